Background: an optimization exercise with open tools, aiming at small area and a short achievable clock period. Do not read the settings as production practice.
The RTL was checked by simulation tests, not by an equivalence proof against the original design.
Order is by start time. A run may have started before the one above it ended, and the first run may already hold edits.
Some runs may be left out. An edit can pass the tests and still lose a function that they never use.

**design/flow/config.mk**
```make
export PLATFORM = sky130hd
export DESIGN_NAME = top_module
export DESIGN_NICKNAME = top_module
export VERILOG_FILES = /design/flow/design.v
export SDC_FILE = /design/flow/constraint.sdc
export NUM_CORES = 4
export LEC_CHECK = 0
export CAP_MARGIN = 20
export CORE_MARGIN = 2
export CORE_UTILIZATION = 40
export PLACE_DENSITY = 0.6
export SLEW_MARGIN = 20
```
**design/flow/constraint.sdc**
```tcl
create_clock -name core_clock -period 45.0 [get_ports {clk}]
set_input_delay 9.0000 -clock core_clock [delete_from_list [all_inputs] [get_ports {clk}]]
set_output_delay 9.0000 -clock core_clock [all_outputs]
set_load 0.01 [all_outputs]
```
**design/flow/design.v**
```verilog
module address_incrementer(
  input clk,
  input reset,
  input [31:0] address,
  input [31:0] increment,
  output reg [31:0] next_address
);
  always @(posedge clk or negedge reset) begin
    if (!reset) begin
      next_address <= 32'b0;
    end else begin
      next_address <= address + increment;
    end
  end
endmodule
module address_register(
  input clk,
  input reset,
  input [31:0] input_address,
  output reg [31:0] output_address
);
  always @(posedge clk or negedge reset) begin
    if (!reset) begin
      output_address <= 32'b0;
    end else begin
      output_address <= input_address;
    end
  end
endmodule
module barrel_shifter(
  input [31:0] data_in,
  input [4:0] shift_amount,
  input [1:0] shift_type,
  output [31:0] data_out
);
  wire [31:0] shifted_data;
  wire [63:0] rotated = {data_in, data_in} >> shift_amount;
  assign shifted_data = (shift_type == 2'b00) ? data_in >> shift_amount :
                        (shift_type == 2'b01) ? data_in << shift_amount :
                        (shift_type == 2'b10) ? $unsigned($signed(data_in) >>> shift_amount) :
                                                rotated[31:0];
  assign data_out = shifted_data;
endmodule
module booth_multiplier(
  input clk,
  input reset,
  input signed [31:0] multiplicand,
  input signed [31:0] multiplier,
  output reg signed [63:0] product
);
  reg signed [32:0] A;
  reg [31:0] S;
  reg s_1;
  reg [32:0] M;
  reg [32:0] addend;
  reg cin;
  integer i;
  always @* begin
    M = {multiplicand[31], multiplicand};
    A = 33'b0;
    S = multiplier;
    s_1 = 1'b0;
    for (i = 0; i < 32; i = i + 1) begin
      if (S[0] && !s_1) begin
        addend = ~M;
        cin = 1'b1;
      end else if (!S[0] && s_1) begin
        addend = M;
        cin = 1'b0;
      end else begin
        addend = 33'b0;
        cin = 1'b0;
      end
      A = A + addend + {32'b0, cin};
      {A, S, s_1} = {A[32], A, S};
    end
  end
  always @(posedge clk or negedge reset) begin
    if (!reset) begin
      product <= 64'b0;
    end else begin
      product <= {A[31:0], S};
    end
  end
endmodule
module register_bank(
  input clk,
  input reset,
  input [4:0] reg_addr1,
  input [4:0] reg_addr2,
  input [31:0] data_in,
  input write_enable,
  input read_enable,
  output reg [31:0] data_out1,
  output reg [31:0] data_out2,
  output reg [31:0] status_reg_out
);
  reg [31:0] registers [30:0];
  reg [31:0] status_regs [5:0];
  always @(posedge clk or negedge reset) begin
    if (!reset) begin
      for (int i = 0; i < 31; i++) begin
        registers[i] <= 32'b0;
      end
      for (int i = 0; i < 6; i++) begin
        status_regs[i] <= 32'b0;
      end
      data_out1 <= 32'b0;
      data_out2 <= 32'b0;
      status_reg_out <= 32'b0;
    end else begin
      if (write_enable) begin
        if (reg_addr1 != reg_addr2 && reg_addr1 != 5'd31) begin
          registers[reg_addr1] <= data_in;
        end
        if (reg_addr2 != 5'd31) begin
          registers[reg_addr2] <= data_in;
        end
      end
      if (read_enable) begin
        data_out1 <= (reg_addr1 == 5'd31) ? 32'b0 : registers[reg_addr1];
        data_out2 <= (reg_addr2 == 5'd31) ? 32'b0 : registers[reg_addr2];
        status_reg_out <= (reg_addr1 > 5'd5) ? 32'b0 : status_regs[reg_addr1];
      end
    end
  end
endmodule
module top_module(
  input clk,
  input reset,
  input [31:0] input_address,
  input [31:0] increment,
  input [31:0] data_in,
  input signed [31:0] multiplicand,
  input signed [31:0] multiplier,
  input [4:0] reg_addr1,
  input [4:0] reg_addr2,
  input [4:0] shift_amount,
  input [1:0] shift_type,
  input write_enable,
  input read_enable,
  output [31:0] next_address,
  output [31:0] output_address,
  output [31:0] data_out1,
  output [31:0] data_out2,
  output [31:0] status_reg_out,
  output [31:0] shifted_data,
  output signed [63:0] product
);
  address_incrementer incrementer(clk, reset, input_address, increment, next_address);
  address_register address_reg(clk, reset, next_address, output_address);
  barrel_shifter shifter(data_in, shift_amount, shift_type, shifted_data);
  booth_multiplier booth_mult(clk, reset, multiplicand, multiplier, product);
  register_bank reg_bank(clk, reset, reg_addr1, reg_addr2, data_in, write_enable, read_enable, data_out1, data_out2, status_reg_out);
endmodule
```
**design/flow/run.sh**
```bash
#!/bin/bash
# synth_recipe.tcl (not shown) runs the flow's synth.tcl, then flattens the netlist and writes it again
# the make line also repeats each setting of config.mk as NAME=value (left out here)
make -C /OpenROAD-flow-scripts/flow DESIGN_CONFIG=/design/flow/config.mk WORK_HOME=/design/flow/orfs CLKGATE_MAP_FILE= SYNTH_SCRIPT=/design/flow/synth_recipe.tcl finish
```
==> results of run 1 <==
synthesized netlist by cell type (70+ instances only):
library cell,n
ha_1,1143
a21o_1,426
a31oi_1,100
nand3_1,195
and3_1,102
a211oi_1,94
inv_1,433
a21oi_1,974
nand2_1,1677
nor2b_1,149
dfrtp_1,1184
xor2_1,276
o22ai_1,94
a22o_1,179
nand2b_1,157
o21a_1,185
clkbuf_1,838
o21ai_0,1618
mux2i_1,77
xnor2_1,640
mux2_2,911
buf_2,76
nor2_1,719
a22oi_1,493
nor3_1,213
a221oi_1,207
buf_1,70
o21ai_1,93
nand4_1,257
o21bai_1,124
final cells by class:
| type | instances | area share [%] |
|---|---|---|
| inverters | 435 | 1.049 |
| multi-input cells | 11970 | 57.44 |
| diodes | 29 | 0.04661 |
| well taps | 3939 | 3.166 |
| clock buffers | 187 | 2.532 |
| flip-flops and latches | 1184 | 19.03 |
| repair buffers | 3240 | 16.31 |
| clock inverters | 50 | 0.4300 |
worst max-delay path: cells and delay by family:
kind,cells,cell delay [ns]
AO/OA/AOI/OAI,59,12.30
adder cells (fa/ha/maj),36,12.00
XOR/XNOR,27,4.30
AND/OR/NAND/NOR,29,4.24
buffers and inverters,19,2.68
worst paths after layout:
| path | cells after the start | end | slack (ns) | from |
|---|---|---|---|---|
| max | 170 | booth_mult.product[62]$_DFF_PN0_ | 1.08 | multiplier[0] |
| min | 0 | address_reg.output_address[29]$_DFF_PN0_ | 0.38 | incrementer.next_address[29]$_DFF_PN0_ |
| max reg2reg | 5 | reg_bank.data_out2[5]$_DFFE_PN0P_ | 42.63 | reg_bank.registers[3][5]$_DFFE_PN0P_ |
| min reg2reg | 0 | address_reg.output_address[29]$_DFF_PN0_ | 0.38 | incrementer.next_address[29]$_DFF_PN0_ |
| max in group asynchronous | 5 | reg_bank.data_out2[2]$_DFFE_PN0P_ | 32.88 | reset |
| min in group asynchronous | 1 | booth_mult.product[7]$_DFF_PN0_ | 7.99 | reset |
per-layer routing:
metal,part of all wire [%],routed length (microns),track usage [%],vias to the layer above
li1,-,-,-,58230
met1,40,199000,39.31,60020
met2,43,216900,49.03,6570
met3,11,53540,9.765,2068
met4,6.1,30460,14.54,24
met5,0.056,279,0.5629,-
state kept, by name, indices dropped and copies added, names as in the netlist:
| register | cells |
|---|---|
| reg_bank.registers | 992 |
| reg_bank.data_out2 | 32 |
| reg_bank.data_out1 | 32 |
| booth_mult.product | 64 |
| incrementer.next_address | 32 |
| address_reg.output_address | 32 |
logic make-up after synthesis:
group,Yosys count,share of synthesized area [%]
AND/OR/NAND/NOR,3722,14.16
flip-flops,1184,24.76
buffers and inverters,1454,4.750
other,1,0.003133
AO/OA/AOI/OAI,5097,27.16
multiplexers,1001,9.460
adder cells (fa/ha/maj),1206,13.00
XOR/XNOR,916,6.704
through the flow:
stage / worst slack [ns] / hold slack [ns] / std cells / setup TNS, ns
global placement: -2.020 / 0.3603 / 20620 / -19.10
floorplan: 0.06801 / 0.4160 / 14610 / 0
CTS: 0.0004796 / 0.3843 / 20870 / 0
detailed placement: -2.659 / 0.3579 / 20620 / -24.59
finish: 1.085 / 0.3801 / 21040 / 0
global route: -0.7360 / 0.3919 / 21010 / -2.992
timing repair:
item / in CTS / in global routing
cloned: 0 / 1
hold buffers: 0 / 0
pin swaps: 50 / 521
resized for setup: 110 / 813
endpoints found under the setup margin: 13 / 19
setup buffers: 13 / 138
==> results.py, run 1 <==
metrics = {
    "sta": {
        "slew_headroom_pct": 8.249,
        "maxSlewViolCount": 0,
        "hold_viol": 0,
        "rsz0062_at_grt": "yes",
        "tightest_slew_ns": 1.371,
        "min_period_over_period_pct": 97.59,
        "min_period_ns": 43.92,
        "clock_skew_ns": 0.09992,
        "setup_viol": 0,
        "max_freq_ghz": 0.02277,
    },
    "setup_path": {
        "cpMostUsedCell": "ha_1",
        "critPathArrivalTime_ns": 44.60,
        "cp_slowest_cell": "fa_2",
        "cp_data_required_time_ns": 45.69,
        "cp_slowest_stage_delay_ns": 0.50,
        "path_max_fanout": 6,
        "cp-start-kind": "input port",
        "crit_type": "in -> reg",
        "end_kind": "flip-flop",
    },
    "clocking": {
        "clk_latency_ns": 0.91,
        "root_buffer": "clkbuf_16",
        "clk_pin_slew_ns": 0.06,
        "cts.sink_count": 1184,
        "cts_buffer_depth": 4,
        "numCtsBuffers": 140,
        "htreeDepth": 4,
        "cts_tree": "done",
    },
    "routing": {
        "drc": 0,
        "wl_per_cell_microns": 23.78,
        "ant_nets": 0,
        "drt_iter0_drc": 15450,
        "wl_mm": 500.2,
        "via_count": 126900,
        "firstDrtPassIters": 12,
        "routed_via_density": 6.033,
    },
    "logic_synthesis": {
        "postSynth.asyncResetShare_pct": 100.0,
        "synth_area_sq_mm": 0.1197,
        "post-synth-top-area-cell": "dfrtp_1",
        "yosysSeqAreaShare_pct": 24.76,
        "postSynthAreaPerCell_sq_um": 8.208,
        "synthCells": 14580,
        "ys_ff_latch": 1184,
        "synth.top_cells.by_area": "dfrtp_1 25%, ha_1 12%, mux2_2 8.6%, o21ai_0 6.8%, nand2_1 5.3%",
        "synth_edf_count": 0,
        "yosys_warnings": 6,
        "ys.flop_type": "dfrtp_1",
        "synth_top_area_share_pct": 24.76,
        "ys_types": 102,
    },
    "die": {
        "core-area_sq_mm": 0.2973,
        "die-area_sq_mm": 0.3036,
        "initial_utilization_pct": 40.26,
        "die_h_microns": 551.0,
        "die_w_microns": 551.0,
        "num_rows": 200,
        "ios": 437,
    },
    "run_status": {
        "status": "complete, no violations",
    },
    "place": {
        "gp_congestion": 0.9329,
        "dp_hpwl_mm": 335.7,
        "port_buffers": 404,
        "place_area_sq_mm": 0.1457,
    },
    "layout": {
        "nets": 18360,
        "layout_commonest_cell": "buf_4",
        "final_util_pct": 52.37,
        "n_fill_cell": 28000,
        "final_cell_mix": "2,849 x buf_4, 1,656 x nand2_1, 1,519 x o21ai_0",
        "stdcell_area_sq_mm": 0.1557,
        "multiInputGateArea_sq_mm": 0.08943,
        "drive_above_1_share_pct": 28.95,
        "register_area_sq_mm": 0.02963,
        "syn2layout_area_growth_pct": 30.09,
    },
    "worst_hold_path": {
        "min_path_type": "reg -> reg",
    },
    "global_route": {
        "grtUsageTotal_pct": 31.37,
        "grt_overflow_total": 0,
        "grt_pass1_wl_mm": 735.8,
        "grt_max_degree": 162,
        "antenna_found_initial": 32,
        "first_global_vias": 119300,
    },
    "run": {
        "maxCapViolations": 0,
    },
}
Power of run 1 is left out: the tool's default activity adds up to more than one toggle a clock period on the data nets, which glitch-free logic cannot reach.
==> inputs of run 2 (changes only) <==
==> design/flow/design.v (replaced) <==
module address_incrementer(
  input clk,
  input reset,
  input [31:0] address,
  input [31:0] increment,
  output reg [31:0] next_address
);
  always @(posedge clk or negedge reset) begin
    if (!reset) begin
      next_address <= 32'b0;
    end else begin
      next_address <= address + increment;
    end
  end
endmodule
module address_register(
  input clk,
  input reset,
  input [31:0] input_address,
  output reg [31:0] output_address
);
  always @(posedge clk or negedge reset) begin
    if (!reset) begin
      output_address <= 32'b0;
    end else begin
      output_address <= input_address;
    end
  end
endmodule
module barrel_shifter(
  input [31:0] data_in,
  input [4:0] shift_amount,
  input [1:0] shift_type,
  output [31:0] data_out
);
  wire left = (shift_type == 2'b01);
  wire [30:0] fill = (shift_type == 2'b11) ? data_in[30:0] :
                     (shift_type == 2'b10) ? {31{data_in[31]}} : 31'b0;
  wire [62:0] funnel = left ? {data_in, 31'b0} : {fill, data_in};
  wire [4:0] amount = left ? ~shift_amount : shift_amount;
  wire [62:0] shifted = funnel >> amount;
  assign data_out = shifted[31:0];
endmodule
module booth_multiplier(
  input clk,
  input reset,
  input signed [31:0] multiplicand,
  input signed [31:0] multiplier,
  output reg signed [63:0] product
);
  wire one0 = multiplier[0] ^ 1'b0;
  wire two0 = (multiplier[1] & ~multiplier[0] & ~1'b0) | (~multiplier[1] & multiplier[0] & 1'b0);
  wire neg0 = multiplier[1] & ~(multiplier[0] & 1'b0);
  wire pp0_0 = (one0 & multiplicand[0]) ^ neg0;
  wire pp0_1 = ((one0 & multiplicand[1]) | (two0 & multiplicand[0])) ^ neg0;
  wire pp0_2 = ((one0 & multiplicand[2]) | (two0 & multiplicand[1])) ^ neg0;
  wire pp0_3 = ((one0 & multiplicand[3]) | (two0 & multiplicand[2])) ^ neg0;
  wire pp0_4 = ((one0 & multiplicand[4]) | (two0 & multiplicand[3])) ^ neg0;
  wire pp0_5 = ((one0 & multiplicand[5]) | (two0 & multiplicand[4])) ^ neg0;
  wire pp0_6 = ((one0 & multiplicand[6]) | (two0 & multiplicand[5])) ^ neg0;
  wire pp0_7 = ((one0 & multiplicand[7]) | (two0 & multiplicand[6])) ^ neg0;
  wire pp0_8 = ((one0 & multiplicand[8]) | (two0 & multiplicand[7])) ^ neg0;
  wire pp0_9 = ((one0 & multiplicand[9]) | (two0 & multiplicand[8])) ^ neg0;
  wire pp0_10 = ((one0 & multiplicand[10]) | (two0 & multiplicand[9])) ^ neg0;
  wire pp0_11 = ((one0 & multiplicand[11]) | (two0 & multiplicand[10])) ^ neg0;
  wire pp0_12 = ((one0 & multiplicand[12]) | (two0 & multiplicand[11])) ^ neg0;
  wire pp0_13 = ((one0 & multiplicand[13]) | (two0 & multiplicand[12])) ^ neg0;
  wire pp0_14 = ((one0 & multiplicand[14]) | (two0 & multiplicand[13])) ^ neg0;
  wire pp0_15 = ((one0 & multiplicand[15]) | (two0 & multiplicand[14])) ^ neg0;
  wire pp0_16 = ((one0 & multiplicand[16]) | (two0 & multiplicand[15])) ^ neg0;
  wire pp0_17 = ((one0 & multiplicand[17]) | (two0 & multiplicand[16])) ^ neg0;
  wire pp0_18 = ((one0 & multiplicand[18]) | (two0 & multiplicand[17])) ^ neg0;
  wire pp0_19 = ((one0 & multiplicand[19]) | (two0 & multiplicand[18])) ^ neg0;
  wire pp0_20 = ((one0 & multiplicand[20]) | (two0 & multiplicand[19])) ^ neg0;
  wire pp0_21 = ((one0 & multiplicand[21]) | (two0 & multiplicand[20])) ^ neg0;
  wire pp0_22 = ((one0 & multiplicand[22]) | (two0 & multiplicand[21])) ^ neg0;
  wire pp0_23 = ((one0 & multiplicand[23]) | (two0 & multiplicand[22])) ^ neg0;
  wire pp0_24 = ((one0 & multiplicand[24]) | (two0 & multiplicand[23])) ^ neg0;
  wire pp0_25 = ((one0 & multiplicand[25]) | (two0 & multiplicand[24])) ^ neg0;
  wire pp0_26 = ((one0 & multiplicand[26]) | (two0 & multiplicand[25])) ^ neg0;
  wire pp0_27 = ((one0 & multiplicand[27]) | (two0 & multiplicand[26])) ^ neg0;
  wire pp0_28 = ((one0 & multiplicand[28]) | (two0 & multiplicand[27])) ^ neg0;
  wire pp0_29 = ((one0 & multiplicand[29]) | (two0 & multiplicand[28])) ^ neg0;
  wire pp0_30 = ((one0 & multiplicand[30]) | (two0 & multiplicand[29])) ^ neg0;
  wire pp0_31 = ((one0 & multiplicand[31]) | (two0 & multiplicand[30])) ^ neg0;
  wire pps0 = ~(((one0 & multiplicand[31]) | (two0 & multiplicand[31])) ^ neg0);
  wire one1 = multiplier[2] ^ multiplier[1];
  wire two1 = (multiplier[3] & ~multiplier[2] & ~multiplier[1]) | (~multiplier[3] & multiplier[2] & multiplier[1]);
  wire neg1 = multiplier[3] & ~(multiplier[2] & multiplier[1]);
  wire pp1_0 = (one1 & multiplicand[0]) ^ neg1;
  wire pp1_1 = ((one1 & multiplicand[1]) | (two1 & multiplicand[0])) ^ neg1;
  wire pp1_2 = ((one1 & multiplicand[2]) | (two1 & multiplicand[1])) ^ neg1;
  wire pp1_3 = ((one1 & multiplicand[3]) | (two1 & multiplicand[2])) ^ neg1;
  wire pp1_4 = ((one1 & multiplicand[4]) | (two1 & multiplicand[3])) ^ neg1;
  wire pp1_5 = ((one1 & multiplicand[5]) | (two1 & multiplicand[4])) ^ neg1;
  wire pp1_6 = ((one1 & multiplicand[6]) | (two1 & multiplicand[5])) ^ neg1;
  wire pp1_7 = ((one1 & multiplicand[7]) | (two1 & multiplicand[6])) ^ neg1;
  wire pp1_8 = ((one1 & multiplicand[8]) | (two1 & multiplicand[7])) ^ neg1;
  wire pp1_9 = ((one1 & multiplicand[9]) | (two1 & multiplicand[8])) ^ neg1;
  wire pp1_10 = ((one1 & multiplicand[10]) | (two1 & multiplicand[9])) ^ neg1;
  wire pp1_11 = ((one1 & multiplicand[11]) | (two1 & multiplicand[10])) ^ neg1;
  wire pp1_12 = ((one1 & multiplicand[12]) | (two1 & multiplicand[11])) ^ neg1;
  wire pp1_13 = ((one1 & multiplicand[13]) | (two1 & multiplicand[12])) ^ neg1;
  wire pp1_14 = ((one1 & multiplicand[14]) | (two1 & multiplicand[13])) ^ neg1;
  wire pp1_15 = ((one1 & multiplicand[15]) | (two1 & multiplicand[14])) ^ neg1;
  wire pp1_16 = ((one1 & multiplicand[16]) | (two1 & multiplicand[15])) ^ neg1;
  wire pp1_17 = ((one1 & multiplicand[17]) | (two1 & multiplicand[16])) ^ neg1;
  wire pp1_18 = ((one1 & multiplicand[18]) | (two1 & multiplicand[17])) ^ neg1;
  wire pp1_19 = ((one1 & multiplicand[19]) | (two1 & multiplicand[18])) ^ neg1;
  wire pp1_20 = ((one1 & multiplicand[20]) | (two1 & multiplicand[19])) ^ neg1;
  wire pp1_21 = ((one1 & multiplicand[21]) | (two1 & multiplicand[20])) ^ neg1;
  wire pp1_22 = ((one1 & multiplicand[22]) | (two1 & multiplicand[21])) ^ neg1;
  wire pp1_23 = ((one1 & multiplicand[23]) | (two1 & multiplicand[22])) ^ neg1;
  wire pp1_24 = ((one1 & multiplicand[24]) | (two1 & multiplicand[23])) ^ neg1;
  wire pp1_25 = ((one1 & multiplicand[25]) | (two1 & multiplicand[24])) ^ neg1;
  wire pp1_26 = ((one1 & multiplicand[26]) | (two1 & multiplicand[25])) ^ neg1;
  wire pp1_27 = ((one1 & multiplicand[27]) | (two1 & multiplicand[26])) ^ neg1;
  wire pp1_28 = ((one1 & multiplicand[28]) | (two1 & multiplicand[27])) ^ neg1;
  wire pp1_29 = ((one1 & multiplicand[29]) | (two1 & multiplicand[28])) ^ neg1;
  wire pp1_30 = ((one1 & multiplicand[30]) | (two1 & multiplicand[29])) ^ neg1;
  wire pp1_31 = ((one1 & multiplicand[31]) | (two1 & multiplicand[30])) ^ neg1;
  wire pps1 = ~(((one1 & multiplicand[31]) | (two1 & multiplicand[31])) ^ neg1);
  wire one2 = multiplier[4] ^ multiplier[3];
  wire two2 = (multiplier[5] & ~multiplier[4] & ~multiplier[3]) | (~multiplier[5] & multiplier[4] & multiplier[3]);
  wire neg2 = multiplier[5] & ~(multiplier[4] & multiplier[3]);
  wire pp2_0 = (one2 & multiplicand[0]) ^ neg2;
  wire pp2_1 = ((one2 & multiplicand[1]) | (two2 & multiplicand[0])) ^ neg2;
  wire pp2_2 = ((one2 & multiplicand[2]) | (two2 & multiplicand[1])) ^ neg2;
  wire pp2_3 = ((one2 & multiplicand[3]) | (two2 & multiplicand[2])) ^ neg2;
  wire pp2_4 = ((one2 & multiplicand[4]) | (two2 & multiplicand[3])) ^ neg2;
  wire pp2_5 = ((one2 & multiplicand[5]) | (two2 & multiplicand[4])) ^ neg2;
  wire pp2_6 = ((one2 & multiplicand[6]) | (two2 & multiplicand[5])) ^ neg2;
  wire pp2_7 = ((one2 & multiplicand[7]) | (two2 & multiplicand[6])) ^ neg2;
  wire pp2_8 = ((one2 & multiplicand[8]) | (two2 & multiplicand[7])) ^ neg2;
  wire pp2_9 = ((one2 & multiplicand[9]) | (two2 & multiplicand[8])) ^ neg2;
  wire pp2_10 = ((one2 & multiplicand[10]) | (two2 & multiplicand[9])) ^ neg2;
  wire pp2_11 = ((one2 & multiplicand[11]) | (two2 & multiplicand[10])) ^ neg2;
  wire pp2_12 = ((one2 & multiplicand[12]) | (two2 & multiplicand[11])) ^ neg2;
  wire pp2_13 = ((one2 & multiplicand[13]) | (two2 & multiplicand[12])) ^ neg2;
  wire pp2_14 = ((one2 & multiplicand[14]) | (two2 & multiplicand[13])) ^ neg2;
  wire pp2_15 = ((one2 & multiplicand[15]) | (two2 & multiplicand[14])) ^ neg2;
  wire pp2_16 = ((one2 & multiplicand[16]) | (two2 & multiplicand[15])) ^ neg2;
  wire pp2_17 = ((one2 & multiplicand[17]) | (two2 & multiplicand[16])) ^ neg2;
  wire pp2_18 = ((one2 & multiplicand[18]) | (two2 & multiplicand[17])) ^ neg2;
  wire pp2_19 = ((one2 & multiplicand[19]) | (two2 & multiplicand[18])) ^ neg2;
  wire pp2_20 = ((one2 & multiplicand[20]) | (two2 & multiplicand[19])) ^ neg2;
  wire pp2_21 = ((one2 & multiplicand[21]) | (two2 & multiplicand[20])) ^ neg2;
  wire pp2_22 = ((one2 & multiplicand[22]) | (two2 & multiplicand[21])) ^ neg2;
  wire pp2_23 = ((one2 & multiplicand[23]) | (two2 & multiplicand[22])) ^ neg2;
  wire pp2_24 = ((one2 & multiplicand[24]) | (two2 & multiplicand[23])) ^ neg2;
  wire pp2_25 = ((one2 & multiplicand[25]) | (two2 & multiplicand[24])) ^ neg2;
  wire pp2_26 = ((one2 & multiplicand[26]) | (two2 & multiplicand[25])) ^ neg2;
  wire pp2_27 = ((one2 & multiplicand[27]) | (two2 & multiplicand[26])) ^ neg2;
  wire pp2_28 = ((one2 & multiplicand[28]) | (two2 & multiplicand[27])) ^ neg2;
  wire pp2_29 = ((one2 & multiplicand[29]) | (two2 & multiplicand[28])) ^ neg2;
  wire pp2_30 = ((one2 & multiplicand[30]) | (two2 & multiplicand[29])) ^ neg2;
  wire pp2_31 = ((one2 & multiplicand[31]) | (two2 & multiplicand[30])) ^ neg2;
  wire pps2 = ~(((one2 & multiplicand[31]) | (two2 & multiplicand[31])) ^ neg2);
  wire one3 = multiplier[6] ^ multiplier[5];
  wire two3 = (multiplier[7] & ~multiplier[6] & ~multiplier[5]) | (~multiplier[7] & multiplier[6] & multiplier[5]);
  wire neg3 = multiplier[7] & ~(multiplier[6] & multiplier[5]);
  wire pp3_0 = (one3 & multiplicand[0]) ^ neg3;
  wire pp3_1 = ((one3 & multiplicand[1]) | (two3 & multiplicand[0])) ^ neg3;
  wire pp3_2 = ((one3 & multiplicand[2]) | (two3 & multiplicand[1])) ^ neg3;
  wire pp3_3 = ((one3 & multiplicand[3]) | (two3 & multiplicand[2])) ^ neg3;
  wire pp3_4 = ((one3 & multiplicand[4]) | (two3 & multiplicand[3])) ^ neg3;
  wire pp3_5 = ((one3 & multiplicand[5]) | (two3 & multiplicand[4])) ^ neg3;
  wire pp3_6 = ((one3 & multiplicand[6]) | (two3 & multiplicand[5])) ^ neg3;
  wire pp3_7 = ((one3 & multiplicand[7]) | (two3 & multiplicand[6])) ^ neg3;
  wire pp3_8 = ((one3 & multiplicand[8]) | (two3 & multiplicand[7])) ^ neg3;
  wire pp3_9 = ((one3 & multiplicand[9]) | (two3 & multiplicand[8])) ^ neg3;
  wire pp3_10 = ((one3 & multiplicand[10]) | (two3 & multiplicand[9])) ^ neg3;
  wire pp3_11 = ((one3 & multiplicand[11]) | (two3 & multiplicand[10])) ^ neg3;
  wire pp3_12 = ((one3 & multiplicand[12]) | (two3 & multiplicand[11])) ^ neg3;
  wire pp3_13 = ((one3 & multiplicand[13]) | (two3 & multiplicand[12])) ^ neg3;
  wire pp3_14 = ((one3 & multiplicand[14]) | (two3 & multiplicand[13])) ^ neg3;
  wire pp3_15 = ((one3 & multiplicand[15]) | (two3 & multiplicand[14])) ^ neg3;
  wire pp3_16 = ((one3 & multiplicand[16]) | (two3 & multiplicand[15])) ^ neg3;
  wire pp3_17 = ((one3 & multiplicand[17]) | (two3 & multiplicand[16])) ^ neg3;
  wire pp3_18 = ((one3 & multiplicand[18]) | (two3 & multiplicand[17])) ^ neg3;
  wire pp3_19 = ((one3 & multiplicand[19]) | (two3 & multiplicand[18])) ^ neg3;
  wire pp3_20 = ((one3 & multiplicand[20]) | (two3 & multiplicand[19])) ^ neg3;
  wire pp3_21 = ((one3 & multiplicand[21]) | (two3 & multiplicand[20])) ^ neg3;
  wire pp3_22 = ((one3 & multiplicand[22]) | (two3 & multiplicand[21])) ^ neg3;
  wire pp3_23 = ((one3 & multiplicand[23]) | (two3 & multiplicand[22])) ^ neg3;
  wire pp3_24 = ((one3 & multiplicand[24]) | (two3 & multiplicand[23])) ^ neg3;
  wire pp3_25 = ((one3 & multiplicand[25]) | (two3 & multiplicand[24])) ^ neg3;
  wire pp3_26 = ((one3 & multiplicand[26]) | (two3 & multiplicand[25])) ^ neg3;
  wire pp3_27 = ((one3 & multiplicand[27]) | (two3 & multiplicand[26])) ^ neg3;
  wire pp3_28 = ((one3 & multiplicand[28]) | (two3 & multiplicand[27])) ^ neg3;
  wire pp3_29 = ((one3 & multiplicand[29]) | (two3 & multiplicand[28])) ^ neg3;
  wire pp3_30 = ((one3 & multiplicand[30]) | (two3 & multiplicand[29])) ^ neg3;
  wire pp3_31 = ((one3 & multiplicand[31]) | (two3 & multiplicand[30])) ^ neg3;
  wire pps3 = ~(((one3 & multiplicand[31]) | (two3 & multiplicand[31])) ^ neg3);
  wire one4 = multiplier[8] ^ multiplier[7];
  wire two4 = (multiplier[9] & ~multiplier[8] & ~multiplier[7]) | (~multiplier[9] & multiplier[8] & multiplier[7]);
  wire neg4 = multiplier[9] & ~(multiplier[8] & multiplier[7]);
  wire pp4_0 = (one4 & multiplicand[0]) ^ neg4;
  wire pp4_1 = ((one4 & multiplicand[1]) | (two4 & multiplicand[0])) ^ neg4;
  wire pp4_2 = ((one4 & multiplicand[2]) | (two4 & multiplicand[1])) ^ neg4;
  wire pp4_3 = ((one4 & multiplicand[3]) | (two4 & multiplicand[2])) ^ neg4;
  wire pp4_4 = ((one4 & multiplicand[4]) | (two4 & multiplicand[3])) ^ neg4;
  wire pp4_5 = ((one4 & multiplicand[5]) | (two4 & multiplicand[4])) ^ neg4;
  wire pp4_6 = ((one4 & multiplicand[6]) | (two4 & multiplicand[5])) ^ neg4;
  wire pp4_7 = ((one4 & multiplicand[7]) | (two4 & multiplicand[6])) ^ neg4;
  wire pp4_8 = ((one4 & multiplicand[8]) | (two4 & multiplicand[7])) ^ neg4;
  wire pp4_9 = ((one4 & multiplicand[9]) | (two4 & multiplicand[8])) ^ neg4;
  wire pp4_10 = ((one4 & multiplicand[10]) | (two4 & multiplicand[9])) ^ neg4;
  wire pp4_11 = ((one4 & multiplicand[11]) | (two4 & multiplicand[10])) ^ neg4;
  wire pp4_12 = ((one4 & multiplicand[12]) | (two4 & multiplicand[11])) ^ neg4;
  wire pp4_13 = ((one4 & multiplicand[13]) | (two4 & multiplicand[12])) ^ neg4;
  wire pp4_14 = ((one4 & multiplicand[14]) | (two4 & multiplicand[13])) ^ neg4;
  wire pp4_15 = ((one4 & multiplicand[15]) | (two4 & multiplicand[14])) ^ neg4;
  wire pp4_16 = ((one4 & multiplicand[16]) | (two4 & multiplicand[15])) ^ neg4;
  wire pp4_17 = ((one4 & multiplicand[17]) | (two4 & multiplicand[16])) ^ neg4;
  wire pp4_18 = ((one4 & multiplicand[18]) | (two4 & multiplicand[17])) ^ neg4;
  wire pp4_19 = ((one4 & multiplicand[19]) | (two4 & multiplicand[18])) ^ neg4;
  wire pp4_20 = ((one4 & multiplicand[20]) | (two4 & multiplicand[19])) ^ neg4;
  wire pp4_21 = ((one4 & multiplicand[21]) | (two4 & multiplicand[20])) ^ neg4;
  wire pp4_22 = ((one4 & multiplicand[22]) | (two4 & multiplicand[21])) ^ neg4;
  wire pp4_23 = ((one4 & multiplicand[23]) | (two4 & multiplicand[22])) ^ neg4;
  wire pp4_24 = ((one4 & multiplicand[24]) | (two4 & multiplicand[23])) ^ neg4;
  wire pp4_25 = ((one4 & multiplicand[25]) | (two4 & multiplicand[24])) ^ neg4;
  wire pp4_26 = ((one4 & multiplicand[26]) | (two4 & multiplicand[25])) ^ neg4;
  wire pp4_27 = ((one4 & multiplicand[27]) | (two4 & multiplicand[26])) ^ neg4;
  wire pp4_28 = ((one4 & multiplicand[28]) | (two4 & multiplicand[27])) ^ neg4;
  wire pp4_29 = ((one4 & multiplicand[29]) | (two4 & multiplicand[28])) ^ neg4;
  wire pp4_30 = ((one4 & multiplicand[30]) | (two4 & multiplicand[29])) ^ neg4;
  wire pp4_31 = ((one4 & multiplicand[31]) | (two4 & multiplicand[30])) ^ neg4;
  wire pps4 = ~(((one4 & multiplicand[31]) | (two4 & multiplicand[31])) ^ neg4);
  wire one5 = multiplier[10] ^ multiplier[9];
  wire two5 = (multiplier[11] & ~multiplier[10] & ~multiplier[9]) | (~multiplier[11] & multiplier[10] & multiplier[9]);
  wire neg5 = multiplier[11] & ~(multiplier[10] & multiplier[9]);
  wire pp5_0 = (one5 & multiplicand[0]) ^ neg5;
  wire pp5_1 = ((one5 & multiplicand[1]) | (two5 & multiplicand[0])) ^ neg5;
  wire pp5_2 = ((one5 & multiplicand[2]) | (two5 & multiplicand[1])) ^ neg5;
  wire pp5_3 = ((one5 & multiplicand[3]) | (two5 & multiplicand[2])) ^ neg5;
  wire pp5_4 = ((one5 & multiplicand[4]) | (two5 & multiplicand[3])) ^ neg5;
  wire pp5_5 = ((one5 & multiplicand[5]) | (two5 & multiplicand[4])) ^ neg5;
  wire pp5_6 = ((one5 & multiplicand[6]) | (two5 & multiplicand[5])) ^ neg5;
  wire pp5_7 = ((one5 & multiplicand[7]) | (two5 & multiplicand[6])) ^ neg5;
  wire pp5_8 = ((one5 & multiplicand[8]) | (two5 & multiplicand[7])) ^ neg5;
  wire pp5_9 = ((one5 & multiplicand[9]) | (two5 & multiplicand[8])) ^ neg5;
  wire pp5_10 = ((one5 & multiplicand[10]) | (two5 & multiplicand[9])) ^ neg5;
  wire pp5_11 = ((one5 & multiplicand[11]) | (two5 & multiplicand[10])) ^ neg5;
  wire pp5_12 = ((one5 & multiplicand[12]) | (two5 & multiplicand[11])) ^ neg5;
  wire pp5_13 = ((one5 & multiplicand[13]) | (two5 & multiplicand[12])) ^ neg5;
  wire pp5_14 = ((one5 & multiplicand[14]) | (two5 & multiplicand[13])) ^ neg5;
  wire pp5_15 = ((one5 & multiplicand[15]) | (two5 & multiplicand[14])) ^ neg5;
  wire pp5_16 = ((one5 & multiplicand[16]) | (two5 & multiplicand[15])) ^ neg5;
  wire pp5_17 = ((one5 & multiplicand[17]) | (two5 & multiplicand[16])) ^ neg5;
  wire pp5_18 = ((one5 & multiplicand[18]) | (two5 & multiplicand[17])) ^ neg5;
  wire pp5_19 = ((one5 & multiplicand[19]) | (two5 & multiplicand[18])) ^ neg5;
  wire pp5_20 = ((one5 & multiplicand[20]) | (two5 & multiplicand[19])) ^ neg5;
  wire pp5_21 = ((one5 & multiplicand[21]) | (two5 & multiplicand[20])) ^ neg5;
  wire pp5_22 = ((one5 & multiplicand[22]) | (two5 & multiplicand[21])) ^ neg5;
  wire pp5_23 = ((one5 & multiplicand[23]) | (two5 & multiplicand[22])) ^ neg5;
  wire pp5_24 = ((one5 & multiplicand[24]) | (two5 & multiplicand[23])) ^ neg5;
  wire pp5_25 = ((one5 & multiplicand[25]) | (two5 & multiplicand[24])) ^ neg5;
  wire pp5_26 = ((one5 & multiplicand[26]) | (two5 & multiplicand[25])) ^ neg5;
  wire pp5_27 = ((one5 & multiplicand[27]) | (two5 & multiplicand[26])) ^ neg5;
  wire pp5_28 = ((one5 & multiplicand[28]) | (two5 & multiplicand[27])) ^ neg5;
  wire pp5_29 = ((one5 & multiplicand[29]) | (two5 & multiplicand[28])) ^ neg5;
  wire pp5_30 = ((one5 & multiplicand[30]) | (two5 & multiplicand[29])) ^ neg5;
  wire pp5_31 = ((one5 & multiplicand[31]) | (two5 & multiplicand[30])) ^ neg5;
  wire pps5 = ~(((one5 & multiplicand[31]) | (two5 & multiplicand[31])) ^ neg5);
  wire one6 = multiplier[12] ^ multiplier[11];
  wire two6 = (multiplier[13] & ~multiplier[12] & ~multiplier[11]) | (~multiplier[13] & multiplier[12] & multiplier[11]);
  wire neg6 = multiplier[13] & ~(multiplier[12] & multiplier[11]);
  wire pp6_0 = (one6 & multiplicand[0]) ^ neg6;
  wire pp6_1 = ((one6 & multiplicand[1]) | (two6 & multiplicand[0])) ^ neg6;
  wire pp6_2 = ((one6 & multiplicand[2]) | (two6 & multiplicand[1])) ^ neg6;
  wire pp6_3 = ((one6 & multiplicand[3]) | (two6 & multiplicand[2])) ^ neg6;
  wire pp6_4 = ((one6 & multiplicand[4]) | (two6 & multiplicand[3])) ^ neg6;
  wire pp6_5 = ((one6 & multiplicand[5]) | (two6 & multiplicand[4])) ^ neg6;
  wire pp6_6 = ((one6 & multiplicand[6]) | (two6 & multiplicand[5])) ^ neg6;
  wire pp6_7 = ((one6 & multiplicand[7]) | (two6 & multiplicand[6])) ^ neg6;
  wire pp6_8 = ((one6 & multiplicand[8]) | (two6 & multiplicand[7])) ^ neg6;
  wire pp6_9 = ((one6 & multiplicand[9]) | (two6 & multiplicand[8])) ^ neg6;
  wire pp6_10 = ((one6 & multiplicand[10]) | (two6 & multiplicand[9])) ^ neg6;
  wire pp6_11 = ((one6 & multiplicand[11]) | (two6 & multiplicand[10])) ^ neg6;
  wire pp6_12 = ((one6 & multiplicand[12]) | (two6 & multiplicand[11])) ^ neg6;
  wire pp6_13 = ((one6 & multiplicand[13]) | (two6 & multiplicand[12])) ^ neg6;
  wire pp6_14 = ((one6 & multiplicand[14]) | (two6 & multiplicand[13])) ^ neg6;
  wire pp6_15 = ((one6 & multiplicand[15]) | (two6 & multiplicand[14])) ^ neg6;
  wire pp6_16 = ((one6 & multiplicand[16]) | (two6 & multiplicand[15])) ^ neg6;
  wire pp6_17 = ((one6 & multiplicand[17]) | (two6 & multiplicand[16])) ^ neg6;
  wire pp6_18 = ((one6 & multiplicand[18]) | (two6 & multiplicand[17])) ^ neg6;
  wire pp6_19 = ((one6 & multiplicand[19]) | (two6 & multiplicand[18])) ^ neg6;
  wire pp6_20 = ((one6 & multiplicand[20]) | (two6 & multiplicand[19])) ^ neg6;
  wire pp6_21 = ((one6 & multiplicand[21]) | (two6 & multiplicand[20])) ^ neg6;
  wire pp6_22 = ((one6 & multiplicand[22]) | (two6 & multiplicand[21])) ^ neg6;
  wire pp6_23 = ((one6 & multiplicand[23]) | (two6 & multiplicand[22])) ^ neg6;
  wire pp6_24 = ((one6 & multiplicand[24]) | (two6 & multiplicand[23])) ^ neg6;
  wire pp6_25 = ((one6 & multiplicand[25]) | (two6 & multiplicand[24])) ^ neg6;
  wire pp6_26 = ((one6 & multiplicand[26]) | (two6 & multiplicand[25])) ^ neg6;
  wire pp6_27 = ((one6 & multiplicand[27]) | (two6 & multiplicand[26])) ^ neg6;
  wire pp6_28 = ((one6 & multiplicand[28]) | (two6 & multiplicand[27])) ^ neg6;
  wire pp6_29 = ((one6 & multiplicand[29]) | (two6 & multiplicand[28])) ^ neg6;
  wire pp6_30 = ((one6 & multiplicand[30]) | (two6 & multiplicand[29])) ^ neg6;
  wire pp6_31 = ((one6 & multiplicand[31]) | (two6 & multiplicand[30])) ^ neg6;
  wire pps6 = ~(((one6 & multiplicand[31]) | (two6 & multiplicand[31])) ^ neg6);
  wire one7 = multiplier[14] ^ multiplier[13];
  wire two7 = (multiplier[15] & ~multiplier[14] & ~multiplier[13]) | (~multiplier[15] & multiplier[14] & multiplier[13]);
  wire neg7 = multiplier[15] & ~(multiplier[14] & multiplier[13]);
  wire pp7_0 = (one7 & multiplicand[0]) ^ neg7;
  wire pp7_1 = ((one7 & multiplicand[1]) | (two7 & multiplicand[0])) ^ neg7;
  wire pp7_2 = ((one7 & multiplicand[2]) | (two7 & multiplicand[1])) ^ neg7;
  wire pp7_3 = ((one7 & multiplicand[3]) | (two7 & multiplicand[2])) ^ neg7;
  wire pp7_4 = ((one7 & multiplicand[4]) | (two7 & multiplicand[3])) ^ neg7;
  wire pp7_5 = ((one7 & multiplicand[5]) | (two7 & multiplicand[4])) ^ neg7;
  wire pp7_6 = ((one7 & multiplicand[6]) | (two7 & multiplicand[5])) ^ neg7;
  wire pp7_7 = ((one7 & multiplicand[7]) | (two7 & multiplicand[6])) ^ neg7;
  wire pp7_8 = ((one7 & multiplicand[8]) | (two7 & multiplicand[7])) ^ neg7;
  wire pp7_9 = ((one7 & multiplicand[9]) | (two7 & multiplicand[8])) ^ neg7;
  wire pp7_10 = ((one7 & multiplicand[10]) | (two7 & multiplicand[9])) ^ neg7;
  wire pp7_11 = ((one7 & multiplicand[11]) | (two7 & multiplicand[10])) ^ neg7;
  wire pp7_12 = ((one7 & multiplicand[12]) | (two7 & multiplicand[11])) ^ neg7;
  wire pp7_13 = ((one7 & multiplicand[13]) | (two7 & multiplicand[12])) ^ neg7;
  wire pp7_14 = ((one7 & multiplicand[14]) | (two7 & multiplicand[13])) ^ neg7;
  wire pp7_15 = ((one7 & multiplicand[15]) | (two7 & multiplicand[14])) ^ neg7;
  wire pp7_16 = ((one7 & multiplicand[16]) | (two7 & multiplicand[15])) ^ neg7;
  wire pp7_17 = ((one7 & multiplicand[17]) | (two7 & multiplicand[16])) ^ neg7;
  wire pp7_18 = ((one7 & multiplicand[18]) | (two7 & multiplicand[17])) ^ neg7;
  wire pp7_19 = ((one7 & multiplicand[19]) | (two7 & multiplicand[18])) ^ neg7;
  wire pp7_20 = ((one7 & multiplicand[20]) | (two7 & multiplicand[19])) ^ neg7;
  wire pp7_21 = ((one7 & multiplicand[21]) | (two7 & multiplicand[20])) ^ neg7;
  wire pp7_22 = ((one7 & multiplicand[22]) | (two7 & multiplicand[21])) ^ neg7;
  wire pp7_23 = ((one7 & multiplicand[23]) | (two7 & multiplicand[22])) ^ neg7;
  wire pp7_24 = ((one7 & multiplicand[24]) | (two7 & multiplicand[23])) ^ neg7;
  wire pp7_25 = ((one7 & multiplicand[25]) | (two7 & multiplicand[24])) ^ neg7;
  wire pp7_26 = ((one7 & multiplicand[26]) | (two7 & multiplicand[25])) ^ neg7;
  wire pp7_27 = ((one7 & multiplicand[27]) | (two7 & multiplicand[26])) ^ neg7;
  wire pp7_28 = ((one7 & multiplicand[28]) | (two7 & multiplicand[27])) ^ neg7;
  wire pp7_29 = ((one7 & multiplicand[29]) | (two7 & multiplicand[28])) ^ neg7;
  wire pp7_30 = ((one7 & multiplicand[30]) | (two7 & multiplicand[29])) ^ neg7;
  wire pp7_31 = ((one7 & multiplicand[31]) | (two7 & multiplicand[30])) ^ neg7;
  wire pps7 = ~(((one7 & multiplicand[31]) | (two7 & multiplicand[31])) ^ neg7);
  wire one8 = multiplier[16] ^ multiplier[15];
  wire two8 = (multiplier[17] & ~multiplier[16] & ~multiplier[15]) | (~multiplier[17] & multiplier[16] & multiplier[15]);
  wire neg8 = multiplier[17] & ~(multiplier[16] & multiplier[15]);
  wire pp8_0 = (one8 & multiplicand[0]) ^ neg8;
  wire pp8_1 = ((one8 & multiplicand[1]) | (two8 & multiplicand[0])) ^ neg8;
  wire pp8_2 = ((one8 & multiplicand[2]) | (two8 & multiplicand[1])) ^ neg8;
  wire pp8_3 = ((one8 & multiplicand[3]) | (two8 & multiplicand[2])) ^ neg8;
  wire pp8_4 = ((one8 & multiplicand[4]) | (two8 & multiplicand[3])) ^ neg8;
  wire pp8_5 = ((one8 & multiplicand[5]) | (two8 & multiplicand[4])) ^ neg8;
  wire pp8_6 = ((one8 & multiplicand[6]) | (two8 & multiplicand[5])) ^ neg8;
  wire pp8_7 = ((one8 & multiplicand[7]) | (two8 & multiplicand[6])) ^ neg8;
  wire pp8_8 = ((one8 & multiplicand[8]) | (two8 & multiplicand[7])) ^ neg8;
  wire pp8_9 = ((one8 & multiplicand[9]) | (two8 & multiplicand[8])) ^ neg8;
  wire pp8_10 = ((one8 & multiplicand[10]) | (two8 & multiplicand[9])) ^ neg8;
  wire pp8_11 = ((one8 & multiplicand[11]) | (two8 & multiplicand[10])) ^ neg8;
  wire pp8_12 = ((one8 & multiplicand[12]) | (two8 & multiplicand[11])) ^ neg8;
  wire pp8_13 = ((one8 & multiplicand[13]) | (two8 & multiplicand[12])) ^ neg8;
  wire pp8_14 = ((one8 & multiplicand[14]) | (two8 & multiplicand[13])) ^ neg8;
  wire pp8_15 = ((one8 & multiplicand[15]) | (two8 & multiplicand[14])) ^ neg8;
  wire pp8_16 = ((one8 & multiplicand[16]) | (two8 & multiplicand[15])) ^ neg8;
  wire pp8_17 = ((one8 & multiplicand[17]) | (two8 & multiplicand[16])) ^ neg8;
  wire pp8_18 = ((one8 & multiplicand[18]) | (two8 & multiplicand[17])) ^ neg8;
  wire pp8_19 = ((one8 & multiplicand[19]) | (two8 & multiplicand[18])) ^ neg8;
  wire pp8_20 = ((one8 & multiplicand[20]) | (two8 & multiplicand[19])) ^ neg8;
  wire pp8_21 = ((one8 & multiplicand[21]) | (two8 & multiplicand[20])) ^ neg8;
  wire pp8_22 = ((one8 & multiplicand[22]) | (two8 & multiplicand[21])) ^ neg8;
  wire pp8_23 = ((one8 & multiplicand[23]) | (two8 & multiplicand[22])) ^ neg8;
  wire pp8_24 = ((one8 & multiplicand[24]) | (two8 & multiplicand[23])) ^ neg8;
  wire pp8_25 = ((one8 & multiplicand[25]) | (two8 & multiplicand[24])) ^ neg8;
  wire pp8_26 = ((one8 & multiplicand[26]) | (two8 & multiplicand[25])) ^ neg8;
  wire pp8_27 = ((one8 & multiplicand[27]) | (two8 & multiplicand[26])) ^ neg8;
  wire pp8_28 = ((one8 & multiplicand[28]) | (two8 & multiplicand[27])) ^ neg8;
  wire pp8_29 = ((one8 & multiplicand[29]) | (two8 & multiplicand[28])) ^ neg8;
  wire pp8_30 = ((one8 & multiplicand[30]) | (two8 & multiplicand[29])) ^ neg8;
  wire pp8_31 = ((one8 & multiplicand[31]) | (two8 & multiplicand[30])) ^ neg8;
  wire pps8 = ~(((one8 & multiplicand[31]) | (two8 & multiplicand[31])) ^ neg8);
  wire one9 = multiplier[18] ^ multiplier[17];
  wire two9 = (multiplier[19] & ~multiplier[18] & ~multiplier[17]) | (~multiplier[19] & multiplier[18] & multiplier[17]);
  wire neg9 = multiplier[19] & ~(multiplier[18] & multiplier[17]);
  wire pp9_0 = (one9 & multiplicand[0]) ^ neg9;
  wire pp9_1 = ((one9 & multiplicand[1]) | (two9 & multiplicand[0])) ^ neg9;
  wire pp9_2 = ((one9 & multiplicand[2]) | (two9 & multiplicand[1])) ^ neg9;
  wire pp9_3 = ((one9 & multiplicand[3]) | (two9 & multiplicand[2])) ^ neg9;
  wire pp9_4 = ((one9 & multiplicand[4]) | (two9 & multiplicand[3])) ^ neg9;
  wire pp9_5 = ((one9 & multiplicand[5]) | (two9 & multiplicand[4])) ^ neg9;
  wire pp9_6 = ((one9 & multiplicand[6]) | (two9 & multiplicand[5])) ^ neg9;
  wire pp9_7 = ((one9 & multiplicand[7]) | (two9 & multiplicand[6])) ^ neg9;
  wire pp9_8 = ((one9 & multiplicand[8]) | (two9 & multiplicand[7])) ^ neg9;
  wire pp9_9 = ((one9 & multiplicand[9]) | (two9 & multiplicand[8])) ^ neg9;
  wire pp9_10 = ((one9 & multiplicand[10]) | (two9 & multiplicand[9])) ^ neg9;
  wire pp9_11 = ((one9 & multiplicand[11]) | (two9 & multiplicand[10])) ^ neg9;
  wire pp9_12 = ((one9 & multiplicand[12]) | (two9 & multiplicand[11])) ^ neg9;
  wire pp9_13 = ((one9 & multiplicand[13]) | (two9 & multiplicand[12])) ^ neg9;
  wire pp9_14 = ((one9 & multiplicand[14]) | (two9 & multiplicand[13])) ^ neg9;
  wire pp9_15 = ((one9 & multiplicand[15]) | (two9 & multiplicand[14])) ^ neg9;
  wire pp9_16 = ((one9 & multiplicand[16]) | (two9 & multiplicand[15])) ^ neg9;
  wire pp9_17 = ((one9 & multiplicand[17]) | (two9 & multiplicand[16])) ^ neg9;
  wire pp9_18 = ((one9 & multiplicand[18]) | (two9 & multiplicand[17])) ^ neg9;
  wire pp9_19 = ((one9 & multiplicand[19]) | (two9 & multiplicand[18])) ^ neg9;
  wire pp9_20 = ((one9 & multiplicand[20]) | (two9 & multiplicand[19])) ^ neg9;
  wire pp9_21 = ((one9 & multiplicand[21]) | (two9 & multiplicand[20])) ^ neg9;
  wire pp9_22 = ((one9 & multiplicand[22]) | (two9 & multiplicand[21])) ^ neg9;
  wire pp9_23 = ((one9 & multiplicand[23]) | (two9 & multiplicand[22])) ^ neg9;
  wire pp9_24 = ((one9 & multiplicand[24]) | (two9 & multiplicand[23])) ^ neg9;
  wire pp9_25 = ((one9 & multiplicand[25]) | (two9 & multiplicand[24])) ^ neg9;
  wire pp9_26 = ((one9 & multiplicand[26]) | (two9 & multiplicand[25])) ^ neg9;
  wire pp9_27 = ((one9 & multiplicand[27]) | (two9 & multiplicand[26])) ^ neg9;
  wire pp9_28 = ((one9 & multiplicand[28]) | (two9 & multiplicand[27])) ^ neg9;
  wire pp9_29 = ((one9 & multiplicand[29]) | (two9 & multiplicand[28])) ^ neg9;
  wire pp9_30 = ((one9 & multiplicand[30]) | (two9 & multiplicand[29])) ^ neg9;
  wire pp9_31 = ((one9 & multiplicand[31]) | (two9 & multiplicand[30])) ^ neg9;
  wire pps9 = ~(((one9 & multiplicand[31]) | (two9 & multiplicand[31])) ^ neg9);
  wire one10 = multiplier[20] ^ multiplier[19];
  wire two10 = (multiplier[21] & ~multiplier[20] & ~multiplier[19]) | (~multiplier[21] & multiplier[20] & multiplier[19]);
  wire neg10 = multiplier[21] & ~(multiplier[20] & multiplier[19]);
  wire pp10_0 = (one10 & multiplicand[0]) ^ neg10;
  wire pp10_1 = ((one10 & multiplicand[1]) | (two10 & multiplicand[0])) ^ neg10;
  wire pp10_2 = ((one10 & multiplicand[2]) | (two10 & multiplicand[1])) ^ neg10;
  wire pp10_3 = ((one10 & multiplicand[3]) | (two10 & multiplicand[2])) ^ neg10;
  wire pp10_4 = ((one10 & multiplicand[4]) | (two10 & multiplicand[3])) ^ neg10;
  wire pp10_5 = ((one10 & multiplicand[5]) | (two10 & multiplicand[4])) ^ neg10;
  wire pp10_6 = ((one10 & multiplicand[6]) | (two10 & multiplicand[5])) ^ neg10;
  wire pp10_7 = ((one10 & multiplicand[7]) | (two10 & multiplicand[6])) ^ neg10;
  wire pp10_8 = ((one10 & multiplicand[8]) | (two10 & multiplicand[7])) ^ neg10;
  wire pp10_9 = ((one10 & multiplicand[9]) | (two10 & multiplicand[8])) ^ neg10;
  wire pp10_10 = ((one10 & multiplicand[10]) | (two10 & multiplicand[9])) ^ neg10;
  wire pp10_11 = ((one10 & multiplicand[11]) | (two10 & multiplicand[10])) ^ neg10;
  wire pp10_12 = ((one10 & multiplicand[12]) | (two10 & multiplicand[11])) ^ neg10;
  wire pp10_13 = ((one10 & multiplicand[13]) | (two10 & multiplicand[12])) ^ neg10;
  wire pp10_14 = ((one10 & multiplicand[14]) | (two10 & multiplicand[13])) ^ neg10;
  wire pp10_15 = ((one10 & multiplicand[15]) | (two10 & multiplicand[14])) ^ neg10;
  wire pp10_16 = ((one10 & multiplicand[16]) | (two10 & multiplicand[15])) ^ neg10;
  wire pp10_17 = ((one10 & multiplicand[17]) | (two10 & multiplicand[16])) ^ neg10;
  wire pp10_18 = ((one10 & multiplicand[18]) | (two10 & multiplicand[17])) ^ neg10;
  wire pp10_19 = ((one10 & multiplicand[19]) | (two10 & multiplicand[18])) ^ neg10;
  wire pp10_20 = ((one10 & multiplicand[20]) | (two10 & multiplicand[19])) ^ neg10;
  wire pp10_21 = ((one10 & multiplicand[21]) | (two10 & multiplicand[20])) ^ neg10;
  wire pp10_22 = ((one10 & multiplicand[22]) | (two10 & multiplicand[21])) ^ neg10;
  wire pp10_23 = ((one10 & multiplicand[23]) | (two10 & multiplicand[22])) ^ neg10;
  wire pp10_24 = ((one10 & multiplicand[24]) | (two10 & multiplicand[23])) ^ neg10;
  wire pp10_25 = ((one10 & multiplicand[25]) | (two10 & multiplicand[24])) ^ neg10;
  wire pp10_26 = ((one10 & multiplicand[26]) | (two10 & multiplicand[25])) ^ neg10;
  wire pp10_27 = ((one10 & multiplicand[27]) | (two10 & multiplicand[26])) ^ neg10;
  wire pp10_28 = ((one10 & multiplicand[28]) | (two10 & multiplicand[27])) ^ neg10;
  wire pp10_29 = ((one10 & multiplicand[29]) | (two10 & multiplicand[28])) ^ neg10;
  wire pp10_30 = ((one10 & multiplicand[30]) | (two10 & multiplicand[29])) ^ neg10;
  wire pp10_31 = ((one10 & multiplicand[31]) | (two10 & multiplicand[30])) ^ neg10;
  wire pps10 = ~(((one10 & multiplicand[31]) | (two10 & multiplicand[31])) ^ neg10);
  wire one11 = multiplier[22] ^ multiplier[21];
  wire two11 = (multiplier[23] & ~multiplier[22] & ~multiplier[21]) | (~multiplier[23] & multiplier[22] & multiplier[21]);
  wire neg11 = multiplier[23] & ~(multiplier[22] & multiplier[21]);
  wire pp11_0 = (one11 & multiplicand[0]) ^ neg11;
  wire pp11_1 = ((one11 & multiplicand[1]) | (two11 & multiplicand[0])) ^ neg11;
  wire pp11_2 = ((one11 & multiplicand[2]) | (two11 & multiplicand[1])) ^ neg11;
  wire pp11_3 = ((one11 & multiplicand[3]) | (two11 & multiplicand[2])) ^ neg11;
  wire pp11_4 = ((one11 & multiplicand[4]) | (two11 & multiplicand[3])) ^ neg11;
  wire pp11_5 = ((one11 & multiplicand[5]) | (two11 & multiplicand[4])) ^ neg11;
  wire pp11_6 = ((one11 & multiplicand[6]) | (two11 & multiplicand[5])) ^ neg11;
  wire pp11_7 = ((one11 & multiplicand[7]) | (two11 & multiplicand[6])) ^ neg11;
  wire pp11_8 = ((one11 & multiplicand[8]) | (two11 & multiplicand[7])) ^ neg11;
  wire pp11_9 = ((one11 & multiplicand[9]) | (two11 & multiplicand[8])) ^ neg11;
  wire pp11_10 = ((one11 & multiplicand[10]) | (two11 & multiplicand[9])) ^ neg11;
  wire pp11_11 = ((one11 & multiplicand[11]) | (two11 & multiplicand[10])) ^ neg11;
  wire pp11_12 = ((one11 & multiplicand[12]) | (two11 & multiplicand[11])) ^ neg11;
  wire pp11_13 = ((one11 & multiplicand[13]) | (two11 & multiplicand[12])) ^ neg11;
  wire pp11_14 = ((one11 & multiplicand[14]) | (two11 & multiplicand[13])) ^ neg11;
  wire pp11_15 = ((one11 & multiplicand[15]) | (two11 & multiplicand[14])) ^ neg11;
  wire pp11_16 = ((one11 & multiplicand[16]) | (two11 & multiplicand[15])) ^ neg11;
  wire pp11_17 = ((one11 & multiplicand[17]) | (two11 & multiplicand[16])) ^ neg11;
  wire pp11_18 = ((one11 & multiplicand[18]) | (two11 & multiplicand[17])) ^ neg11;
  wire pp11_19 = ((one11 & multiplicand[19]) | (two11 & multiplicand[18])) ^ neg11;
  wire pp11_20 = ((one11 & multiplicand[20]) | (two11 & multiplicand[19])) ^ neg11;
  wire pp11_21 = ((one11 & multiplicand[21]) | (two11 & multiplicand[20])) ^ neg11;
  wire pp11_22 = ((one11 & multiplicand[22]) | (two11 & multiplicand[21])) ^ neg11;
  wire pp11_23 = ((one11 & multiplicand[23]) | (two11 & multiplicand[22])) ^ neg11;
  wire pp11_24 = ((one11 & multiplicand[24]) | (two11 & multiplicand[23])) ^ neg11;
  wire pp11_25 = ((one11 & multiplicand[25]) | (two11 & multiplicand[24])) ^ neg11;
  wire pp11_26 = ((one11 & multiplicand[26]) | (two11 & multiplicand[25])) ^ neg11;
  wire pp11_27 = ((one11 & multiplicand[27]) | (two11 & multiplicand[26])) ^ neg11;
  wire pp11_28 = ((one11 & multiplicand[28]) | (two11 & multiplicand[27])) ^ neg11;
  wire pp11_29 = ((one11 & multiplicand[29]) | (two11 & multiplicand[28])) ^ neg11;
  wire pp11_30 = ((one11 & multiplicand[30]) | (two11 & multiplicand[29])) ^ neg11;
  wire pp11_31 = ((one11 & multiplicand[31]) | (two11 & multiplicand[30])) ^ neg11;
  wire pps11 = ~(((one11 & multiplicand[31]) | (two11 & multiplicand[31])) ^ neg11);
  wire one12 = multiplier[24] ^ multiplier[23];
  wire two12 = (multiplier[25] & ~multiplier[24] & ~multiplier[23]) | (~multiplier[25] & multiplier[24] & multiplier[23]);
  wire neg12 = multiplier[25] & ~(multiplier[24] & multiplier[23]);
  wire pp12_0 = (one12 & multiplicand[0]) ^ neg12;
  wire pp12_1 = ((one12 & multiplicand[1]) | (two12 & multiplicand[0])) ^ neg12;
  wire pp12_2 = ((one12 & multiplicand[2]) | (two12 & multiplicand[1])) ^ neg12;
  wire pp12_3 = ((one12 & multiplicand[3]) | (two12 & multiplicand[2])) ^ neg12;
  wire pp12_4 = ((one12 & multiplicand[4]) | (two12 & multiplicand[3])) ^ neg12;
  wire pp12_5 = ((one12 & multiplicand[5]) | (two12 & multiplicand[4])) ^ neg12;
  wire pp12_6 = ((one12 & multiplicand[6]) | (two12 & multiplicand[5])) ^ neg12;
  wire pp12_7 = ((one12 & multiplicand[7]) | (two12 & multiplicand[6])) ^ neg12;
  wire pp12_8 = ((one12 & multiplicand[8]) | (two12 & multiplicand[7])) ^ neg12;
  wire pp12_9 = ((one12 & multiplicand[9]) | (two12 & multiplicand[8])) ^ neg12;
  wire pp12_10 = ((one12 & multiplicand[10]) | (two12 & multiplicand[9])) ^ neg12;
  wire pp12_11 = ((one12 & multiplicand[11]) | (two12 & multiplicand[10])) ^ neg12;
  wire pp12_12 = ((one12 & multiplicand[12]) | (two12 & multiplicand[11])) ^ neg12;
  wire pp12_13 = ((one12 & multiplicand[13]) | (two12 & multiplicand[12])) ^ neg12;
  wire pp12_14 = ((one12 & multiplicand[14]) | (two12 & multiplicand[13])) ^ neg12;
  wire pp12_15 = ((one12 & multiplicand[15]) | (two12 & multiplicand[14])) ^ neg12;
  wire pp12_16 = ((one12 & multiplicand[16]) | (two12 & multiplicand[15])) ^ neg12;
  wire pp12_17 = ((one12 & multiplicand[17]) | (two12 & multiplicand[16])) ^ neg12;
  wire pp12_18 = ((one12 & multiplicand[18]) | (two12 & multiplicand[17])) ^ neg12;
  wire pp12_19 = ((one12 & multiplicand[19]) | (two12 & multiplicand[18])) ^ neg12;
  wire pp12_20 = ((one12 & multiplicand[20]) | (two12 & multiplicand[19])) ^ neg12;
  wire pp12_21 = ((one12 & multiplicand[21]) | (two12 & multiplicand[20])) ^ neg12;
  wire pp12_22 = ((one12 & multiplicand[22]) | (two12 & multiplicand[21])) ^ neg12;
  wire pp12_23 = ((one12 & multiplicand[23]) | (two12 & multiplicand[22])) ^ neg12;
  wire pp12_24 = ((one12 & multiplicand[24]) | (two12 & multiplicand[23])) ^ neg12;
  wire pp12_25 = ((one12 & multiplicand[25]) | (two12 & multiplicand[24])) ^ neg12;
  wire pp12_26 = ((one12 & multiplicand[26]) | (two12 & multiplicand[25])) ^ neg12;
  wire pp12_27 = ((one12 & multiplicand[27]) | (two12 & multiplicand[26])) ^ neg12;
  wire pp12_28 = ((one12 & multiplicand[28]) | (two12 & multiplicand[27])) ^ neg12;
  wire pp12_29 = ((one12 & multiplicand[29]) | (two12 & multiplicand[28])) ^ neg12;
  wire pp12_30 = ((one12 & multiplicand[30]) | (two12 & multiplicand[29])) ^ neg12;
  wire pp12_31 = ((one12 & multiplicand[31]) | (two12 & multiplicand[30])) ^ neg12;
  wire pps12 = ~(((one12 & multiplicand[31]) | (two12 & multiplicand[31])) ^ neg12);
  wire one13 = multiplier[26] ^ multiplier[25];
  wire two13 = (multiplier[27] & ~multiplier[26] & ~multiplier[25]) | (~multiplier[27] & multiplier[26] & multiplier[25]);
  wire neg13 = multiplier[27] & ~(multiplier[26] & multiplier[25]);
  wire pp13_0 = (one13 & multiplicand[0]) ^ neg13;
  wire pp13_1 = ((one13 & multiplicand[1]) | (two13 & multiplicand[0])) ^ neg13;
  wire pp13_2 = ((one13 & multiplicand[2]) | (two13 & multiplicand[1])) ^ neg13;
  wire pp13_3 = ((one13 & multiplicand[3]) | (two13 & multiplicand[2])) ^ neg13;
  wire pp13_4 = ((one13 & multiplicand[4]) | (two13 & multiplicand[3])) ^ neg13;
  wire pp13_5 = ((one13 & multiplicand[5]) | (two13 & multiplicand[4])) ^ neg13;
  wire pp13_6 = ((one13 & multiplicand[6]) | (two13 & multiplicand[5])) ^ neg13;
  wire pp13_7 = ((one13 & multiplicand[7]) | (two13 & multiplicand[6])) ^ neg13;
  wire pp13_8 = ((one13 & multiplicand[8]) | (two13 & multiplicand[7])) ^ neg13;
  wire pp13_9 = ((one13 & multiplicand[9]) | (two13 & multiplicand[8])) ^ neg13;
  wire pp13_10 = ((one13 & multiplicand[10]) | (two13 & multiplicand[9])) ^ neg13;
  wire pp13_11 = ((one13 & multiplicand[11]) | (two13 & multiplicand[10])) ^ neg13;
  wire pp13_12 = ((one13 & multiplicand[12]) | (two13 & multiplicand[11])) ^ neg13;
  wire pp13_13 = ((one13 & multiplicand[13]) | (two13 & multiplicand[12])) ^ neg13;
  wire pp13_14 = ((one13 & multiplicand[14]) | (two13 & multiplicand[13])) ^ neg13;
  wire pp13_15 = ((one13 & multiplicand[15]) | (two13 & multiplicand[14])) ^ neg13;
  wire pp13_16 = ((one13 & multiplicand[16]) | (two13 & multiplicand[15])) ^ neg13;
  wire pp13_17 = ((one13 & multiplicand[17]) | (two13 & multiplicand[16])) ^ neg13;
  wire pp13_18 = ((one13 & multiplicand[18]) | (two13 & multiplicand[17])) ^ neg13;
  wire pp13_19 = ((one13 & multiplicand[19]) | (two13 & multiplicand[18])) ^ neg13;
  wire pp13_20 = ((one13 & multiplicand[20]) | (two13 & multiplicand[19])) ^ neg13;
  wire pp13_21 = ((one13 & multiplicand[21]) | (two13 & multiplicand[20])) ^ neg13;
  wire pp13_22 = ((one13 & multiplicand[22]) | (two13 & multiplicand[21])) ^ neg13;
  wire pp13_23 = ((one13 & multiplicand[23]) | (two13 & multiplicand[22])) ^ neg13;
  wire pp13_24 = ((one13 & multiplicand[24]) | (two13 & multiplicand[23])) ^ neg13;
  wire pp13_25 = ((one13 & multiplicand[25]) | (two13 & multiplicand[24])) ^ neg13;
  wire pp13_26 = ((one13 & multiplicand[26]) | (two13 & multiplicand[25])) ^ neg13;
  wire pp13_27 = ((one13 & multiplicand[27]) | (two13 & multiplicand[26])) ^ neg13;
  wire pp13_28 = ((one13 & multiplicand[28]) | (two13 & multiplicand[27])) ^ neg13;
  wire pp13_29 = ((one13 & multiplicand[29]) | (two13 & multiplicand[28])) ^ neg13;
  wire pp13_30 = ((one13 & multiplicand[30]) | (two13 & multiplicand[29])) ^ neg13;
  wire pp13_31 = ((one13 & multiplicand[31]) | (two13 & multiplicand[30])) ^ neg13;
  wire pps13 = ~(((one13 & multiplicand[31]) | (two13 & multiplicand[31])) ^ neg13);
  wire one14 = multiplier[28] ^ multiplier[27];
  wire two14 = (multiplier[29] & ~multiplier[28] & ~multiplier[27]) | (~multiplier[29] & multiplier[28] & multiplier[27]);
  wire neg14 = multiplier[29] & ~(multiplier[28] & multiplier[27]);
  wire pp14_0 = (one14 & multiplicand[0]) ^ neg14;
  wire pp14_1 = ((one14 & multiplicand[1]) | (two14 & multiplicand[0])) ^ neg14;
  wire pp14_2 = ((one14 & multiplicand[2]) | (two14 & multiplicand[1])) ^ neg14;
  wire pp14_3 = ((one14 & multiplicand[3]) | (two14 & multiplicand[2])) ^ neg14;
  wire pp14_4 = ((one14 & multiplicand[4]) | (two14 & multiplicand[3])) ^ neg14;
  wire pp14_5 = ((one14 & multiplicand[5]) | (two14 & multiplicand[4])) ^ neg14;
  wire pp14_6 = ((one14 & multiplicand[6]) | (two14 & multiplicand[5])) ^ neg14;
  wire pp14_7 = ((one14 & multiplicand[7]) | (two14 & multiplicand[6])) ^ neg14;
  wire pp14_8 = ((one14 & multiplicand[8]) | (two14 & multiplicand[7])) ^ neg14;
  wire pp14_9 = ((one14 & multiplicand[9]) | (two14 & multiplicand[8])) ^ neg14;
  wire pp14_10 = ((one14 & multiplicand[10]) | (two14 & multiplicand[9])) ^ neg14;
  wire pp14_11 = ((one14 & multiplicand[11]) | (two14 & multiplicand[10])) ^ neg14;
  wire pp14_12 = ((one14 & multiplicand[12]) | (two14 & multiplicand[11])) ^ neg14;
  wire pp14_13 = ((one14 & multiplicand[13]) | (two14 & multiplicand[12])) ^ neg14;
  wire pp14_14 = ((one14 & multiplicand[14]) | (two14 & multiplicand[13])) ^ neg14;
  wire pp14_15 = ((one14 & multiplicand[15]) | (two14 & multiplicand[14])) ^ neg14;
  wire pp14_16 = ((one14 & multiplicand[16]) | (two14 & multiplicand[15])) ^ neg14;
  wire pp14_17 = ((one14 & multiplicand[17]) | (two14 & multiplicand[16])) ^ neg14;
  wire pp14_18 = ((one14 & multiplicand[18]) | (two14 & multiplicand[17])) ^ neg14;
  wire pp14_19 = ((one14 & multiplicand[19]) | (two14 & multiplicand[18])) ^ neg14;
  wire pp14_20 = ((one14 & multiplicand[20]) | (two14 & multiplicand[19])) ^ neg14;
  wire pp14_21 = ((one14 & multiplicand[21]) | (two14 & multiplicand[20])) ^ neg14;
  wire pp14_22 = ((one14 & multiplicand[22]) | (two14 & multiplicand[21])) ^ neg14;
  wire pp14_23 = ((one14 & multiplicand[23]) | (two14 & multiplicand[22])) ^ neg14;
  wire pp14_24 = ((one14 & multiplicand[24]) | (two14 & multiplicand[23])) ^ neg14;
  wire pp14_25 = ((one14 & multiplicand[25]) | (two14 & multiplicand[24])) ^ neg14;
  wire pp14_26 = ((one14 & multiplicand[26]) | (two14 & multiplicand[25])) ^ neg14;
  wire pp14_27 = ((one14 & multiplicand[27]) | (two14 & multiplicand[26])) ^ neg14;
  wire pp14_28 = ((one14 & multiplicand[28]) | (two14 & multiplicand[27])) ^ neg14;
  wire pp14_29 = ((one14 & multiplicand[29]) | (two14 & multiplicand[28])) ^ neg14;
  wire pp14_30 = ((one14 & multiplicand[30]) | (two14 & multiplicand[29])) ^ neg14;
  wire pp14_31 = ((one14 & multiplicand[31]) | (two14 & multiplicand[30])) ^ neg14;
  wire pps14 = ~(((one14 & multiplicand[31]) | (two14 & multiplicand[31])) ^ neg14);
  wire one15 = multiplier[30] ^ multiplier[29];
  wire two15 = (multiplier[31] & ~multiplier[30] & ~multiplier[29]) | (~multiplier[31] & multiplier[30] & multiplier[29]);
  wire neg15 = multiplier[31] & ~(multiplier[30] & multiplier[29]);
  wire pp15_0 = (one15 & multiplicand[0]) ^ neg15;
  wire pp15_1 = ((one15 & multiplicand[1]) | (two15 & multiplicand[0])) ^ neg15;
  wire pp15_2 = ((one15 & multiplicand[2]) | (two15 & multiplicand[1])) ^ neg15;
  wire pp15_3 = ((one15 & multiplicand[3]) | (two15 & multiplicand[2])) ^ neg15;
  wire pp15_4 = ((one15 & multiplicand[4]) | (two15 & multiplicand[3])) ^ neg15;
  wire pp15_5 = ((one15 & multiplicand[5]) | (two15 & multiplicand[4])) ^ neg15;
  wire pp15_6 = ((one15 & multiplicand[6]) | (two15 & multiplicand[5])) ^ neg15;
  wire pp15_7 = ((one15 & multiplicand[7]) | (two15 & multiplicand[6])) ^ neg15;
  wire pp15_8 = ((one15 & multiplicand[8]) | (two15 & multiplicand[7])) ^ neg15;
  wire pp15_9 = ((one15 & multiplicand[9]) | (two15 & multiplicand[8])) ^ neg15;
  wire pp15_10 = ((one15 & multiplicand[10]) | (two15 & multiplicand[9])) ^ neg15;
  wire pp15_11 = ((one15 & multiplicand[11]) | (two15 & multiplicand[10])) ^ neg15;
  wire pp15_12 = ((one15 & multiplicand[12]) | (two15 & multiplicand[11])) ^ neg15;
  wire pp15_13 = ((one15 & multiplicand[13]) | (two15 & multiplicand[12])) ^ neg15;
  wire pp15_14 = ((one15 & multiplicand[14]) | (two15 & multiplicand[13])) ^ neg15;
  wire pp15_15 = ((one15 & multiplicand[15]) | (two15 & multiplicand[14])) ^ neg15;
  wire pp15_16 = ((one15 & multiplicand[16]) | (two15 & multiplicand[15])) ^ neg15;
  wire pp15_17 = ((one15 & multiplicand[17]) | (two15 & multiplicand[16])) ^ neg15;
  wire pp15_18 = ((one15 & multiplicand[18]) | (two15 & multiplicand[17])) ^ neg15;
  wire pp15_19 = ((one15 & multiplicand[19]) | (two15 & multiplicand[18])) ^ neg15;
  wire pp15_20 = ((one15 & multiplicand[20]) | (two15 & multiplicand[19])) ^ neg15;
  wire pp15_21 = ((one15 & multiplicand[21]) | (two15 & multiplicand[20])) ^ neg15;
  wire pp15_22 = ((one15 & multiplicand[22]) | (two15 & multiplicand[21])) ^ neg15;
  wire pp15_23 = ((one15 & multiplicand[23]) | (two15 & multiplicand[22])) ^ neg15;
  wire pp15_24 = ((one15 & multiplicand[24]) | (two15 & multiplicand[23])) ^ neg15;
  wire pp15_25 = ((one15 & multiplicand[25]) | (two15 & multiplicand[24])) ^ neg15;
  wire pp15_26 = ((one15 & multiplicand[26]) | (two15 & multiplicand[25])) ^ neg15;
  wire pp15_27 = ((one15 & multiplicand[27]) | (two15 & multiplicand[26])) ^ neg15;
  wire pp15_28 = ((one15 & multiplicand[28]) | (two15 & multiplicand[27])) ^ neg15;
  wire pp15_29 = ((one15 & multiplicand[29]) | (two15 & multiplicand[28])) ^ neg15;
  wire pp15_30 = ((one15 & multiplicand[30]) | (two15 & multiplicand[29])) ^ neg15;
  wire pp15_31 = ((one15 & multiplicand[31]) | (two15 & multiplicand[30])) ^ neg15;
  wire pps15 = ~(((one15 & multiplicand[31]) | (two15 & multiplicand[31])) ^ neg15);
  wire ni1 = ~pp15_2;
  wire ni2 = ~pp15_2;
  wire ni3 = ~pp15_5;
  wire ni4 = ~pp15_7;
  wire ni5 = ~pp15_9;
  wire ni6 = ~pp15_11;
  wire ni7 = ~pp15_13;
  wire ni8 = ~pp15_15;
  wire ni9 = ~pp15_17;
  wire ni10 = ~pp15_19;
  wire ni11 = ~pp15_21;
  wire ni12 = ~pp15_23;
  wire ni13 = ~pp15_25;
  wire ni14 = ~pp15_27;
  wire ni15 = ~pp15_29;
  wire ni16 = ~pp15_31;
  wire s17 = pp0_24 ^ pp1_22;
  wire c18 = pp0_24 & pp1_22;
  wire s19 = pp0_25 ^ pp1_23;
  wire c20 = pp0_25 & pp1_23;
  wire s21, c22;
  assign {c22, s21} = pp0_26 + pp1_24 + pp2_22;
  wire s23 = pp3_20 ^ pp4_18;
  wire c24 = pp3_20 & pp4_18;
  wire s25, c26;
  assign {c26, s25} = pp0_27 + pp1_25 + pp2_23;
  wire s27 = pp3_21 ^ pp4_19;
  wire c28 = pp3_21 & pp4_19;
  wire s29, c30;
  assign {c30, s29} = pp0_28 + pp1_26 + pp2_24;
  wire s31, c32;
  assign {c32, s31} = pp3_22 + pp4_20 + pp5_18;
  wire s33 = pp6_16 ^ pp7_14;
  wire c34 = pp6_16 & pp7_14;
  wire s35, c36;
  assign {c36, s35} = pp0_29 + pp1_27 + pp2_25;
  wire s37, c38;
  assign {c38, s37} = pp3_23 + pp4_21 + pp5_19;
  wire s39 = pp6_17 ^ pp7_15;
  wire c40 = pp6_17 & pp7_15;
  wire s41, c42;
  assign {c42, s41} = pp0_30 + pp1_28 + pp2_26;
  wire s43, c44;
  assign {c44, s43} = pp3_24 + pp4_22 + pp5_20;
  wire s45, c46;
  assign {c46, s45} = pp6_18 + pp7_16 + pp8_14;
  wire s47 = pp9_12 ^ pp10_10;
  wire c48 = pp9_12 & pp10_10;
  wire s49, c50;
  assign {c50, s49} = pp0_31 + pp1_29 + pp2_27;
  wire s51, c52;
  assign {c52, s51} = pp3_25 + pp4_23 + pp5_21;
  wire s53, c54;
  assign {c54, s53} = pp6_19 + pp7_17 + pp8_15;
  wire s55 = pp9_13 ^ pp10_11;
  wire c56 = pp9_13 & pp10_11;
  wire s57, c58;
  assign {c58, s57} = pps0 + pp1_30 + pp2_28;
  wire s59, c60;
  assign {c60, s59} = pp3_26 + pp4_24 + pp5_22;
  wire s61, c62;
  assign {c62, s61} = pp6_20 + pp7_18 + pp8_16;
  wire s63 = pp9_14 ^ pp10_12;
  wire c64 = pp9_14 & pp10_12;
  wire s65, c66;
  assign {c66, s65} = pp1_31 + pp2_29 + pp3_27;
  wire s67, c68;
  assign {c68, s67} = pp4_25 + pp5_23 + pp6_21;
  wire s69, c70;
  assign {c70, s69} = pp7_19 + pp8_17 + pp9_15;
  wire s71 = pp10_13 ^ pp11_11;
  wire c72 = pp10_13 & pp11_11;
  wire s73, c74;
  assign {c74, s73} = pps1 + pp2_30 + pp3_28;
  wire s75, c76;
  assign {c76, s75} = pp4_26 + pp5_24 + pp6_22;
  wire s77, c78;
  assign {c78, s77} = pp7_20 + pp8_18 + pp9_16;
  wire s79 = pp10_14 ^ pp11_12;
  wire c80 = pp10_14 & pp11_12;
  wire s81, c82;
  assign {c82, s81} = pp2_31 + pp3_29 + pp4_27;
  wire s83, c84;
  assign {c84, s83} = pp5_25 + pp6_23 + pp7_21;
  wire s85 = pp8_19 ^ pp9_17;
  wire c86 = pp8_19 & pp9_17;
  wire s87, c88;
  assign {c88, s87} = pps2 + pp3_30 + pp4_28;
  wire s89, c90;
  assign {c90, s89} = pp5_26 + pp6_24 + pp7_22;
  wire s91 = pp8_20 ^ pp9_18;
  wire c92 = pp8_20 & pp9_18;
  wire s93, c94;
  assign {c94, s93} = pp3_31 + pp4_29 + pp5_27;
  wire s95 = pp6_25 ^ pp7_23;
  wire c96 = pp6_25 & pp7_23;
  wire s97, c98;
  assign {c98, s97} = pps3 + pp4_30 + pp5_28;
  wire s99 = pp6_26 ^ pp7_24;
  wire c100 = pp6_26 & pp7_24;
  wire s101 = pp4_31 ^ pp5_29;
  wire c102 = pp4_31 & pp5_29;
  wire s103 = pps4 ^ pp5_30;
  wire c104 = pps4 & pp5_30;
  wire s105 = pp0_16 ^ pp1_14;
  wire c106 = pp0_16 & pp1_14;
  wire s107 = pp0_17 ^ pp1_15;
  wire c108 = pp0_17 & pp1_15;
  wire s109, c110;
  assign {c110, s109} = pp0_18 + pp1_16 + pp2_14;
  wire s111 = pp3_12 ^ pp4_10;
  wire c112 = pp3_12 & pp4_10;
  wire s113, c114;
  assign {c114, s113} = pp0_19 + pp1_17 + pp2_15;
  wire s115 = pp3_13 ^ pp4_11;
  wire c116 = pp3_13 & pp4_11;
  wire s117, c118;
  assign {c118, s117} = pp0_20 + pp1_18 + pp2_16;
  wire s119, c120;
  assign {c120, s119} = pp3_14 + pp4_12 + pp5_10;
  wire s121 = pp6_8 ^ pp7_6;
  wire c122 = pp6_8 & pp7_6;
  wire s123, c124;
  assign {c124, s123} = pp0_21 + pp1_19 + pp2_17;
  wire s125, c126;
  assign {c126, s125} = pp3_15 + pp4_13 + pp5_11;
  wire s127 = pp6_9 ^ pp7_7;
  wire c128 = pp6_9 & pp7_7;
  wire s129, c130;
  assign {c130, s129} = pp0_22 + pp1_20 + pp2_18;
  wire s131, c132;
  assign {c132, s131} = pp3_16 + pp4_14 + pp5_12;
  wire s133, c134;
  assign {c134, s133} = pp6_10 + pp7_8 + pp8_6;
  wire s135 = pp9_4 ^ pp10_2;
  wire c136 = pp9_4 & pp10_2;
  wire s137, c138;
  assign {c138, s137} = pp0_23 + pp1_21 + pp2_19;
  wire s139, c140;
  assign {c140, s139} = pp3_17 + pp4_15 + pp5_13;
  wire s141, c142;
  assign {c142, s141} = pp6_11 + pp7_9 + pp8_7;
  wire s143 = pp9_5 ^ pp10_3;
  wire c144 = pp9_5 & pp10_3;
  wire s145, c146;
  assign {c146, s145} = s17 + pp2_20 + pp3_18;
  wire s147, c148;
  assign {c148, s147} = pp4_16 + pp5_14 + pp6_12;
  wire s149, c150;
  assign {c150, s149} = pp7_10 + pp8_8 + pp9_6;
  wire s151, c152;
  assign {c152, s151} = pp10_4 + pp11_2 + pp12_0;
  wire s153, c154;
  assign {c154, s153} = c18 + s19 + pp2_21;
  wire s155, c156;
  assign {c156, s155} = pp3_19 + pp4_17 + pp5_15;
  wire s157, c158;
  assign {c158, s157} = pp6_13 + pp7_11 + pp8_9;
  wire s159, c160;
  assign {c160, s159} = pp9_7 + pp10_5 + pp11_3;
  wire s161, c162;
  assign {c162, s161} = c20 + s21 + s23;
  wire s163, c164;
  assign {c164, s163} = pp5_16 + pp6_14 + pp7_12;
  wire s165, c166;
  assign {c166, s165} = pp8_10 + pp9_8 + pp10_6;
  wire s167, c168;
  assign {c168, s167} = pp11_4 + pp12_2 + pp13_0;
  wire s169, c170;
  assign {c170, s169} = c22 + c24 + s25;
  wire s171, c172;
  assign {c172, s171} = s27 + pp5_17 + pp6_15;
  wire s173, c174;
  assign {c174, s173} = pp7_13 + pp8_11 + pp9_9;
  wire s175, c176;
  assign {c176, s175} = pp10_7 + pp11_5 + pp12_3;
  wire s177, c178;
  assign {c178, s177} = c26 + c28 + s29;
  wire s179, c180;
  assign {c180, s179} = s31 + s33 + pp8_12;
  wire s181, c182;
  assign {c182, s181} = pp9_10 + pp10_8 + pp11_6;
  wire s183, c184;
  assign {c184, s183} = pp12_4 + pp13_2 + pp14_0;
  wire s185, c186;
  assign {c186, s185} = c30 + c32 + c34;
  wire s187, c188;
  assign {c188, s187} = s35 + s37 + s39;
  wire s189, c190;
  assign {c190, s189} = pp8_13 + pp9_11 + pp10_9;
  wire s191, c192;
  assign {c192, s191} = pp11_7 + pp12_5 + pp13_3;
  wire s193, c194;
  assign {c194, s193} = c36 + c38 + c40;
  wire s195, c196;
  assign {c196, s195} = s41 + s43 + s45;
  wire s197, c198;
  assign {c198, s197} = s47 + pp11_8 + pp12_6;
  wire s199, c200;
  assign {c200, s199} = pp13_4 + pp14_2 + pp15_0;
  wire s201, c202;
  assign {c202, s201} = c42 + c44 + c46;
  wire s203, c204;
  assign {c204, s203} = c48 + s49 + s51;
  wire s205, c206;
  assign {c206, s205} = s53 + s55 + pp11_9;
  wire s207, c208;
  assign {c208, s207} = pp12_7 + pp13_5 + pp14_3;
  wire s209, c210;
  assign {c210, s209} = c50 + c52 + c54;
  wire s211, c212;
  assign {c212, s211} = c56 + s57 + s59;
  wire s213, c214;
  assign {c214, s213} = s61 + s63 + pp11_10;
  wire s215, c216;
  assign {c216, s215} = pp12_8 + pp13_6 + pp14_4;
  wire s217, c218;
  assign {c218, s217} = c58 + c60 + c62;
  wire s219, c220;
  assign {c220, s219} = c64 + s65 + s67;
  wire s221, c222;
  assign {c222, s221} = s69 + s71 + pp12_9;
  wire s223, c224;
  assign {c224, s223} = pp13_7 + pp14_5 + pp15_3;
  wire s225, c226;
  assign {c226, s225} = c66 + c68 + c70;
  wire s227, c228;
  assign {c228, s227} = c72 + s73 + s75;
  wire s229, c230;
  assign {c230, s229} = s77 + s79 + pp12_10;
  wire s231, c232;
  assign {c232, s231} = pp13_8 + pp14_6 + pp15_4;
  wire s233, c234;
  assign {c234, s233} = c74 + c76 + c78;
  wire s235, c236;
  assign {c236, s235} = c80 + s81 + s83;
  wire s237, c238;
  assign {c238, s237} = s85 + pp10_15 + pp11_13;
  wire s239, c240;
  assign {c240, s239} = pp12_11 + pp13_9 + pp14_7;
  wire s241, c242;
  assign {c242, s241} = c82 + c84 + c86;
  wire s243, c244;
  assign {c244, s243} = s87 + s89 + s91;
  wire s245, c246;
  assign {c246, s245} = pp10_16 + pp11_14 + pp12_12;
  wire s247, c248;
  assign {c248, s247} = pp13_10 + pp14_8 + pp15_6;
  wire s249, c250;
  assign {c250, s249} = c88 + c90 + c92;
  wire s251, c252;
  assign {c252, s251} = s93 + s95 + pp8_21;
  wire s253, c254;
  assign {c254, s253} = pp9_19 + pp10_17 + pp11_15;
  wire s255, c256;
  assign {c256, s255} = pp12_13 + pp13_11 + pp14_9;
  wire s257, c258;
  assign {c258, s257} = c94 + c96 + s97;
  wire s259, c260;
  assign {c260, s259} = s99 + pp8_22 + pp9_20;
  wire s261, c262;
  assign {c262, s261} = pp10_18 + pp11_16 + pp12_14;
  wire s263, c264;
  assign {c264, s263} = pp13_12 + pp14_10 + pp15_8;
  wire s265, c266;
  assign {c266, s265} = c98 + c100 + s101;
  wire s267, c268;
  assign {c268, s267} = pp6_27 + pp7_25 + pp8_23;
  wire s269, c270;
  assign {c270, s269} = pp9_21 + pp10_19 + pp11_17;
  wire s271, c272;
  assign {c272, s271} = pp12_15 + pp13_13 + pp14_11;
  wire s273, c274;
  assign {c274, s273} = c102 + s103 + pp6_28;
  wire s275, c276;
  assign {c276, s275} = pp7_26 + pp8_24 + pp9_22;
  wire s277, c278;
  assign {c278, s277} = pp10_20 + pp11_18 + pp12_16;
  wire s279, c280;
  assign {c280, s279} = pp13_14 + pp14_12 + pp15_10;
  wire s281, c282;
  assign {c282, s281} = c104 + pp5_31 + pp6_29;
  wire s283, c284;
  assign {c284, s283} = pp7_27 + pp8_25 + pp9_23;
  wire s285, c286;
  assign {c286, s285} = pp10_21 + pp11_19 + pp12_17;
  wire s287 = pp13_15 ^ pp14_13;
  wire c288 = pp13_15 & pp14_13;
  wire s289, c290;
  assign {c290, s289} = pps5 + pp6_30 + pp7_28;
  wire s291, c292;
  assign {c292, s291} = pp8_26 + pp9_24 + pp10_22;
  wire s293, c294;
  assign {c294, s293} = pp11_20 + pp12_18 + pp13_16;
  wire s295 = pp14_14 ^ pp15_12;
  wire c296 = pp14_14 & pp15_12;
  wire s297, c298;
  assign {c298, s297} = pp6_31 + pp7_29 + pp8_27;
  wire s299, c300;
  assign {c300, s299} = pp9_25 + pp10_23 + pp11_21;
  wire s301 = pp12_19 ^ pp13_17;
  wire c302 = pp12_19 & pp13_17;
  wire s303, c304;
  assign {c304, s303} = pps6 + pp7_30 + pp8_28;
  wire s305, c306;
  assign {c306, s305} = pp9_26 + pp10_24 + pp11_22;
  wire s307 = pp12_20 ^ pp13_18;
  wire c308 = pp12_20 & pp13_18;
  wire s309, c310;
  assign {c310, s309} = pp7_31 + pp8_29 + pp9_27;
  wire s311 = pp10_25 ^ pp11_23;
  wire c312 = pp10_25 & pp11_23;
  wire s313, c314;
  assign {c314, s313} = pps7 + pp8_30 + pp9_28;
  wire s315 = pp10_26 ^ pp11_24;
  wire c316 = pp10_26 & pp11_24;
  wire s317 = pp8_31 ^ pp9_29;
  wire c318 = pp8_31 & pp9_29;
  wire s319 = pps8 ^ pp9_30;
  wire c320 = pps8 & pp9_30;
  wire s321 = pp0_10 ^ pp1_8;
  wire c322 = pp0_10 & pp1_8;
  wire s323 = pp0_11 ^ pp1_9;
  wire c324 = pp0_11 & pp1_9;
  wire s325, c326;
  assign {c326, s325} = pp0_12 + pp1_10 + pp2_8;
  wire s327 = pp3_6 ^ pp4_4;
  wire c328 = pp3_6 & pp4_4;
  wire s329, c330;
  assign {c330, s329} = pp0_13 + pp1_11 + pp2_9;
  wire s331 = pp3_7 ^ pp4_5;
  wire c332 = pp3_7 & pp4_5;
  wire s333, c334;
  assign {c334, s333} = pp0_14 + pp1_12 + pp2_10;
  wire s335, c336;
  assign {c336, s335} = pp3_8 + pp4_6 + pp5_4;
  wire s337 = pp6_2 ^ pp7_0;
  wire c338 = pp6_2 & pp7_0;
  wire s339, c340;
  assign {c340, s339} = pp0_15 + pp1_13 + pp2_11;
  wire s341, c342;
  assign {c342, s341} = pp3_9 + pp4_7 + pp5_5;
  wire s343 = pp6_3 ^ pp7_1;
  wire c344 = pp6_3 & pp7_1;
  wire s345, c346;
  assign {c346, s345} = s105 + pp2_12 + pp3_10;
  wire s347, c348;
  assign {c348, s347} = pp4_8 + pp5_6 + pp6_4;
  wire s349, c350;
  assign {c350, s349} = pp7_2 + pp8_0 + neg8;
  wire s351, c352;
  assign {c352, s351} = c106 + s107 + pp2_13;
  wire s353, c354;
  assign {c354, s353} = pp3_11 + pp4_9 + pp5_7;
  wire s355, c356;
  assign {c356, s355} = pp6_5 + pp7_3 + pp8_1;
  wire s357, c358;
  assign {c358, s357} = c108 + s109 + s111;
  wire s359, c360;
  assign {c360, s359} = pp5_8 + pp6_6 + pp7_4;
  wire s361, c362;
  assign {c362, s361} = pp8_2 + pp9_0 + neg9;
  wire s363, c364;
  assign {c364, s363} = c110 + c112 + s113;
  wire s365, c366;
  assign {c366, s365} = s115 + pp5_9 + pp6_7;
  wire s367, c368;
  assign {c368, s367} = pp7_5 + pp8_3 + pp9_1;
  wire s369, c370;
  assign {c370, s369} = c114 + c116 + s117;
  wire s371, c372;
  assign {c372, s371} = s119 + s121 + pp8_4;
  wire s373, c374;
  assign {c374, s373} = pp9_2 + pp10_0 + neg10;
  wire s375, c376;
  assign {c376, s375} = c118 + c120 + c122;
  wire s377, c378;
  assign {c378, s377} = s123 + s125 + s127;
  wire s379, c380;
  assign {c380, s379} = pp8_5 + pp9_3 + pp10_1;
  wire s381, c382;
  assign {c382, s381} = c124 + c126 + c128;
  wire s383, c384;
  assign {c384, s383} = s129 + s131 + s133;
  wire s385, c386;
  assign {c386, s385} = s135 + pp11_0 + neg11;
  wire s387, c388;
  assign {c388, s387} = c130 + c132 + c134;
  wire s389, c390;
  assign {c390, s389} = c136 + s137 + s139;
  wire s391, c392;
  assign {c392, s391} = s141 + s143 + pp11_1;
  wire s393, c394;
  assign {c394, s393} = c138 + c140 + c142;
  wire s395, c396;
  assign {c396, s395} = c144 + s145 + s147;
  wire s397, c398;
  assign {c398, s397} = s149 + s151 + neg12;
  wire s399, c400;
  assign {c400, s399} = c146 + c148 + c150;
  wire s401, c402;
  assign {c402, s401} = c152 + s153 + s155;
  wire s403, c404;
  assign {c404, s403} = s157 + s159 + pp12_1;
  wire s405, c406;
  assign {c406, s405} = c154 + c156 + c158;
  wire s407, c408;
  assign {c408, s407} = c160 + s161 + s163;
  wire s409, c410;
  assign {c410, s409} = s165 + s167 + neg13;
  wire s411, c412;
  assign {c412, s411} = c162 + c164 + c166;
  wire s413, c414;
  assign {c414, s413} = c168 + s169 + s171;
  wire s415, c416;
  assign {c416, s415} = s173 + s175 + pp13_1;
  wire s417, c418;
  assign {c418, s417} = c170 + c172 + c174;
  wire s419, c420;
  assign {c420, s419} = c176 + s177 + s179;
  wire s421, c422;
  assign {c422, s421} = s181 + s183 + neg14;
  wire s423, c424;
  assign {c424, s423} = c178 + c180 + c182;
  wire s425, c426;
  assign {c426, s425} = c184 + s185 + s187;
  wire s427, c428;
  assign {c428, s427} = s189 + s191 + pp14_1;
  wire s429, c430;
  assign {c430, s429} = c186 + c188 + c190;
  wire s431, c432;
  assign {c432, s431} = c192 + s193 + s195;
  wire s433, c434;
  assign {c434, s433} = s197 + s199 + neg15;
  wire s435, c436;
  assign {c436, s435} = c194 + c196 + c198;
  wire s437, c438;
  assign {c438, s437} = c200 + s201 + s203;
  wire s439, c440;
  assign {c440, s439} = s205 + s207 + pp15_1;
  wire s441, c442;
  assign {c442, s441} = c202 + c204 + c206;
  wire s443, c444;
  assign {c444, s443} = c208 + s209 + s211;
  wire s445, c446;
  assign {c446, s445} = s213 + s215 + ni1;
  wire s447, c448;
  assign {c448, s447} = c210 + c212 + c214;
  wire s449, c450;
  assign {c450, s449} = c216 + s217 + s219;
  wire s451, c452;
  assign {c452, s451} = s221 + s223 + ni2;
  wire s453, c454;
  assign {c454, s453} = c218 + c220 + c222;
  wire s455, c456;
  assign {c456, s455} = c224 + s225 + s227;
  wire s457, c458;
  assign {c458, s457} = s229 + s231 + pp15_2;
  wire s459, c460;
  assign {c460, s459} = c226 + c228 + c230;
  wire s461, c462;
  assign {c462, s461} = c232 + s233 + s235;
  wire s463, c464;
  assign {c464, s463} = s237 + s239 + ni3;
  wire s465, c466;
  assign {c466, s465} = c234 + c236 + c238;
  wire s467, c468;
  assign {c468, s467} = c240 + s241 + s243;
  wire s469, c470;
  assign {c470, s469} = s245 + s247 + pp15_5;
  wire s471, c472;
  assign {c472, s471} = c242 + c244 + c246;
  wire s473, c474;
  assign {c474, s473} = c248 + s249 + s251;
  wire s475, c476;
  assign {c476, s475} = s253 + s255 + ni4;
  wire s477, c478;
  assign {c478, s477} = c250 + c252 + c254;
  wire s479, c480;
  assign {c480, s479} = c256 + s257 + s259;
  wire s481, c482;
  assign {c482, s481} = s261 + s263 + pp15_7;
  wire s483, c484;
  assign {c484, s483} = c258 + c260 + c262;
  wire s485, c486;
  assign {c486, s485} = c264 + s265 + s267;
  wire s487, c488;
  assign {c488, s487} = s269 + s271 + ni5;
  wire s489, c490;
  assign {c490, s489} = c266 + c268 + c270;
  wire s491, c492;
  assign {c492, s491} = c272 + s273 + s275;
  wire s493, c494;
  assign {c494, s493} = s277 + s279 + pp15_9;
  wire s495, c496;
  assign {c496, s495} = c274 + c276 + c278;
  wire s497, c498;
  assign {c498, s497} = c280 + s281 + s283;
  wire s499, c500;
  assign {c500, s499} = s285 + s287 + ni6;
  wire s501, c502;
  assign {c502, s501} = c282 + c284 + c286;
  wire s503, c504;
  assign {c504, s503} = c288 + s289 + s291;
  wire s505, c506;
  assign {c506, s505} = s293 + s295 + pp15_11;
  wire s507, c508;
  assign {c508, s507} = c290 + c292 + c294;
  wire s509, c510;
  assign {c510, s509} = c296 + s297 + s299;
  wire s511, c512;
  assign {c512, s511} = s301 + pp14_15 + ni7;
  wire s513, c514;
  assign {c514, s513} = c298 + c300 + c302;
  wire s515, c516;
  assign {c516, s515} = s303 + s305 + s307;
  wire s517, c518;
  assign {c518, s517} = pp14_16 + pp15_14 + pp15_13;
  wire s519, c520;
  assign {c520, s519} = c304 + c306 + c308;
  wire s521, c522;
  assign {c522, s521} = s309 + s311 + pp12_21;
  wire s523, c524;
  assign {c524, s523} = pp13_19 + pp14_17 + ni8;
  wire s525, c526;
  assign {c526, s525} = c310 + c312 + s313;
  wire s527, c528;
  assign {c528, s527} = s315 + pp12_22 + pp13_20;
  wire s529, c530;
  assign {c530, s529} = pp14_18 + pp15_16 + pp15_15;
  wire s531, c532;
  assign {c532, s531} = c314 + c316 + s317;
  wire s533, c534;
  assign {c534, s533} = pp10_27 + pp11_25 + pp12_23;
  wire s535, c536;
  assign {c536, s535} = pp13_21 + pp14_19 + ni9;
  wire s537, c538;
  assign {c538, s537} = c318 + s319 + pp10_28;
  wire s539, c540;
  assign {c540, s539} = pp11_26 + pp12_24 + pp13_22;
  wire s541, c542;
  assign {c542, s541} = pp14_20 + pp15_18 + pp15_17;
  wire s543, c544;
  assign {c544, s543} = c320 + pp9_31 + pp10_29;
  wire s545, c546;
  assign {c546, s545} = pp11_27 + pp12_25 + pp13_23;
  wire s547 = pp14_21 ^ ni10;
  wire c548 = pp14_21 & ni10;
  wire s549, c550;
  assign {c550, s549} = pps9 + pp10_30 + pp11_28;
  wire s551, c552;
  assign {c552, s551} = pp12_26 + pp13_24 + pp14_22;
  wire s553 = pp15_20 ^ pp15_19;
  wire c554 = pp15_20 & pp15_19;
  wire s555, c556;
  assign {c556, s555} = pp10_31 + pp11_29 + pp12_27;
  wire s557 = pp13_25 ^ pp14_23;
  wire c558 = pp13_25 & pp14_23;
  wire s559, c560;
  assign {c560, s559} = pps10 + pp11_30 + pp12_28;
  wire s561 = pp13_26 ^ pp14_24;
  wire c562 = pp13_26 & pp14_24;
  wire s563 = pp11_31 ^ pp12_29;
  wire c564 = pp11_31 & pp12_29;
  wire s565 = pps11 ^ pp12_30;
  wire c566 = pps11 & pp12_30;
  wire s567 = pp0_6 ^ pp1_4;
  wire c568 = pp0_6 & pp1_4;
  wire s569 = pp0_7 ^ pp1_5;
  wire c570 = pp0_7 & pp1_5;
  wire s571, c572;
  assign {c572, s571} = pp0_8 + pp1_6 + pp2_4;
  wire s573 = pp3_2 ^ pp4_0;
  wire c574 = pp3_2 & pp4_0;
  wire s575, c576;
  assign {c576, s575} = pp0_9 + pp1_7 + pp2_5;
  wire s577 = pp3_3 ^ pp4_1;
  wire c578 = pp3_3 & pp4_1;
  wire s579, c580;
  assign {c580, s579} = s321 + pp2_6 + pp3_4;
  wire s581, c582;
  assign {c582, s581} = pp4_2 + pp5_0 + neg5;
  wire s583, c584;
  assign {c584, s583} = c322 + s323 + pp2_7;
  wire s585, c586;
  assign {c586, s585} = pp3_5 + pp4_3 + pp5_1;
  wire s587, c588;
  assign {c588, s587} = c324 + s325 + s327;
  wire s589, c590;
  assign {c590, s589} = pp5_2 + pp6_0 + neg6;
  wire s591, c592;
  assign {c592, s591} = c326 + c328 + s329;
  wire s593, c594;
  assign {c594, s593} = s331 + pp5_3 + pp6_1;
  wire s595, c596;
  assign {c596, s595} = c330 + c332 + s333;
  wire s597, c598;
  assign {c598, s597} = s335 + s337 + neg7;
  wire s599, c600;
  assign {c600, s599} = c334 + c336 + c338;
  wire s601, c602;
  assign {c602, s601} = s339 + s341 + s343;
  wire s603, c604;
  assign {c604, s603} = c340 + c342 + c344;
  wire s605, c606;
  assign {c606, s605} = s345 + s347 + s349;
  wire s607, c608;
  assign {c608, s607} = c346 + c348 + c350;
  wire s609, c610;
  assign {c610, s609} = s351 + s353 + s355;
  wire s611, c612;
  assign {c612, s611} = c352 + c354 + c356;
  wire s613, c614;
  assign {c614, s613} = s357 + s359 + s361;
  wire s615, c616;
  assign {c616, s615} = c358 + c360 + c362;
  wire s617, c618;
  assign {c618, s617} = s363 + s365 + s367;
  wire s619, c620;
  assign {c620, s619} = c364 + c366 + c368;
  wire s621, c622;
  assign {c622, s621} = s369 + s371 + s373;
  wire s623, c624;
  assign {c624, s623} = c370 + c372 + c374;
  wire s625, c626;
  assign {c626, s625} = s375 + s377 + s379;
  wire s627, c628;
  assign {c628, s627} = c376 + c378 + c380;
  wire s629, c630;
  assign {c630, s629} = s381 + s383 + s385;
  wire s631, c632;
  assign {c632, s631} = c382 + c384 + c386;
  wire s633, c634;
  assign {c634, s633} = s387 + s389 + s391;
  wire s635, c636;
  assign {c636, s635} = c388 + c390 + c392;
  wire s637, c638;
  assign {c638, s637} = s393 + s395 + s397;
  wire s639, c640;
  assign {c640, s639} = c394 + c396 + c398;
  wire s641, c642;
  assign {c642, s641} = s399 + s401 + s403;
  wire s643, c644;
  assign {c644, s643} = c400 + c402 + c404;
  wire s645, c646;
  assign {c646, s645} = s405 + s407 + s409;
  wire s647, c648;
  assign {c648, s647} = c406 + c408 + c410;
  wire s649, c650;
  assign {c650, s649} = s411 + s413 + s415;
  wire s651, c652;
  assign {c652, s651} = c412 + c414 + c416;
  wire s653, c654;
  assign {c654, s653} = s417 + s419 + s421;
  wire s655, c656;
  assign {c656, s655} = c418 + c420 + c422;
  wire s657, c658;
  assign {c658, s657} = s423 + s425 + s427;
  wire s659, c660;
  assign {c660, s659} = c424 + c426 + c428;
  wire s661, c662;
  assign {c662, s661} = s429 + s431 + s433;
  wire s663, c664;
  assign {c664, s663} = c430 + c432 + c434;
  wire s665, c666;
  assign {c666, s665} = s435 + s437 + s439;
  wire s667, c668;
  assign {c668, s667} = c436 + c438 + c440;
  wire s669, c670;
  assign {c670, s669} = s441 + s443 + s445;
  wire s671, c672;
  assign {c672, s671} = c442 + c444 + c446;
  wire s673, c674;
  assign {c674, s673} = s447 + s449 + s451;
  wire s675, c676;
  assign {c676, s675} = c448 + c450 + c452;
  wire s677, c678;
  assign {c678, s677} = s453 + s455 + s457;
  wire s679, c680;
  assign {c680, s679} = c454 + c456 + c458;
  wire s681, c682;
  assign {c682, s681} = s459 + s461 + s463;
  wire s683, c684;
  assign {c684, s683} = c460 + c462 + c464;
  wire s685, c686;
  assign {c686, s685} = s465 + s467 + s469;
  wire s687, c688;
  assign {c688, s687} = c466 + c468 + c470;
  wire s689, c690;
  assign {c690, s689} = s471 + s473 + s475;
  wire s691, c692;
  assign {c692, s691} = c472 + c474 + c476;
  wire s693, c694;
  assign {c694, s693} = s477 + s479 + s481;
  wire s695, c696;
  assign {c696, s695} = c478 + c480 + c482;
  wire s697, c698;
  assign {c698, s697} = s483 + s485 + s487;
  wire s699, c700;
  assign {c700, s699} = c484 + c486 + c488;
  wire s701, c702;
  assign {c702, s701} = s489 + s491 + s493;
  wire s703, c704;
  assign {c704, s703} = c490 + c492 + c494;
  wire s705, c706;
  assign {c706, s705} = s495 + s497 + s499;
  wire s707, c708;
  assign {c708, s707} = c496 + c498 + c500;
  wire s709, c710;
  assign {c710, s709} = s501 + s503 + s505;
  wire s711, c712;
  assign {c712, s711} = c502 + c504 + c506;
  wire s713, c714;
  assign {c714, s713} = s507 + s509 + s511;
  wire s715, c716;
  assign {c716, s715} = c508 + c510 + c512;
  wire s717, c718;
  assign {c718, s717} = s513 + s515 + s517;
  wire s719, c720;
  assign {c720, s719} = c514 + c516 + c518;
  wire s721, c722;
  assign {c722, s721} = s519 + s521 + s523;
  wire s723, c724;
  assign {c724, s723} = c520 + c522 + c524;
  wire s725, c726;
  assign {c726, s725} = s525 + s527 + s529;
  wire s727, c728;
  assign {c728, s727} = c526 + c528 + c530;
  wire s729, c730;
  assign {c730, s729} = s531 + s533 + s535;
  wire s731, c732;
  assign {c732, s731} = c532 + c534 + c536;
  wire s733, c734;
  assign {c734, s733} = s537 + s539 + s541;
  wire s735, c736;
  assign {c736, s735} = c538 + c540 + c542;
  wire s737, c738;
  assign {c738, s737} = s543 + s545 + s547;
  wire s739, c740;
  assign {c740, s739} = c544 + c546 + c548;
  wire s741, c742;
  assign {c742, s741} = s549 + s551 + s553;
  wire s743, c744;
  assign {c744, s743} = c550 + c552 + c554;
  wire s745, c746;
  assign {c746, s745} = s555 + s557 + ni11;
  wire s747, c748;
  assign {c748, s747} = c556 + c558 + s559;
  wire s749, c750;
  assign {c750, s749} = s561 + pp15_22 + pp15_21;
  wire s751, c752;
  assign {c752, s751} = c560 + c562 + s563;
  wire s753, c754;
  assign {c754, s753} = pp13_27 + pp14_25 + ni12;
  wire s755, c756;
  assign {c756, s755} = c564 + s565 + pp13_28;
  wire s757, c758;
  assign {c758, s757} = pp14_26 + pp15_24 + pp15_23;
  wire s759, c760;
  assign {c760, s759} = c566 + pp12_31 + pp13_29;
  wire s761 = pp14_27 ^ ni13;
  wire c762 = pp14_27 & ni13;
  wire s763, c764;
  assign {c764, s763} = pps12 + pp13_30 + pp14_28;
  wire s765 = pp15_26 ^ pp15_25;
  wire c766 = pp15_26 & pp15_25;
  wire s767 = pp13_31 ^ pp14_29;
  wire c768 = pp13_31 & pp14_29;
  wire s769 = pps13 ^ pp14_30;
  wire c770 = pps13 & pp14_30;
  wire s771 = pp0_4 ^ pp1_2;
  wire c772 = pp0_4 & pp1_2;
  wire s773 = pp0_5 ^ pp1_3;
  wire c774 = pp0_5 & pp1_3;
  wire s775, c776;
  assign {c776, s775} = s567 + pp2_2 + pp3_0;
  wire s777, c778;
  assign {c778, s777} = c568 + s569 + pp2_3;
  wire s779, c780;
  assign {c780, s779} = c570 + s571 + s573;
  wire s781, c782;
  assign {c782, s781} = c572 + c574 + s575;
  wire s783, c784;
  assign {c784, s783} = c576 + c578 + s579;
  wire s785, c786;
  assign {c786, s785} = c580 + c582 + s583;
  wire s787, c788;
  assign {c788, s787} = c584 + c586 + s587;
  wire s789, c790;
  assign {c790, s789} = c588 + c590 + s591;
  wire s791, c792;
  assign {c792, s791} = c592 + c594 + s595;
  wire s793, c794;
  assign {c794, s793} = c596 + c598 + s599;
  wire s795, c796;
  assign {c796, s795} = c600 + c602 + s603;
  wire s797, c798;
  assign {c798, s797} = c604 + c606 + s607;
  wire s799, c800;
  assign {c800, s799} = c608 + c610 + s611;
  wire s801, c802;
  assign {c802, s801} = c612 + c614 + s615;
  wire s803, c804;
  assign {c804, s803} = c616 + c618 + s619;
  wire s805, c806;
  assign {c806, s805} = c620 + c622 + s623;
  wire s807, c808;
  assign {c808, s807} = c624 + c626 + s627;
  wire s809, c810;
  assign {c810, s809} = c628 + c630 + s631;
  wire s811, c812;
  assign {c812, s811} = c632 + c634 + s635;
  wire s813, c814;
  assign {c814, s813} = c636 + c638 + s639;
  wire s815, c816;
  assign {c816, s815} = c640 + c642 + s643;
  wire s817, c818;
  assign {c818, s817} = c644 + c646 + s647;
  wire s819, c820;
  assign {c820, s819} = c648 + c650 + s651;
  wire s821, c822;
  assign {c822, s821} = c652 + c654 + s655;
  wire s823, c824;
  assign {c824, s823} = c656 + c658 + s659;
  wire s825, c826;
  assign {c826, s825} = c660 + c662 + s663;
  wire s827, c828;
  assign {c828, s827} = c664 + c666 + s667;
  wire s829, c830;
  assign {c830, s829} = c668 + c670 + s671;
  wire s831, c832;
  assign {c832, s831} = c672 + c674 + s675;
  wire s833, c834;
  assign {c834, s833} = c676 + c678 + s679;
  wire s835, c836;
  assign {c836, s835} = c680 + c682 + s683;
  wire s837, c838;
  assign {c838, s837} = c684 + c686 + s687;
  wire s839, c840;
  assign {c840, s839} = c688 + c690 + s691;
  wire s841, c842;
  assign {c842, s841} = c692 + c694 + s695;
  wire s843, c844;
  assign {c844, s843} = c696 + c698 + s699;
  wire s845, c846;
  assign {c846, s845} = c700 + c702 + s703;
  wire s847, c848;
  assign {c848, s847} = c704 + c706 + s707;
  wire s849, c850;
  assign {c850, s849} = c708 + c710 + s711;
  wire s851, c852;
  assign {c852, s851} = c712 + c714 + s715;
  wire s853, c854;
  assign {c854, s853} = c716 + c718 + s719;
  wire s855, c856;
  assign {c856, s855} = c720 + c722 + s723;
  wire s857, c858;
  assign {c858, s857} = c724 + c726 + s727;
  wire s859, c860;
  assign {c860, s859} = c728 + c730 + s731;
  wire s861, c862;
  assign {c862, s861} = c732 + c734 + s735;
  wire s863, c864;
  assign {c864, s863} = c736 + c738 + s739;
  wire s865, c866;
  assign {c866, s865} = c740 + c742 + s743;
  wire s867, c868;
  assign {c868, s867} = c744 + c746 + s747;
  wire s869, c870;
  assign {c870, s869} = c748 + c750 + s751;
  wire s871, c872;
  assign {c872, s871} = c752 + c754 + s755;
  wire s873, c874;
  assign {c874, s873} = c756 + c758 + s759;
  wire s875, c876;
  assign {c876, s875} = c760 + c762 + s763;
  wire s877, c878;
  assign {c878, s877} = c764 + c766 + s767;
  wire s879, c880;
  assign {c880, s879} = c768 + s769 + pp15_28;
  wire s881 = c770 ^ pp14_31;
  wire c882 = c770 & pp14_31;
  wire s883 = pps14 ^ pp15_30;
  wire c884 = pps14 & pp15_30;
  wire s885 = pp0_2 ^ pp1_0;
  wire c886 = pp0_2 & pp1_0;
  wire s887 = pp0_3 ^ pp1_1;
  wire c888 = pp0_3 & pp1_1;
  wire s889, c890;
  assign {c890, s889} = s771 + pp2_0 + neg2;
  wire s891, c892;
  assign {c892, s891} = c772 + s773 + pp2_1;
  wire s893, c894;
  assign {c894, s893} = c774 + s775 + neg3;
  wire s895, c896;
  assign {c896, s895} = c776 + s777 + pp3_1;
  wire s897, c898;
  assign {c898, s897} = c778 + s779 + neg4;
  wire s899, c900;
  assign {c900, s899} = c780 + s781 + s577;
  wire s901, c902;
  assign {c902, s901} = c782 + s783 + s581;
  wire s903, c904;
  assign {c904, s903} = c784 + s785 + s585;
  wire s905, c906;
  assign {c906, s905} = c786 + s787 + s589;
  wire s907, c908;
  assign {c908, s907} = c788 + s789 + s593;
  wire s909, c910;
  assign {c910, s909} = c790 + s791 + s597;
  wire s911, c912;
  assign {c912, s911} = c792 + s793 + s601;
  wire s913, c914;
  assign {c914, s913} = c794 + s795 + s605;
  wire s915, c916;
  assign {c916, s915} = c796 + s797 + s609;
  wire s917, c918;
  assign {c918, s917} = c798 + s799 + s613;
  wire s919, c920;
  assign {c920, s919} = c800 + s801 + s617;
  wire s921, c922;
  assign {c922, s921} = c802 + s803 + s621;
  wire s923, c924;
  assign {c924, s923} = c804 + s805 + s625;
  wire s925, c926;
  assign {c926, s925} = c806 + s807 + s629;
  wire s927, c928;
  assign {c928, s927} = c808 + s809 + s633;
  wire s929, c930;
  assign {c930, s929} = c810 + s811 + s637;
  wire s931, c932;
  assign {c932, s931} = c812 + s813 + s641;
  wire s933, c934;
  assign {c934, s933} = c814 + s815 + s645;
  wire s935, c936;
  assign {c936, s935} = c816 + s817 + s649;
  wire s937, c938;
  assign {c938, s937} = c818 + s819 + s653;
  wire s939, c940;
  assign {c940, s939} = c820 + s821 + s657;
  wire s941, c942;
  assign {c942, s941} = c822 + s823 + s661;
  wire s943, c944;
  assign {c944, s943} = c824 + s825 + s665;
  wire s945, c946;
  assign {c946, s945} = c826 + s827 + s669;
  wire s947, c948;
  assign {c948, s947} = c828 + s829 + s673;
  wire s949, c950;
  assign {c950, s949} = c830 + s831 + s677;
  wire s951, c952;
  assign {c952, s951} = c832 + s833 + s681;
  wire s953, c954;
  assign {c954, s953} = c834 + s835 + s685;
  wire s955, c956;
  assign {c956, s955} = c836 + s837 + s689;
  wire s957, c958;
  assign {c958, s957} = c838 + s839 + s693;
  wire s959, c960;
  assign {c960, s959} = c840 + s841 + s697;
  wire s961, c962;
  assign {c962, s961} = c842 + s843 + s701;
  wire s963, c964;
  assign {c964, s963} = c844 + s845 + s705;
  wire s965, c966;
  assign {c966, s965} = c846 + s847 + s709;
  wire s967, c968;
  assign {c968, s967} = c848 + s849 + s713;
  wire s969, c970;
  assign {c970, s969} = c850 + s851 + s717;
  wire s971, c972;
  assign {c972, s971} = c852 + s853 + s721;
  wire s973, c974;
  assign {c974, s973} = c854 + s855 + s725;
  wire s975, c976;
  assign {c976, s975} = c856 + s857 + s729;
  wire s977, c978;
  assign {c978, s977} = c858 + s859 + s733;
  wire s979, c980;
  assign {c980, s979} = c860 + s861 + s737;
  wire s981, c982;
  assign {c982, s981} = c862 + s863 + s741;
  wire s983, c984;
  assign {c984, s983} = c864 + s865 + s745;
  wire s985, c986;
  assign {c986, s985} = c866 + s867 + s749;
  wire s987, c988;
  assign {c988, s987} = c868 + s869 + s753;
  wire s989, c990;
  assign {c990, s989} = c870 + s871 + s757;
  wire s991, c992;
  assign {c992, s991} = c872 + s873 + s761;
  wire s993, c994;
  assign {c994, s993} = c874 + s875 + s765;
  wire s995, c996;
  assign {c996, s995} = c876 + s877 + ni14;
  wire s997, c998;
  assign {c998, s997} = c878 + s879 + pp15_27;
  wire s999, c1000;
  assign {c1000, s999} = c880 + s881 + ni15;
  wire s1001, c1002;
  assign {c1002, s1001} = c882 + s883 + pp15_29;
  wire s1003 = c884 ^ ni16;
  wire c1004 = c884 & ni16;
  wire s1005 = pps15 ^ pp15_31;
  wire c1006 = pps15 & pp15_31;
  wire [63:0] ra = {c1006, c1004, c1002, c1000, c998, c996, c994, c992, c990, c988, c986, c984, c982, c980, c978, c976, c974, c972, c970, c968, c966, c964, c962, c960, c958, c956, c954, c952, c950, c948, c946, c944, c942, c940, c938, c936, c934, c932, c930, c928, c926, c924, c922, c920, c918, c916, c914, c912, c910, c908, c906, c904, c902, c900, c898, c896, c894, c892, c890, c888, c886, s885, pp0_1, pp0_0};
  wire [63:0] rb = {1'b1, s1005, s1003, s1001, s999, s997, s995, s993, s991, s989, s987, s985, s983, s981, s979, s977, s975, s973, s971, s969, s967, s965, s963, s961, s959, s957, s955, s953, s951, s949, s947, s945, s943, s941, s939, s937, s935, s933, s931, s929, s927, s925, s923, s921, s919, s917, s915, s913, s911, s909, s907, s905, s903, s901, s899, s897, s895, s893, s891, s889, s887, neg1, 1'b0, neg0};
  wire [63:0] sum = ra + rb;
  always @(posedge clk or negedge reset) begin
    if (!reset) begin
      product <= 64'b0;
    end else begin
      product <= sum;
    end
  end
endmodule
module register_bank(
  input clk,
  input reset,
  input [4:0] reg_addr1,
  input [4:0] reg_addr2,
  input [31:0] data_in,
  input write_enable,
  input read_enable,
  output reg [31:0] data_out1,
  output reg [31:0] data_out2,
  output [31:0] status_reg_out
);
  reg [31:0] registers [0:30];
  genvar g;
  generate
    for (g = 0; g < 31; g = g + 1) begin : bank
      always @(posedge clk or negedge reset) begin
        if (!reset) begin
          registers[g] <= 32'b0;
        end else if (write_enable && (reg_addr1 == g || reg_addr2 == g)) begin
          registers[g] <= data_in;
        end
      end
    end
  endgenerate
  wire [31:0] rd1 = (reg_addr1 == 5'd31) ? 32'b0 : registers[reg_addr1];
  wire [31:0] rd2 = (reg_addr2 == 5'd31) ? 32'b0 : registers[reg_addr2];
  always @(posedge clk or negedge reset) begin
    if (!reset) begin
      data_out1 <= 32'b0;
      data_out2 <= 32'b0;
    end else if (read_enable) begin
      data_out1 <= rd1;
      data_out2 <= rd2;
    end
  end
  assign status_reg_out = 32'b0;
endmodule
module top_module(
  input clk,
  input reset,
  input [31:0] input_address,
  input [31:0] increment,
  input [31:0] data_in,
  input signed [31:0] multiplicand,
  input signed [31:0] multiplier,
  input [4:0] reg_addr1,
  input [4:0] reg_addr2,
  input [4:0] shift_amount,
  input [1:0] shift_type,
  input write_enable,
  input read_enable,
  output [31:0] next_address,
  output [31:0] output_address,
  output [31:0] data_out1,
  output [31:0] data_out2,
  output [31:0] status_reg_out,
  output [31:0] shifted_data,
  output signed [63:0] product
);
  address_incrementer incrementer(clk, reset, input_address, increment, next_address);
  address_register address_reg(clk, reset, next_address, output_address);
  barrel_shifter shifter(data_in, shift_amount, shift_type, shifted_data);
  booth_multiplier booth_mult(clk, reset, multiplicand, multiplier, product);
  register_bank reg_bank(clk, reset, reg_addr1, reg_addr2, data_in, write_enable, read_enable, data_out1, data_out2, status_reg_out);
endmodule
==> run 2 against run 1 <==
  * Flip-flop and latch count unchanged
  * Still clean
  * Clock-buffer cell count down 3
  * First-iteration DRC count down 21%
  * Sequential share of layout area up 12 points
==> results.py, run 2 <==
metrics = {
    "logic_synthesis": {
        "ys.flop_type": "dfrtp_1",
        "postSynth.asyncResetShare_pct": 100.0,
        "synth_top_area_share_pct": 35.74,
        "ys_types": 80,
        "synthCells": 7652,
        "post-synth-top-area-cell": "dfrtp_1",
        "postSynthAreaPerCell_sq_um": 10.83,
        "ys_ff_latch": 1184,
        "synth.most_common_cell": "dfrtp_1",
        "yosysSeqAreaShare_pct": 35.74,
        "yosys-top-cells-count": "1,184 x dfrtp_1, 1,038 x mux2_2, 900 x a22oi_1, 700 x clkbuf_1, 428 x fa_1",
        "synth_area_sq_mm": 0.08289,
        "yosys_warnings": 5,
        "synth_edf_count": 0,
        "synth.top_cells.by_area": "dfrtp_1 36%, mux2_2 14%, fa_1 10%, a22oi_1 8.2%, xor2_1 3.8%",
    },
    "clocking": {
        "cts_resized": 0,
        "cts_tree": "done",
        "clk_latency_ns": 0.78,
        "ctsHoldBuffers": 0,
        "cts.sink_count": 1184,
        "cts_setup_buffers": 0,
        "htreeDepth": 4,
        "cts_buffer_depth": 3,
        "clk_pin_slew_ns": 0.06,
        "numCtsBuffers": 135,
        "root_buffer": "clkbuf_16",
    },
    "layout": {
        "largest_reg_flops": 992,
        "top_regs": "reg_bank.registers: 992 flops, booth_mult.product: 64 flops",
        "syn2layout_area_growth_pct": 14.97,
        "stdcell_area_sq_mm": 0.09531,
        "final_cell_mix": "1,184 x dfrtp_1, 1,038 x mux2_2, 900 x a22oi_1",
        "drive_above_1_share_pct": 22.21,
        "fin_cells": 10510,
        "regMostFlops": "reg_bank.registers",
        "nets": 8468,
        "layout_commonest_cell": "dfrtp_1",
    },
    "worst_hold_path": {
        "hp-start": "incrementer.next_address[30]$_DFF_PN0_",
        "min_path_type": "reg -> reg",
    },
    "routing": {
        "via_count": 72660,
        "wl_mm": 375.1,
        "routed_via_density": 6.914,
        "ant_nets": 0,
        "drt_iter0_drc": 12190,
        "wl_per_cell_microns": 35.69,
        "drc": 0,
        "firstDrtPassIters": 10,
    },
    "global_route": {
        "antenna_found_initial": 12,
        "grtUsageTotal_pct": 34.74,
        "first_global_vias": 72440,
        "grt_max_degree": 169,
        "grt_overflow_total": 0,
        "grt_pass1_wl_mm": 532.5,
    },
    "sta": {
        "min_period_ns": 22.01,
        "setup_tns_ns": 0,
        "maxSlewViolCount": 0,
        "tightest_slew_ns": 1.229,
        "min_period_over_period_pct": 48.92,
        "hold_viol": 0,
        "clock_skew_ns": 0.04854,
        "slew_headroom_pct": 17.77,
        "fin_ws_ns": 22.99,
        "rsz0062_at_grt": "no",
        "setup_viol": 0,
        "max_freq_ghz": 0.04543,
    },
    "die": {
        "initial_utilization_pct": 40.15,
        "core-area_sq_mm": 0.2064,
        "die-area_sq_mm": 0.2109,
        "die_h_microns": 459.2,
        "num_rows": 167,
        "die_w_microns": 459.2,
        "ios": 437,
    },
    "place": {
        "dp_slack_ns": 23.00,
        "port_buffers": 404,
        "dp_hpwl_mm": 221.6,
        "dp.cells": 10250,
        "gp_congestion": 0.9483,
        "place_area_sq_mm": 0.09051,
    },
    "setup_path": {
        "crit_type": "in -> out",
        "end_kind": "output pin",
        "r2r_start": "reg_bank.registers[19][7]$_DFFE_PN0P_",
        "cp-startpoint": "shift_type[0]",
        "cp-start-kind": "input port",
        "path_max_fanout": 37,
        "critPathArrivalTime_ns": 13.01,
        "cp_data_required_time_ns": 36.00,
        "r2r_setup_slack_ns": 42.74,
    },
    "run": {
        "maxCapViolations": 0,
    },
    "run_status": {
        "status": "complete, no violations",
    },
}
## run 2: changes by cell type after synthesis, moves of 368 or more
cell / change
a21oi_1: -756
xnor2_1: -418
nor2_1: -549
ha_1: -973
a22oi_1: +407
nand2_1: -1530
a21o_1: -368
o21ai_0: -1455
## run 2: metal layers
metal | track usage, % | share of wire (%) | vias up
li1 | - | - | 28200
met1 | 43.00 | 36 | 36500
met2 | 51.29 | 42 | 6130
met3 | 13.64 | 14 | 1829
met4 | 20.15 | 7.3 | 10
met5 | 0.2067 | 0.025 | -
## run 2: final cells by class
class	count	area, sq um
Clock inverter	58	844.6
Fill cell	18920	111100
Multi-Input combinational cell	5271	49720
Inverter	416	1562
Clock buffer	184	3855
Timing Repair Buffer	681	6284
Antenna cell	11	27.53
Tap cell	2704	3383
Sequential cell	1184	29630
## run 2: worst paths after layout
kind                                                            endpoint  depth (start not counted)
worst max register to register         reg_bank.data_out1[7]$_DFFE_PN0P_                          5
min in group asynchronous               booth_mult.product[63]$_DFF_PN0_                          1
worst min-delay path            address_reg.output_address[30]$_DFF_PN0_                          0
worst min register to register  address_reg.output_address[30]$_DFF_PN0_                          0
max in group asynchronous       address_reg.output_address[27]$_DFF_PN0_                          4
worst max-delay path                                    shifted_data[31]                         14
## run 2: cells by family after synthesis
| family | Yosys count | share of synthesized area (%) |
|---|---|---|
| AO/OA/AOI/OAI | 2083 | 18.46 |
| buffers and inverters | 1228 | 5.739 |
| multiplexers | 1191 | 16.21 |
| flip-flops | 1184 | 35.74 |
| AND/OR/NAND/NOR | 783 | 4.777 |
| adder cells (fa/ha/maj) | 598 | 12.90 |
| XOR/XNOR | 584 | 6.170 |
| other | 1 | 0.004524 |
## run 2: worst max-delay path, stage by stage
cell and delay [ns]:
clkdlybuf4s50_1 0.46, buf_4 0.35, nor2b_2 0.21, buf_4 0.35, xnor2_2 0.15, buf_4 0.45, mux2i_1 0.35, mux2_2 0.23
nor2_1 0.05, a21oi_1 0.29, mux2_2 0.23, nand2_1 0.04, o21ai_0 0.18, clkdlybuf4s50_1 0.62
## run 2: per-stage QoR
stage	util [%]	hold WS [ns]
6_report	46.17	0.3804
5_1_grt	46.15	0.3901
3_3_place_gp	43.76	0.3629
2_1_floorplan	-	0.4160
3_5_place_dp	43.84	0.3631
4_1_cts	46.12	0.3720
Power of run 2 is left out for the same reason.

## what the ideal ports hide
The flow's constraints put no driver on any port. The routed layouts listed below were extracted and timed again, unchanged, in two steps.
Step 1 (the two cells are an assumption about what drives the block):
set clk [get_ports {clk}]
set_driving_cell -lib_cell sky130_fd_sc_hd__clkbuf_16 $clk
set_driving_cell -lib_cell sky130_fd_sc_hd__buf_2 [delete_from_list [all_inputs] $clk]
Step 2 moves the port delays by t, midway between the first and last clock arrival at a register: inputs arrive t later, outputs are due t later. That takes back most of the time a late clock gives input paths.
Three values: ideal ports, drivers, drivers and shift; two values: the first two.
| run | t (ns) | setup slack, ns | clock arrival spread, ns |
|---|---|---|---|
| run 1 | 0.929 | 1.085 / 1.149 / 0.220 | 0.154 / 0.154 |
| run 2 | 0.866 | 22.986 / 22.963 / 22.963 | 0.072 / 0.072 |
After both steps setup and hold are still met in every run listed. The setup slack of run 1, which loses most, moves by +0.064 ns with the drivers and by -0.865 ns with both steps.
